Context: an optimization exercise on an open-source flow, tuned for small area. The choices shown serve that exercise and are no tape-out recipe. Function was checked by simulation only, so behaviour that the tests miss may differ from the original. Runs are listed by start time; runs that overlapped did not see each other's results, and the first one shown may already differ from the original design. The series may have gaps, and a smaller design here may also do less where the tests do not look. The flow treats the clock pin as an ideal source. Dropping or thinning the clock tree relies on that and would not hold on a real chip. Power figures rest on the tool's default switching activity, not on a simulated workload.

### design/flow/run.sh
#!/bin/bash
# synth_recipe.tcl (not shown) runs the flow's synth.tcl, then flattens the netlist and writes it again
# the make line also repeats each setting of config.mk as NAME=value (left out here)
make -C /OpenROAD-flow-scripts/flow DESIGN_CONFIG=/design/flow/config.mk WORK_HOME=/design/flow/orfs CLKGATE_MAP_FILE= SYNTH_SCRIPT=/design/flow/synth_recipe.tcl finish
### design/flow/config.mk
export PLATFORM = sky130hd
export DESIGN_NAME = Student_Project
export DESIGN_NICKNAME = Student_Project
export VERILOG_FILES = /design/flow/design.v
export SDC_FILE = /design/flow/constraint.sdc
export NUM_CORES = 4
export LEC_CHECK = 0
export CAP_MARGIN = 20
export CORE_MARGIN = 2
export CORE_UTILIZATION = 40
export PLACE_DENSITY = 0.6
export SLEW_MARGIN = 20
### design/flow/constraint.sdc
create_clock -name core_clock -period 10.0 [get_ports {M_CLOCK}]
set_input_delay 2.0000 -clock core_clock [delete_from_list [all_inputs] [get_ports {M_CLOCK}]]
set_output_delay 2.0000 -clock core_clock [all_outputs]
set_load 0.01 [all_outputs]
### design/flow/design.v
`timescale 1ns / 1ps
module Student_Project(input [3:0] IO_PB, input [7:0] IO_DSW, input M_CLOCK, input rst,
							  output reg [7:0] IO_SSEG, output reg [3:0] IO_SSEGD, output [3:0] F_LED, output IO_SSEG_COL, output reg [7:0] IO_LED);
localparam [31:0] CYCLE_COUNT = 32'd98;
reg [31:0] CycleCounter;
reg clock1;
localparam [31:0] CYCLE_COUNT200Hz = 32'd2;
reg [31:0] CycleCounter2;
reg clock2;
reg tick1;
reg tick2;
integer display;
reg [7:0] sequenceLED;
reg [3:0] sequenceHold;
reg [3:0] sequenceHold1;
reg [3:0] sequenceHold2;
reg [3:0] sequenceHold3;
reg [3:0] sequenceHold4;
reg [3:0] sequenceHold5;
reg [3:0] sequenceHold6;
reg [3:0] sequenceHold7;
reg [3:0] score0;
reg [3:0] score1;
integer decrementFlag;
reg [3:0] PBarray;
reg [7:0] score0segs;
reg [7:0] score1segs;
assign F_LED = 4'b0000;
assign IO_SSEG_COL = 1'b1;
always @* begin
	IO_LED[7:0] = sequenceLED;
	{PBarray[0], PBarray[1], PBarray[2], PBarray[3]} = ~IO_PB[3:0];
end
integer i;
integer j;
integer k;
integer l;
integer m;
integer n;
integer p;
integer a;
parameter SHOW = 0;
parameter READY = 1;
reg state;
reg [2:0] round;
reg [2:0] order;
reg [3:0] simonSays;
reg [3:0] simonSays1;
reg [3:0] simonSays2;
reg [3:0] simonSays3;
reg [3:0] simonSays4;
reg [3:0] simonSays5;
reg [3:0] simonSays6;
reg [3:0] simonSays7;
always @(posedge M_CLOCK) begin
	if(rst) begin
		CycleCounter = 0;
		clock1 = 1'b0;
		CycleCounter2 = 0;
		clock2 = 1'b0;
		display = 0;
		IO_SSEGD = 4'b1111;
		IO_SSEG = 8'b11111111;
		sequenceLED = 8'b00000000;
		sequenceHold = 4'b0000;
		sequenceHold1 = 4'b0000;
		sequenceHold2 = 4'b0000;
		sequenceHold3 = 4'b0000;
		sequenceHold4 = 4'b0000;
		sequenceHold5 = 4'b0000;
		sequenceHold6 = 4'b0000;
		sequenceHold7 = 4'b0000;
		score0 = 4'b0000;
		score1 = 4'b0000;
		decrementFlag = 0;
		i = 0;
		j = 0;
		k = 0;
		l = 0;
		m = 0;
		n = 0;
		p = 0;
		a = 0;
		state = SHOW;
		round = 3'b000;
		order = 3'b000;
		simonSays = 4'b0000;
		simonSays1 = 4'b0000;
		simonSays2 = 4'b0000;
		simonSays3 = 4'b0000;
		simonSays4 = 4'b0000;
		simonSays5 = 4'b0000;
		simonSays6 = 4'b0000;
		simonSays7 = 4'b0000;
		tick1 = 1'b0;
		tick2 = 1'b0;
		score0segs = 8'b11000000;
		score1segs = 8'b11000000;
	end
	else begin
	tick1 = (CycleCounter > CYCLE_COUNT) && (clock1 == 1'b0);
	tick2 = (CycleCounter2 > CYCLE_COUNT200Hz) && (clock2 == 1'b0);
		case(score0)
			4'b0000:	score0segs = 8'b11000000;  
			4'b0001: score0segs = 8'b11111001;  
			4'b0010: score0segs = 8'b10100100;  
			4'b0011: score0segs = 8'b10110000;  
			4'b0100: score0segs = 8'b10011001;  
			4'b0101: score0segs = 8'b10010010;  
			4'b0110: score0segs = 8'b10000010;  
			4'b0111: score0segs = 8'b11111000;  
			4'b1000: score0segs = 8'b10000000;  
			4'b1001: score0segs = 8'b10011000;  
			default: score0segs = 8'b11000000;
		endcase
		case(score1)
			4'b0000:	score1segs = 8'b11000000;  
			4'b0001: score1segs = 8'b11111001;  
			4'b0010: score1segs = 8'b10100100;  
			4'b0011: score1segs = 8'b10110000;  
			4'b0100: score1segs = 8'b10011001;  
			4'b0101: score1segs = 8'b10010010;  
			4'b0110: score1segs = 8'b10000010;  
			4'b0111: score1segs = 8'b11111000;  
			4'b1000: score1segs = 8'b10000000;  
			4'b1001: score1segs = 8'b10011000;  
			default: score1segs = 8'b11000000;
		endcase
	if(tick2) begin  
		if(display == 1)
			display = 0;				
		else
			display = display + 1;
		case(display)		
			0: begin
				IO_SSEGD[3:0] = 4'b0111;
				IO_SSEG = score0segs;  
			end
			1: begin
				IO_SSEGD[3:0] = 4'b1011;
				IO_SSEG = score1segs;  
			end
			default: begin
				IO_SSEGD[3:0] = 4'b1111;
				IO_SSEG = 8'b11001100;
			end
		endcase
	end
	if(tick1) begin
		if(state == SHOW) begin  
			if(round == 3'b000) begin  
				simonSays[2] = 1'b1;  
				sequenceLED[7:4] = simonSays;  
				sequenceHold = simonSays;
				score0 = 4'b1001;  
				score1 = 4'b0000;
				decrementFlag = 0;
				state = READY;
			end
			else if(round == 3'b001) begin  
				simonSays[0] = 1'b1;  
				simonSays1[3] = 1'b1;  
				sequenceHold = simonSays;
				sequenceHold1 = simonSays1;
				sequenceLED[7:4] = simonSays;
				i = i + 1;
				if(state == SHOW && i > 1) begin
					i = 0;
					sequenceLED[7:4] = simonSays1;
					state = READY;
				end
			end
			else if(round == 3'b010) begin  
				simonSays[0] = 1'b1;  
				simonSays1[1] = 1'b1;  
				simonSays2[2] = 1'b1;  
				sequenceHold = simonSays;
				sequenceHold1 = simonSays1;
				sequenceHold2 = simonSays2;
				sequenceLED[7:4] = simonSays;
				i = i + 1;
				if(state == SHOW && i > 1) begin
					sequenceLED[7:4] = simonSays1;
					j = j + 1;
					if(state == SHOW && j > 1) begin
						i = 0;
						j = 0;
						sequenceLED[7:4] = simonSays2;
						state = READY;
					end
				end
			end
			else if(round == 3'b011) begin  
				simonSays[3] = 1'b1;  
				simonSays1[2] = 1'b1;  
				simonSays2[1] = 1'b1;  
				simonSays3[0] = 1'b1;  
				sequenceHold = simonSays;
				sequenceHold1 = simonSays1;
				sequenceHold2 = simonSays2;
				sequenceHold3 = simonSays3;
				sequenceLED[7:4] = simonSays;
				i = i + 1;
				if(state == SHOW && i > 1) begin
					sequenceLED[7:4] = simonSays1;
					j = j + 1;
					if(state == SHOW && j > 1) begin
						sequenceLED[7:4] = simonSays2;
						k = k + 1;
						if(state == SHOW && k > 1) begin
							i = 0;
							j = 0;
							k = 0;
							sequenceLED[7:4] = simonSays3;
							state = READY;
						end
					end
				end
			end
			else if(round == 3'b100) begin  
				simonSays[2] = 1'b1;  
				simonSays1[3] = 1'b1;  
				simonSays2[2] = 1'b1;  
				simonSays3[3] = 1'b1;  
				simonSays4[0] = 1'b1;  
				sequenceHold = simonSays;
				sequenceHold1 = simonSays1;
				sequenceHold2 = simonSays2;
				sequenceHold3 = simonSays3;
				sequenceHold4 = simonSays4;
				sequenceLED[7:4] = simonSays;
				i = i + 1;
				if(state == SHOW && i > 1) begin
					sequenceLED[7:4] = simonSays1;
					j = j + 1;
					if(state == SHOW && j > 1) begin
						sequenceLED[7:4] = simonSays2;
						k = k + 1;
						if(state == SHOW && k > 1) begin
							sequenceLED[7:4] = simonSays3;
							l = l + 1;
							if(state == SHOW && l > 1) begin
								i = 0;
								j = 0;
								k = 0;
								l = 0;
								sequenceLED[7:4] = simonSays4;
								state = READY;
							end
						end
					end
				end
			end
			else if(round == 3'b101) begin  
				simonSays[3] = 1'b1;  
				simonSays1[3] = 1'b1;  
				simonSays2[0] = 1'b1;  
				simonSays3[1] = 1'b1;  
				simonSays4[2] = 1'b1;  
				simonSays5[3] = 1'b1;  
				sequenceHold = simonSays;
				sequenceHold1 = simonSays1;
				sequenceHold2 = simonSays2;
				sequenceHold3 = simonSays3;
				sequenceHold4 = simonSays4;
				sequenceHold5 = simonSays5;
				sequenceLED[7:4] = simonSays;
				i = i + 1;
				if(state == SHOW && i > 1) begin
					sequenceLED[7:4] = simonSays1;
					j = j + 1;
					if(state == SHOW && j > 1) begin
						sequenceLED[7:4] = simonSays2;
						k = k + 1;
						if(state == SHOW && k > 1) begin
							sequenceLED[7:4] = simonSays3;
							l = l + 1;
							if(state == SHOW && l > 1) begin
								sequenceLED[7:4] = simonSays4;
								m = m + 1;
								if(state == SHOW && m > 1) begin
									i = 0;
									j = 0;
									k = 0;
									l = 0;
									m = 0;
									sequenceLED[7:4] = simonSays5;
									state = READY;
								end
							end
						end
					end
				end
			end
			else if(round == 3'b110) begin  
				simonSays[2] = 1'b1;  
				simonSays1[1] = 1'b1;  
				simonSays2[3] = 1'b1;  
				simonSays3[0] = 1'b1;  
				simonSays4[1] = 1'b1;  
				simonSays5[2] = 1'b1;  
				simonSays6[2] = 1'b1;  
				sequenceHold = simonSays;
				sequenceHold1 = simonSays1;
				sequenceHold2 = simonSays2;
				sequenceHold3 = simonSays3;
				sequenceHold4 = simonSays4;
				sequenceHold5 = simonSays5;
				sequenceHold6 = simonSays6;
				sequenceLED[7:4] = simonSays;
				i = i + 1;
				if(state == SHOW && i > 1) begin
					sequenceLED[7:4] = simonSays1;
					j = j + 1;
					if(state == SHOW && j > 1) begin
						sequenceLED[7:4] = simonSays2;
						k = k + 1;
						if(state == SHOW && k > 1) begin
							sequenceLED[7:4] = simonSays3;
							l = l + 1;
							if(state == SHOW && l > 1) begin
								sequenceLED[7:4] = simonSays4;
								m = m + 1;
								if(state == SHOW && m > 1) begin
									sequenceLED[7:4] = simonSays5;
									n = n + 1;
									if(state == SHOW && n > 1) begin
										i = 0;
										j = 0;
										k = 0;
										l = 0;
										m = 0;
										n = 0;
										sequenceLED[7:4] = simonSays6;
										state = READY;
									end
								end
							end
						end
					end
				end
			end
			else if(round == 3'b111) begin  
				simonSays[1] = 1'b1;  
				simonSays1[0] = 1'b1;  
				simonSays2[3] = 1'b1;  
				simonSays3[2] = 1'b1;  
				simonSays4[1] = 1'b1;  
				simonSays5[3] = 1'b1;  
				simonSays6[1] = 1'b1;  
				simonSays7[2] = 1'b1;  
				sequenceHold = simonSays;
				sequenceHold1 = simonSays1;
				sequenceHold2 = simonSays2;
				sequenceHold3 = simonSays3;
				sequenceHold4 = simonSays4;
				sequenceHold5 = simonSays5;
				sequenceHold6 = simonSays6;
				sequenceHold7 = simonSays7;
				sequenceLED[7:4] = simonSays;
				i = i + 1;
				if(state == SHOW && i > 1) begin
					sequenceLED[7:4] = simonSays1;
					j = j + 1;
					if(state == SHOW && j > 1) begin
						sequenceLED[7:4] = simonSays2;
						k = k + 1;
						if(state == SHOW && k > 1) begin
							sequenceLED[7:4] = simonSays3;
							l = l + 1;
							if(state == SHOW && l > 1) begin
								sequenceLED[7:4] = simonSays4;
								m = m + 1;
								if(state == SHOW && m > 1) begin
									sequenceLED[7:4] = simonSays5;
									n = n + 1;
									if(state == SHOW && n > 1) begin
										sequenceLED[7:4] = simonSays6;
										p = p + 1;
										if(state == SHOW && p > 1) begin
											i = 0;
											j = 0;
											k = 0;
											l = 0;
											m = 0;
											n = 0;
											p = 0;
											sequenceLED[7:4] = simonSays7;
											state = READY;
										end
									end
								end
							end
						end
					end
				end
			end
			a = 0;
		end
		a = a + 1;
		if(state == READY && a > 1) begin
			a = 0;
			sequenceLED[7:4] = 4'b0000;
		end
		if(state == READY) begin  
			if(round == 3'b000) begin  
				if(sequenceHold == PBarray) begin
					round = 3'b001;
					state = SHOW;
					simonSays = 4'b0000;
					sequenceHold = 4'b0000;
					score0 = score0 + 1'b1;
					if(score0 > 4'b1001) begin
						score0 = score0 - 4'b1010;
						score1 = score1 + 1'b1;
					end
				end
				else begin
				round = 3'b000;
				state = READY;
					if((score0 != 4'b0000) || (score1 != 4'b0000)) begin  
						score0 = score0 - 4'b0001;
						if(decrementFlag == 1) begin
							score0 = 4'b1001;
							score1 = score1 - 4'b0001;
							decrementFlag = 0;
						end
						if(score0 == 0) begin
							decrementFlag = 1;
						end
					end
					else begin
						decrementFlag = 0;
						score0 = 1'b0;
					end
				end
			end
			else if(round == 3'b001) begin  
				if(sequenceHold == PBarray && order == 3'b000) begin
					round = 3'b001;
					state = READY;
					order = 3'b001;
					simonSays = 4'b0000;
					sequenceHold = 4'b0000;
					score0 = score0 + 1'b1;
					if(score0 > 4'b1001) begin
						score0 = score0 - 4'b1010;
						score1 = score1 + 1'b1;
					end
				end
				else if(sequenceHold1 == PBarray && order == 3'b001) begin
					round = 3'b010;  
					state = SHOW;
					order = 3'b000;
					simonSays1 = 4'b0000;
					sequenceHold1 = 4'b0000;
					score0 = score0 + 2'b10;
					if(score0 > 4'b1001) begin
						score0 = score0 - 4'b1010;
						score1 = score1 + 1'b1;
					end
				end
				else begin
				round = 3'b001;
				state = READY;
					if((score0 != 4'b0000) || (score1 != 4'b0000)) begin  
						score0 = score0 - 4'b0001;
						if(decrementFlag == 1) begin
							score0 = 4'b1001;
							score1 = score1 - 4'b0001;
							decrementFlag = 0;
						end
						if(score0 == 0) begin
							decrementFlag = 1;
						end
					end
					else begin
						decrementFlag = 0;
						score0 = 1'b0;
					end
				end
			end
			else if(round == 3'b010) begin  
				if(sequenceHold == PBarray && order == 3'b000) begin
					round = 3'b010;
					state = READY;
					order = 3'b001;
					simonSays = 4'b0000;
					sequenceHold = 4'b0000;
					score0 = score0 + 1'b1;
					if(score0 > 4'b1001) begin
						score0 = score0 - 4'b1010;
						score1 = score1 + 1'b1;
					end
				end
				else if(sequenceHold1 == PBarray && order == 3'b001) begin
					round = 3'b010;
					state = READY;
					order = 3'b010;
					simonSays1 = 4'b0000;
					sequenceHold1 = 4'b0000;
					score0 = score0 + 2'b10;
					if(score0 > 4'b1001) begin
						score0 = score0 - 4'b1010;
						score1 = score1 + 1'b1;
					end
				end
				else if(sequenceHold2 == PBarray && order == 3'b010) begin
					round = 3'b011;
					state = SHOW;
					order = 3'b000;
					simonSays2 = 4'b0000;
					sequenceHold2 = 4'b0000;
					score0 = score0 + 2'b11;
					if(score0 > 4'b1001) begin
						score0 = score0 - 4'b1010;
						score1 = score1 + 1'b1;
					end
				end
				else begin
				round = 3'b010;
				state = READY;
					if((score0 != 4'b0000) || (score1 != 4'b0000)) begin  
						score0 = score0 - 4'b0001;
						if(decrementFlag == 1) begin
							score0 = 4'b1001;
							score1 = score1 - 4'b0001;
							decrementFlag = 0;
						end
						if(score0 == 0) begin
							decrementFlag = 1;
						end
					end
					else begin
						decrementFlag = 0;
						score0 = 1'b0;
					end
				end
			end
			else if(round == 3'b011) begin  
				if(sequenceHold == PBarray && order == 3'b000) begin
					round = 3'b011;
					state = READY;
					order = 3'b001;
					simonSays = 4'b0000;
					sequenceHold = 4'b0000;
					score0 = score0 + 1'b1;
					if(score0 > 4'b1001) begin
						score0 = score0 - 4'b1010;
						score1 = score1 + 1'b1;
					end
				end
				else if(sequenceHold1 == PBarray && order == 3'b001) begin
					round = 3'b011;
					state = READY;
					order = 3'b010;
					simonSays1 = 4'b0000;
					sequenceHold1 = 4'b0000;
					score0 = score0 + 2'b10;
					if(score0 > 4'b1001) begin
						score0 = score0 - 4'b1010;
						score1 = score1 + 1'b1;
					end
				end
				else if(sequenceHold2 == PBarray && order == 3'b010) begin
					round = 3'b011;
					state = READY;
					order = 3'b011;
					simonSays2 = 4'b0000;
					sequenceHold2 = 4'b0000;
					score0 = score0 + 2'b11;
					if(score0 > 4'b1001) begin
						score0 = score0 - 4'b1010;
						score1 = score1 + 1'b1;
					end
				end
				else if(sequenceHold3 == PBarray && order == 3'b011) begin
					round = 3'b100;
					state = SHOW;
					order = 3'b000;
					simonSays3 = 4'b0000;
					sequenceHold3 = 4'b0000;
					score0 = score0 + 3'b100;
					if(score0 > 4'b1001) begin
						score0 = score0 - 4'b1010;
						score1 = score1 + 1'b1;
					end
				end
				else begin
				round = 3'b011;
				state = READY;
					if((score0 != 4'b0000) || (score1 != 4'b0000)) begin  
						score0 = score0 - 4'b0001;
						if(decrementFlag == 1) begin
							score0 = 4'b1001;
							score1 = score1 - 4'b0001;
							decrementFlag = 0;
						end
						if(score0 == 0) begin
							decrementFlag = 1;
						end
					end
					else begin
						decrementFlag = 0;
						score0 = 1'b0;
					end
				end
			end
			else if(round == 3'b100) begin  
				if(sequenceHold == PBarray && order == 3'b000) begin
					round = 3'b100;
					state = READY;
					order = 3'b001;
					simonSays = 4'b0000;
					sequenceHold = 4'b0000;
					score0 = score0 + 1'b1;
					if(score0 > 4'b1001) begin
						score0 = score0 - 4'b1010;
						score1 = score1 + 1'b1;
					end
				end
				else if(sequenceHold1 == PBarray && order == 3'b001) begin
					round = 3'b100;
					state = READY;
					order = 3'b010;
					simonSays1 = 4'b0000;
					sequenceHold1 = 4'b0000;
					score0 = score0 + 2'b10;
					if(score0 > 4'b1001) begin
						score0 = score0 - 4'b1010;
						score1 = score1 + 1'b1;
					end
				end
				else if(sequenceHold2 == PBarray && order == 3'b010) begin
					round = 3'b100;
					state = READY;
					order = 3'b011;
					simonSays2 = 4'b0000;
					sequenceHold2 = 4'b0000;
					score0 = score0 + 2'b11;
					if(score0 > 4'b1001) begin
						score0 = score0 - 4'b1010;
						score1 = score1 + 1'b1;
					end
				end
				else if(sequenceHold3 == PBarray && order == 3'b011) begin
					round = 3'b100;
					state = READY;
					order = 3'b100;
					simonSays3 = 4'b0000;
					sequenceHold3 = 4'b0000;
					score0 = score0 + 3'b100;
					if(score0 > 4'b1001) begin
						score0 = score0 - 4'b1010;
						score1 = score1 + 1'b1;
					end
				end
				else if(sequenceHold4 == PBarray && order == 3'b100) begin
					round = 3'b101;
					state = SHOW;
					order = 3'b000;
					simonSays4 = 4'b0000;
					sequenceHold4 = 4'b0000;
					score0 = score0 + 3'b101;
					if(score0 > 4'b1001) begin
						score0 = score0 - 4'b1010;
						score1 = score1 + 1'b1;
					end
				end
				else begin
				round = 3'b100;
				state = READY;
					if((score0 != 4'b0000) || (score1 != 4'b0000)) begin  
						score0 = score0 - 4'b0001;
						if(decrementFlag == 1) begin
							score0 = 4'b1001;
							score1 = score1 - 4'b0001;
							decrementFlag = 0;
						end
						if(score0 == 0) begin
							decrementFlag = 1;
						end
					end
					else begin
						decrementFlag = 0;
						score0 = 1'b0;
					end
				end
			end
			else if(round == 3'b101) begin  
				if(sequenceHold == PBarray && order == 3'b000) begin
					round = 3'b101;
					state = READY;
					order = 3'b001;
					simonSays = 4'b0000;
					sequenceHold = 4'b0000;
					score0 = score0 + 1'b1;
					if(score0 > 4'b1001) begin
						score0 = score0 - 4'b1010;
						score1 = score1 + 1'b1;
					end
				end
				else if(sequenceHold1 == PBarray && order == 3'b001) begin
					round = 3'b101;
					state = READY;
					order = 3'b010;
					simonSays1 = 4'b0000;
					sequenceHold1 = 4'b0000;
					score0 = score0 + 2'b10;
					if(score0 > 4'b1001) begin
						score0 = score0 - 4'b1010;
						score1 = score1 + 1'b1;
					end
				end
				else if(sequenceHold2 == PBarray && order == 3'b010) begin
					round = 3'b101;
					state = READY;
					order = 3'b011;
					simonSays2 = 4'b0000;
					sequenceHold2 = 4'b0000;
					score0 = score0 + 2'b11;
					if(score0 > 4'b1001) begin
						score0 = score0 - 4'b1010;
						score1 = score1 + 1'b1;
					end
				end
				else if(sequenceHold3 == PBarray && order == 3'b011) begin
					round = 3'b101;
					state = READY;
					order = 3'b100;
					simonSays3 = 4'b0000;
					sequenceHold3 = 4'b0000;
					score0 = score0 + 3'b100;
					if(score0 > 4'b1001) begin
						score0 = score0 - 4'b1010;
						score1 = score1 + 1'b1;
					end
				end
				else if(sequenceHold4 == PBarray && order == 3'b100) begin
					round = 3'b101;
					state = READY;
					order = 3'b101;
					simonSays4 = 4'b0000;
					sequenceHold4 = 4'b0000;
					score0 = score0 + 3'b101;
					if(score0 > 4'b1001) begin
						score0 = score0 - 4'b1010;
						score1 = score1 + 1'b1;
					end
				end
				else if(sequenceHold5 == PBarray && order == 3'b101) begin
					round = 3'b110;
					state = SHOW;
					order = 3'b000;
					simonSays5 = 4'b0000;
					sequenceHold5 = 4'b0000;
					score0 = score0 + 3'b110;
					if(score0 > 4'b1001) begin
						score0 = score0 - 4'b1010;
						score1 = score1 + 1'b1;
					end
				end
				else begin
				round = 3'b101;
				state = READY;
					if((score0 != 4'b0000) || (score1 != 4'b0000)) begin  
						score0 = score0 - 4'b0001;
						if(decrementFlag == 1) begin
							score0 = 4'b1001;
							score1 = score1 - 4'b0001;
							decrementFlag = 0;
						end
						if(score0 == 0) begin
							decrementFlag = 1;
						end
					end
					else begin
						decrementFlag = 0;
						score0 = 1'b0;
					end
				end
			end
			else if(round == 3'b110) begin  
				if(sequenceHold == PBarray && order == 3'b000) begin
					round = 3'b110;
					state = READY;
					order = 3'b001;
					simonSays = 4'b0000;
					sequenceHold = 4'b0000;
					score0 = score0 + 1'b1;
					if(score0 > 4'b1001) begin
						score0 = score0 - 4'b1010;
						score1 = score1 + 1'b1;
					end
				end
				else if(sequenceHold1 == PBarray && order == 3'b001) begin
					round = 3'b110;
					state = READY;
					order = 3'b010;
					simonSays1 = 4'b0000;
					sequenceHold1 = 4'b0000;
					score0 = score0 + 2'b10;
					if(score0 > 4'b1001) begin
						score0 = score0 - 4'b1010;
						score1 = score1 + 1'b1;
					end
				end
				else if(sequenceHold2 == PBarray && order == 3'b010) begin
					round = 3'b110;
					state = READY;
					order = 3'b011;
					simonSays2 = 4'b0000;
					sequenceHold2 = 4'b0000;
					score0 = score0 + 2'b11;
					if(score0 > 4'b1001) begin
						score0 = score0 - 4'b1010;
						score1 = score1 + 1'b1;
					end
				end
				else if(sequenceHold3 == PBarray && order == 3'b011) begin
					round = 3'b110;
					state = READY;
					order = 3'b100;
					simonSays3 = 4'b0000;
					sequenceHold3 = 4'b0000;
					score0 = score0 + 3'b100;
					if(score0 > 4'b1001) begin
						score0 = score0 - 4'b1010;
						score1 = score1 + 1'b1;
					end
				end
				else if(sequenceHold4 == PBarray && order == 3'b100) begin
					round = 3'b110;
					state = READY;
					order = 3'b101;
					simonSays4 = 4'b0000;
					sequenceHold4 = 4'b0000;
					score0 = score0 + 3'b101;
					if(score0 > 4'b1001) begin
						score0 = score0 - 4'b1010;
						score1 = score1 + 1'b1;
					end
				end
				else if(sequenceHold5 == PBarray && order == 3'b101) begin
					round = 3'b110;
					state = READY;
					order = 3'b110;
					simonSays5 = 4'b0000;
					sequenceHold5 = 4'b0000;
					score0 = score0 + 3'b110;
					if(score0 > 4'b1001) begin
						score0 = score0 - 4'b1010;
						score1 = score1 + 1'b1;
					end
				end
				else if(sequenceHold6 == PBarray && order == 3'b110) begin
					round = 3'b111;
					state = SHOW;
					order = 3'b000;
					simonSays6 = 4'b0000;
					sequenceHold6 = 4'b0000;
					score0 = score0 + 3'b111;
					if(score0 > 4'b1001) begin
						score0 = score0 - 4'b1010;
						score1 = score1 + 1'b1;
					end
				end
				else begin
				round = 3'b110;
				state = READY;
					if((score0 != 4'b0000) || (score1 != 4'b0000)) begin  
						score0 = score0 - 4'b0001;
						if(decrementFlag == 1) begin
							score0 = 4'b1001;
							score1 = score1 - 4'b0001;
							decrementFlag = 0;
						end
						if(score0 == 0) begin
							decrementFlag = 1;
						end
					end
					else begin
						decrementFlag = 0;
						score0 = 1'b0;
					end
				end
			end
			else if(round == 3'b111) begin  
				if(sequenceHold == PBarray && order == 3'b000) begin
					round = 3'b111;
					state = READY;
					order = 3'b001;
					simonSays = 4'b0000;
					sequenceHold = 4'b0000;
					score0 = score0 + 1'b1;
					if(score0 > 4'b1001) begin
						score0 = score0 - 4'b1010;
						score1 = score1 + 1'b1;
					end
				end
				else if(sequenceHold1 == PBarray && order == 3'b001) begin
					round = 3'b111;
					state = READY;
					order = 3'b010;
					simonSays1 = 4'b0000;
					sequenceHold1 = 4'b0000;
					score0 = score0 + 2'b10;
					if(score0 > 4'b1001) begin
						score0 = score0 - 4'b1010;
						score1 = score1 + 1'b1;
					end
				end
				else if(sequenceHold2 == PBarray && order == 3'b010) begin
					round = 3'b111;
					state = READY;
					order = 3'b011;
					simonSays2 = 4'b0000;
					sequenceHold2 = 4'b0000;
					score0 = score0 + 2'b11;
					if(score0 > 4'b1001) begin
						score0 = score0 - 4'b1010;
						score1 = score1 + 1'b1;
					end
				end
				else if(sequenceHold3 == PBarray && order == 3'b011) begin
					round = 3'b111;
					state = READY;
					order = 3'b100;
					simonSays3 = 4'b0000;
					sequenceHold3 = 4'b0000;
					score0 = score0 + 3'b100;
					if(score0 > 4'b1001) begin
						score0 = score0 - 4'b1010;
						score1 = score1 + 1'b1;
					end
				end
				else if(sequenceHold4 == PBarray && order == 3'b100) begin
					round = 3'b111;
					state = READY;
					order = 3'b101;
					simonSays4 = 4'b0000;
					sequenceHold4 = 4'b0000;
					score0 = score0 + 3'b101;
					if(score0 > 4'b1001) begin
						score0 = score0 - 4'b1010;
						score1 = score1 + 1'b1;
					end
				end
				else if(sequenceHold5 == PBarray && order == 3'b101) begin
					round = 3'b111;
					state = READY;
					order = 3'b110;
					simonSays5 = 4'b0000;
					sequenceHold5 = 4'b0000;
					score0 = score0 + 3'b110;
					if(score0 > 4'b1001) begin
						score0 = score0 - 4'b1010;
						score1 = score1 + 1'b1;
					end
				end
				else if(sequenceHold6 == PBarray && order == 3'b110) begin
					round = 3'b111;
					state = READY;
					order = 3'b111;
					simonSays6 = 4'b0000;
					sequenceHold6 = 4'b0000;
					score0 = score0 + 3'b111;
					if(score0 > 4'b1001) begin
						score0 = score0 - 4'b1010;
						score1 = score1 + 1'b1;
					end
				end
				else if(sequenceHold7 == PBarray && order == 3'b111) begin
					round = 3'b000;  
					state = SHOW;
					order = 3'b000;
					simonSays7 = 4'b0000;
					sequenceHold7 = 4'b0000;
					score0 = score0 + 4'b1000;
					if(score0 > 4'b1001) begin
						score0 = score0 - 4'b1010;
						score1 = score1 + 1'b1;
					end
				end
				else begin
				round = 3'b111;
				state = READY;
					if((score0 != 4'b0000) || (score1 != 4'b0000)) begin  
						score0 = score0 - 4'b0001;
						if(decrementFlag == 1) begin
							score0 = 4'b1001;
							score1 = score1 - 4'b0001;
							decrementFlag = 0;
						end
						if(score0 == 0) begin
							decrementFlag = 1;
						end
					end
					else begin
						decrementFlag = 0;
						score0 = 1'b0;
					end
				end
			end
		end
	end
	if(CycleCounter <= CYCLE_COUNT)	begin
		CycleCounter = CycleCounter + 1;
	end
	else begin
		CycleCounter = 0;
		clock1 = ~clock1;
	end
	if(CycleCounter2 <= CYCLE_COUNT200Hz)	begin
		CycleCounter2 = CycleCounter2 + 1;
	end
	else begin
		CycleCounter2 = 0;
		clock2 = ~clock2;
	end
	end
end
endmodule
==> results.cfg, run 1 <==
[outcome]
status = timing/DRC/antenna clean

[global_routing]
antenna_found_initial = 2
grt_pass1_vias = 32200
grt_max_degree = 85
grt.total_usage = 0.251
grt_first_pass_wirelength_mm = 180
gr-total-overflow = 0

[cts]
clkLatencyLatePin_ns = 0.65
clock-root-buffer = clkbuf_16
clk_pin_slew_ns = 0.06
post-cts-setup-buffers = 0
cts_buffers = 58
hold_buffers = 0
clockBufferDepth = 3
cts_sinks = 488
cts_resized = 0
h-tree-depth = 2
cts_tree = built

[sta]
hold_viol_final = 0
fmax_mhz = 140
setup_tns_ns = 0
period_minus_slack_ns = 7.12
slew_headroom = 0.239
finClkSkew_ns = 0.0401
setup_violations = 0
rsz0062_at_grt = no
fin_hold_ws_ns = 0.449
final.setup.worst_slack_ns = 2.88
maxSlewViolCount = 0
post-route-period-util = 0.712
worst_pin_slew_ns = 1.14

[synthesis]
synth_mux_area_frac = 0.0133
synth_top_family_by_area = simple AND/OR/NAND/NOR gates
ys_seq_area_frac = 0.287
synth_adder_area_share = 0.0226
synthTopCellsByArea = dfxtp_1 29%, a21oi_1 6.4%, o21ai_0 5.7%
synth_xor_area_frac = 0.0425
synth-edff-count = 0
synth_compound_area_frac = 0.267
synth_simple_gate_area_frac = 0.310
ys_async_sr_fraction = 0
yosysMostFrequentCell = nor2_1
synth_flop_cell = dfxtp_1
syn_inst = 4679
yosysTopAreaCell = dfxtp_1
ys_ff_latch = 488
synth_area_um2 = 34000
syn_area_per_cell_um2 = 7.27
synth.distinct_cells = 118
synth_top_cell_area_share = 0.287
synth_commonest_cells = 512 x nor2_1, 488 x dfxtp_1, 433 x a21oi_1
ys_warn_count = 1

[power]
p_per_area_nw_per_um2 = 167
ir_worst_vdd_v = 0.000146
power_leakage_uw = 0.0124

[setup_path]
critPathArrivalTime_ns = 7.66
end_kind = register
slowest_delay_ns = 0.93
crit_type = input port to register
crit_chain = clkdlybuf4s50_1 -> xor2_1 -> nand2_1 -> o221a_2 -> a221oi_1 -> and2_1 -> nor3_2 -> a21oi_1 -> a31oi_1 -> a221o_1 -> a211oi_1 -> mux2i_1 -> mux2_2 -> o211ai_1
cp.required_ns = 10.53
critical_path.top_delay_family = compound AO/OA/AOI/OAI gates
worst-path-buf-inv = 1
cp_slowest_cell = clkdlybuf4s50_1
path_max_fanout = 19
start_kind = input port

[drt]
vias_per_cell = 6.25
wire_per_inst_um = 19.9
vias = 35700
dr.pass1.iters = 9
drt-initial-drc-count = 4082
postRouteAntennaNets = 0
wirelength_mm = 113
drc_errors = 0

[finish]
nets = 4601
n_antenna_cell = 0
fin_cells = 5712
syn_to_final_growth_pct = 9.11
drive_gt1_frac = 0.0684

[placement]
numPortBuffers = 18
dpl.cell_count = 5602
routabilityCongestion = 1.03
place_ws_ns = 2.51
dpl.hpwl_mm = 75.2

[floorplan]
fp-row-count = 106
io_pins = 39
die_y_um = 296
core_um2 = 84000
die_w_um = 296
dieArea_um2 = 87300
initial_core_util = 0.405

[job]
cap_violations = 0

[worst_hold_path]
holdCritPathClass = register to register
kinds of logic after synthesis:
| group | after synthesis |
|---|---|
| muxes | 44 |
| adders and majority gates | 62 |
| other | 2 |
| xor gates and xnor gates | 165 |
| buffers and inverters | 476 |
| DFF | 488 |
| AOI/OAI and AO/OA | 1442 |
| and+or+nand+nor | 2000 |
sequential cells by signal (all words and copies together) (netlist names), 7 cells and up, named ones only:
| name | count |
|---|---|
| IO_SSEG | 7 |
| decrementFlag | 32 |
| display | 32 |
| p | 32 |
| m | 32 |
| n | 32 |
| CycleCounter | 32 |
| CycleCounter2 | 32 |
| a | 32 |
| i | 32 |
| k | 32 |
| l | 32 |
| j | 32 |
final timing paths:
| path | startpoint | end | slack [ns] | depth (start not counted) |
|---|---|---|---|---|
| hold / removal | sequenceHold4[1] | sequenceHold4[1] | 0.45 | 2 |
| setup / recovery | IO_PB[0] | register | 2.88 | 14 |
| hold reg to reg | sequenceHold4[1] | sequenceHold4[1] | 0.45 | 2 |
| setup reg to reg | round[1] | register | 3.41 | 17 |
per-layer routing:
layer / up-vias / share of wire / global-route usage
met5: - / 0 / 0
li1: 17100 / - / -
met3: 374 / 0.087 / 0.0479
met2: 1514 / 0.42 / 0.380
met4: 0 / 0.041 / 0.0979
met1: 16700 / 0.45 / 0.350
cell usage in the layout, fill, tap and decap left out, drive strengths merged, types with 108 or more instances in the layout:
| master | instances |
|---|---|
| nor2 | 516 |
| dfxtp | 488 |
| a21oi | 434 |
| o21ai | 397 |
| nand2 | 325 |
| nand3 | 187 |
| nor3 | 161 |
| nand4 | 138 |
| xnor2 | 120 |
| or3 | 113 |
| inv | 110 |
| nor4 | 108 |
power by group:
part           total [uW]  internal [uW]  leakage, uW  switching [uW]
combinational        1750            556      0.00734            1190
sequential           2070           2010      0.00396            62.5
clock                2370           1460      0.00105             917
total                6190           4020       0.0124            2170
tightest hold or removal path, stage by stage, from the launching register on:
cell and delay (ns):
dfxtp_1 0.30, nand2_1 0.05, a21oi_1 0.05
through the flow:
step	utilization	instance area [um^2]	total power (uW)
final	0.442	37100	6190
after global routing	0.442	37100	6460
after CTS	0.442	37100	6180
after detailed placement	0.416	34900	3790
after global placement	0.416	34900	3790
after floorplan	-	34200	3270
cell type report:
class,count,area (um^2)
multi-input combinational,3779,22600
clock inverter,36,552
fill,8586,46900
tap,1134,1420
sequential,488,9770
timing repair buffer,92,741
inverter,109,409
clock buffer,74,1610
==> run 2: changes to the inputs <==
==> design/flow/design.v (replaced) <==
module Student_Project(input [3:0] IO_PB, input [7:0] IO_DSW, input M_CLOCK, input rst,
		       output [7:0] IO_SSEG, output [3:0] IO_SSEGD, output [3:0] F_LED, output IO_SSEG_COL, output [7:0] IO_LED);
assign F_LED = 4'b0000;
assign IO_SSEG_COL = 1'b1;
reg [2:0] c8;
reg [4:0] c25;
reg ph;          
wire t2 = &c8;
wire blank = c25[4] & c25[3] & c25[0];
wire t1 = t2 & (c25 == 5'd11);
wire ap = t2 & (c25 == 5'd12);
always @(posedge M_CLOCK) begin
	if (rst) begin
		c8 <= 3'd4;
		c25 <= 5'd31;
	end else begin
		c8 <= c8 + 3'd1;
		if (t2)
			c25 <= (c25[4] & c25[3]) ? 5'd0 : c25 + 5'd1;
	end
	if (t2)
		ph <= blank | ~ph;
end
reg S;           
reg [2:0] r;     
reg [2:0] p;     
reg L;           
reg eok;         
reg [1:0] sp;
always @* begin
	case ({r, p})
		6'o00: sp = 2;
		6'o10: sp = 0; 6'o11: sp = 3; 6'o17: sp = 2;
		6'o20: sp = 0; 6'o21: sp = 1; 6'o22: sp = 2;
		6'o30: sp = 3; 6'o31: sp = 2; 6'o32: sp = 1; 6'o33: sp = 0;
		6'o40: sp = 2; 6'o41: sp = 3; 6'o42: sp = 2; 6'o43: sp = 3; 6'o44: sp = 0;
		6'o50: sp = 3; 6'o51: sp = 3; 6'o52: sp = 0; 6'o53: sp = 1; 6'o54: sp = 2; 6'o55: sp = 3;
		6'o60: sp = 2; 6'o61: sp = 1; 6'o62: sp = 3; 6'o63: sp = 0; 6'o64: sp = 1; 6'o65: sp = 2; 6'o66: sp = 2;
		6'o70: sp = 1; 6'o71: sp = 0; 6'o72: sp = 3; 6'o73: sp = 2; 6'o74: sp = 1; 6'o75: sp = 3; 6'o76: sp = 1; 6'o77: sp = 2;
		default: sp = 2'bxx;
	endcase
end
reg [1:0] sf, sl;
always @* begin
	case (r)
		3'd0: begin sf = 2; sl = 2; end
		3'd1: begin sf = 0; sl = 3; end
		3'd2: begin sf = 0; sl = 2; end
		3'd3: begin sf = 3; sl = 0; end
		3'd4: begin sf = 2; sl = 0; end
		3'd5: begin sf = 3; sl = 3; end
		3'd6: begin sf = 2; sl = 2; end
		default: begin sf = 1; sl = 2; end
	endcase
end
wire [1:0] ci = S ? sp : sf;
wire ok = (IO_PB == ~(4'b1000 >> ci));
wire [2:0] n = p + 3'd1;
always @(posedge M_CLOCK) begin
	if (rst) begin
		S <= 1'b0;
		r <= 3'd0;
		p <= 3'd7;
		L <= 1'b0;
	end else if (t1) begin
		L <= ~S;
		if (!S) begin
			if (n == r) begin
				if (ok) begin
					if (r == 3'd0) begin
						r <= 3'd1;
						p <= 3'd7;
					end else begin
						p <= 3'd1;
						S <= 1'b1;
					end
				end else begin
					p <= 3'd0;
					S <= 1'b1;
				end
			end else
				p <= n;
		end else if (ok) begin
			if (p == r) begin
				r <= r + 3'd1;
				p <= 3'd7;
				S <= 1'b0;
			end else
				p <= n;
		end
	end
	if (t1)
		eok <= ok;
end
reg [3:0] s0, s1;
reg fl;
wire base = L & ((S & (r == 3'd0)) | (~S & (r == 3'd1) & (p == 3'd7)));
wire chk = ~(L & ~S & (p != 3'd7));
wire [3:0] inc = S ? {1'b0, p} : {r == 3'd0, r};
wire nz = (s0 != 4'd0) | (s1 != 4'd0);
wire dec = ~eok & nz;
wire [3:0] sum = s0 + (eok ? inc : 4'd15);
wire cy = eok & sum[3] & (sum[2] | sum[1]);
wire [3:0] s0n = base ? {~eok, 3'b000} : (dec & fl) ? 4'd9 : cy ? sum + 4'd6 : (eok | dec) ? sum : s0;
wire [3:0] s1n = base ? {3'b000, eok} : s1 + {{3{dec & fl}}, cy | (dec & fl)};
wire fln = base ? 1'b0 : eok ? fl : dec ? (~fl & (s0 == 4'd1)) : 1'b0;
always @(posedge M_CLOCK) begin
	if (rst) begin
		s0 <= 4'd0;
		s1 <= 4'd0;
	end else if (ap && chk) begin
		s0 <= s0n;
		s1 <= s1n;
	end
	if (ap && chk)
		fl <= fln;
end
wire [3:0] dig = ph ? s1 : s0;
reg [6:0] sg;
always @*
	case (dig)
		4'd1: sg = 7'b1111001;
		4'd2: sg = 7'b0100100;
		4'd3: sg = 7'b0110000;
		4'd4: sg = 7'b0011001;
		4'd5: sg = 7'b0010010;
		4'd6: sg = 7'b0000010;
		4'd7: sg = 7'b1111000;
		4'd8: sg = 7'b0000000;
		4'd9: sg = 7'b0011000;
		default: sg = 7'b1000000;
	endcase
assign IO_SSEG = {1'b1, blank ? 7'h7F : sg};
assign IO_SSEGD = {blank | ph, blank | ~ph, 2'b11};
wire [1:0] li = S ? sl : sp;
assign IO_LED = {L ? (4'b0001 << li) : 4'b0000, 4'b0000};
endmodule
==> run 2 against run 1 <==
Compared with the run above: power is 97% lower; first-iteration DRC count decreased by 96%; worst hold slack lost 0.019 ns; register-to-register slack improved by 2.8 ns; clock skew decreased by 0.034 ns; critical path depth shrank 5; die area down 92%; sequential power down 94%; largest power group is now sequential cells.
==> results.cfg, run 2 <==
[global_routing]
grt_pass1_vias = 2019
grt.total_usage = 0.153
gr-total-overflow = 0
antenna_found_initial = 0
grt_max_degree = 27
grt_first_pass_wirelength_mm = 9.32

[job]
cap_violations = 0

[cts]
clockBufferDepth = 2
clock-root-buffer = clkbuf_8
cts_buffers = 3
hold_buffers = 0
cts_resized = 0
cts_sinks = 27
cts_tree = built
clk_pin_slew_ns = 0.08
h-tree-depth = 1
clkLatencyLatePin_ns = 0.27
post-cts-setup-buffers = 0

[finish]
nets = 371
syn_to_final_growth_pct = 7.64
top_register = c25
n_antenna_cell = 0
final_common_cell = nand2_1
fill_cells = 655
final_cell_mix = 30 x nand2_1, 28 x ha_1, 26 x nor2_1, 24 x dfxtp_1, 20 x inv_1
fin_cells = 403
largest_reg_flops = 5
top_regs = c25 (5), s0 (4), s1 (4)
drive_gt1_frac = 0.0491

[sta]
period_minus_slack_ns = 5.53
hold_viol_final = 0
slew_headroom = 0.402
worst_pin_slew_ns = 0.884
finClkSkew_ns = 0.00588
maxSlewViolCount = 0
setup_tns_ns = 0
fmax_mhz = 181
fin_hold_ws_ns = 0.431
rsz0062_at_grt = no
setup_violations = 0
post-route-period-util = 0.553

[setup_path]
cp.required_ns = 8.00
critical_path.top_delay_family = buffers and inverters
slowest_delay_ns = 0.64
critPathArrivalTime_ns = 3.53
start_kind = register
end_kind = primary output
crit_chain = inv_1 -> ha_1 -> clkinv_1 -> mux4_2 -> o211a_1 -> o31a_1 -> or2_2 -> nor2_1 -> clkdlybuf4s50_1
worst-path-buf-inv = 3
cp_slowest_cell = dfxtp_1
crit_type = register to primary output
path_max_fanout = 15

[floorplan]
die_y_um = 84.4
io_pins = 39
initial_core_util = 0.410
dieArea_um2 = 7130
core_um2 = 6310
die_w_um = 84.4
fp-row-count = 29

[outcome]
status = timing/DRC/antenna clean

[power]
power_leakage_uw = 0.00119
p_per_area_nw_per_um2 = 72.7
ir_worst_vdd_v = 0.0000470

[synthesis]
ys_warn_count = 1
synth-edff-count = 3
syn_inst = 322
ys_ff_latch = 27
syn_area_per_cell_um2 = 8.04
synth.distinct_cells = 67
synthTopCellsByArea = dfxtp_1 19%, ha_1 14%, nand2_1 4.4%
synth_commonest_cells = 30 x nand2_1, 28 x ha_1, 26 x nor2_1
synth_top_cell_area_share = 0.186
synth_area_um2 = 2590
yosysTopAreaCell = dfxtp_1
synth_flop_cell = dfxtp_1
ys_async_sr_fraction = 0
yosysMostFrequentCell = nand2_1
ys_seq_area_frac = 0.221

[drt]
vias = 2221
dr.pass1.iters = 4
drc_errors = 0
drt-initial-drc-count = 147
vias_per_cell = 5.51
postRouteAntennaNets = 0
wire_per_inst_um = 13.1
wirelength_mm = 5.27

[placement]
numPortBuffers = 18
routabilityCongestion = 0.857
dpl.hpwl_mm = 3.99
dpl.cell_count = 399

[worst_hold_path]
holdCritPathClass = register to register
==> run 2: cell count changes in the layout (fill, tap and decap cells not counted), moves of 113 or more <==
cell / previous run / this run
a21oi_1: 433 / 18
nor3_1: 154 / 12
xnor2_1: 120 / 7
nand3_1: 187 / 5
nor2_1: 507 / 26
o21ai_0: 385 / 10
dfxtp_1: 484 / 24
nand2_1: 324 / 30
nand4_1: 136 / 2
==> run 2: final cells by class <==
type | count | area (um^2) | area share
Timing Repair Buffer | 19 | 188 | 0.0674
Clock buffer | 4 | 45.0 | 0.0162
Inverter | 22 | 82.6 | 0.0296
Multi-Input combinational cell | 254 | 1800 | 0.647
Sequential cell | 27 | 571 | 0.205
Tap cell | 77 | 96.3 | 0.0346
==> run 2: path summary, 6_finish.rpt <==
| kind | cells past startpoint | slack [ns] | endpoint | start |
|---|---|---|---|---|
| setup / recovery | 9 | 4.47 | IO_LED[5] | p[0] |
| hold / removal | 1 | 0.43 | c8[0] | c8[0] |
| setup reg to reg | 16 | 6.19 | s1[3] | r[0] |
| hold reg to reg | 1 | 0.43 | c8[0] | c8[0] |
==> run 2: metal layers <==
layer | global-route usage | up-vias | routed length, um
li1 | - | 1133 | -
met1 | 0.213 | 1026 | 2590
met2 | 0.255 | 56 | 2440
met3 | 0.0275 | 6 | 209
met4 | 0.0173 | 0 | 34
met5 | 0 | - | 0
==> run 2: where the power goes <==
| part | leakage [uW] | total (uW) | internal (uW) | switching (uW) |
|---|---|---|---|---|
| logic | 0.000950 | 28.1 | 13.7 | 14.4 |
| clock network | 0.0000228 | 60.5 | 28.5 | 32.0 |
| registers | 0.000219 | 114 | 112 | 2.24 |
==> run 2: worst reg2reg max path, stage by stage, from the launching register on <==
cell and delay (ns):
dfxtp_1 0.73, inv_1 0.28, o211ai_1 0.24, ha_1 0.20, inv_1 0.05, fa_1 0.37, xor2_1 0.17, ha_1 0.21
nor3b_1 0.41, or2_2 0.19, ha_1 0.17, a21o_1 0.12, a21oi_1 0.07, xnor2_1 0.19, o21ai_0 0.10, nand2_1 0.12
a21oi_1 0.06
==> run 2: cells by family after synthesis <==
| kind of cell | count (synthesis) | share of synthesized area |
|---|---|---|
| xor gates and xnor gates | 12 | 0.0406 |
| adders and majority gates | 30 | 0.151 |
| buffers and inverters | 51 | 0.0972 |
| and+or+nand+nor | 113 | 0.233 |
| DFF | 27 | 0.221 |
| other | 2 | 0.00290 |
| muxes | 11 | 0.0484 |
| AOI/OAI and AO/OA | 76 | 0.207 |
==> run 2: metrics by stage <==
stage	instance area (um^2)	setup WS, ns	util	power (uW)
3_5_place_dp	2740	4.76	0.434	145
2_1_floorplan	2630	5.51	-	135
6_report	2790	4.47	0.441	202
4_1_cts	2790	4.44	0.441	206
3_3_place_gp	2740	4.80	0.434	144
5_1_grt	2790	4.30	0.441	213
==> run 3: changes to the inputs <==
==> design/flow/flow/run.sh (new file) <==
#!/bin/bash
# Standard synthesis, then the combinational logic re-mapped for area (registers
# untouched), then the standard layout with small port buffers.
set -euo pipefail
R=orfs/results/sky130hd/Student_Project/base
export LIB=$FLOW_HOME/platforms/sky130hd/lib/sky130_fd_sc_hd__tt_025C_1v80.lib
export DONT_USE="$(grep -o 'cell *( *"*sky130_fd_sc_hd__\(lpflow\|probe\)[a-z0-9_]*' $LIB | sed 's/.*(\s*"*//' | sort -u | tr '\n' ' ')"
bash standard.sh synth > 1_standard_synth.log 2>&1
cp $R/1_2_yosys.v std_netlist.v
for i in 1 2 3; do
	IN=std_netlist.v OUT=reopt_$i.v ABCSCRIPT=flow/abc_$i.script yosys -c flow/reopt.tcl > 2_reopt_$i.log 2>&1 &
done
wait
best=std_netlist.v
besta=1e12
for i in 1 2 3; do
	a=$(grep "Chip area for module '.Student_Project'" 2_reopt_$i.log | tail -1 | awk '{print $NF}' || true)
	[[ -n "$a" && -s reopt_$i.v ]] || continue
	if GOLD=std_netlist.v GATE=reopt_$i.v yosys -c flow/equiv.tcl > 3_equiv_$i.log 2>&1; then
		if python3 -c "import sys; sys.exit(0 if float('$a') < float('$besta') else 1)"; then
			best=reopt_$i.v; besta=$a
		fi
	fi
done
echo "chosen netlist: $best ($besta)" > chosen.log
cp $best $R/1_2_yosys.v
rm -f $R/1_synth.odb $R/1_synth.sdc
bash standard.sh BUFFER_PORTS_ARGS="-buffer_cell sky130_fd_sc_hd__buf_1" finish > 4_standard_finish.log 2>&1
==> design/flow/flow/abc_1.script (new file) <==
&get -n
&st
&deepsyn -T 30
&dch -f
&nf -R 1000
&put
==> design/flow/flow/abc_2.script (new file) <==
&get -n
&st
&deepsyn -T 30
&put
dch -f
map -a
topo
==> design/flow/flow/abc_3.script (new file) <==
strash
dch -f
map -a
topo
==> design/flow/flow/equiv.tcl (new file) <==
# Prove that the re-mapped netlist equals the standard synthesis netlist.
yosys -import
read_liberty -overwrite -ignore_miss_func $::env(LIB)
read_verilog $::env(GOLD)
rename Student_Project gold
read_verilog $::env(GATE)
rename Student_Project gate
flatten gold gate
opt_clean
equiv_make gold gate equiv
hierarchy -top equiv
equiv_simple -seq 2
equiv_induct -seq 2
equiv_status -assert
==> design/flow/flow/reopt.tcl (new file) <==
# Re-map the combinational logic of the standard synthesis netlist for area.
# Flip-flops (and tie cells) are kept as they are, under their own names.
yosys -import
set lib $::env(LIB)
read_liberty -overwrite -ignore_miss_func -setattr liberty_cell $lib
read_verilog -overwrite $::env(IN)
hierarchy -top Student_Project
setattr -mod -set keep_hierarchy 1 sky130_fd_sc_hd__df* sky130_fd_sc_hd__edf* sky130_fd_sc_hd__sdf* sky130_fd_sc_hd__conb_1
flatten
opt -purge
set dont_use {}
foreach c [split $::env(DONT_USE) " "] { if {$c ne ""} { lappend dont_use -dont_use $c } }
abc -liberty $lib {*}$dont_use -script $::env(ABCSCRIPT)
opt_clean -purge
rename -enumerate
stat -liberty $lib
select Student_Project
write_verilog -noattr -noexpr -selected $::env(OUT)
==> design/flow/standard.sh (new file) <==
#!/bin/bash
# synth_recipe.tcl (not shown) runs the flow's synth.tcl, then flattens the netlist and writes it again
# the make line also repeats each setting of config.mk as NAME=value (left out here)
make -C /OpenROAD-flow-scripts/flow DESIGN_CONFIG=/design/flow/config.mk WORK_HOME=/design/flow/orfs CLKGATE_MAP_FILE= SYNTH_SCRIPT=/design/flow/synth_recipe.tcl "${@:-finish}"
removed: design/flow/run.sh
==> run 3 against run 2 <==
Compared with the run above: non-clock buffer count is 1 lower; fmax is 6.7% higher; first-iteration DRC count is 50% lower; final cell count is 0.25% lower; area after synthesis stayed put; sequential power hardly changed; global-route usage is 0.28 points higher.
==> results.cfg, run 3 <==
[global_routing]
grt_first_pass_wirelength_mm = 9.34
grt.total_usage = 0.156
grt_max_degree = 27
antenna_found_initial = 0
gr-total-overflow = 0
grt_pass1_vias = 1959

[floorplan]
die_y_um = 84.4
io_pins = 39
fp-row-count = 29
dieArea_um2 = 7130
die_w_um = 84.4
initial_core_util = 0.410
core_um2 = 6310

[setup_path]
start_kind = register
r2r-start = r[0]
path_max_fanout = 15
critPathArrivalTime_ns = 3.18
end_kind = primary output
cp.required_ns = 8.00
crit_type = register to primary output
startpoint = p[0]

[sta]
rsz0062_at_grt = no
hold_viol_final = 0
worst_pin_slew_ns = 0.945
slew_headroom = 0.370
period_minus_slack_ns = 5.18
maxSlewViolCount = 0
setup_violations = 0
finClkSkew_ns = 0.00388
post-route-period-util = 0.518
fin_hold_ws_ns = 0.424
fmax_mhz = 193
setup_tns_ns = 0

[outcome]
status = timing/DRC/antenna clean

[drt]
wire_per_inst_um = 13.2
postRouteAntennaNets = 0
vias_per_cell = 5.44
drt-initial-drc-count = 73
dr.pass1.iters = 4
vias = 2188
wirelength_mm = 5.32
drc_errors = 0

[power]
ir_worst_vdd_v = 0.0000651
power_leakage_uw = 0.00114
p_per_area_nw_per_um2 = 74.5

[placement]
routabilityCongestion = 0.854
dpl.hpwl_mm = 3.98
dpl_cell_area_um2 = 2620
numPortBuffers = 18

[cts]
cts_resized = 0
clock-root-buffer = clkbuf_8
cts_tree = built
cts_sinks = 27
hold_buffers = 0
clk_pin_slew_ns = 0.09
cts_buffers = 3
clkLatencyLatePin_ns = 0.27
h-tree-depth = 1
clockBufferDepth = 2
post-cts-setup-buffers = 0

[finish]
top_regs = c25 (5), s0 (4), s1 (4)
drive_gt1_frac = 0.0462
seqCellArea_um2 = 571
multi_input_area_um2 = 1800
top_register = c25
nets = 370
design_area_um2 = 2670
fill_cells = 648
final_cell_mix = 30 x nand2_1, 28 x ha_1, 26 x nor2_1, 24 x dfxtp_1, 20 x inv_1
n_antenna_cell = 0
syn_to_final_growth_pct = 3.00
largest_reg_flops = 5
final_common_cell = nand2_1

[synthesis]
synth_flop_cell = dfxtp_1
synth_top_cell_area_share = 0.186
yosysTopAreaCell = dfxtp_1
syn_area_per_cell_um2 = 8.04
synth.distinct_cells = 67
synth_area_um2 = 2590
synth-edff-count = 3
ys_async_sr_fraction = 0
ys_warn_count = 1
synthTopCellsByArea = dfxtp_1 19%, ha_1 14%, nand2_1 4.4%
ys_seq_area_frac = 0.221
syn_inst = 322
synth_commonest_cells = 30 x nand2_1, 28 x ha_1, 26 x nor2_1
ys_ff_latch = 27
yosysMostFrequentCell = nand2_1

[worst_hold_path]
hp-start = c8[0]
holdCritPathClass = register to register

[job]
cap_violations = 0
==> run 3: layout make-up <==
type	count	share of cell area
inverters	22	0.0310
clock buffers	4	0.0169
multi-input cells	254	0.677
repair buffers	18	0.0254
well taps	77	0.0362
flip-flops and latches	27	0.214
==> run 3: power by group <==
group,switching (uW),internal (uW)
logic,14.4,7.17
registers,2.32,112
clock network,34.3,28.6
==> run 3: critical path, stage by stage, from the launching register on <==
cell      delay [ns]
dfxtp_1         0.67
inv_1           0.22
ha_1            0.40
clkinv_1        0.07
mux4_2          0.49
o211a_1         0.23
o31a_1          0.28
or2_2           0.29
nor2_1          0.10
buf_1           0.16
==> run 3: worst paths after layout <==
path / slack, ns / to / cells after the start
worst max-delay path: 4.82 / IO_LED[5] / 9
worst min-delay path: 0.42 / c8[0] / 1
worst max register to register: 6.11 / s1[3] / 16
worst min register to register: 0.42 / c8[0] / 1
==> run 3: cells by family after synthesis <==
| group | share of synthesized area |
|---|---|
| simple gates | 0.233 |
| compound gates | 0.207 |
| buf+inv | 0.0972 |
| fa+ha+maj | 0.151 |
| flops | 0.221 |
| xor+xnor | 0.0406 |
| mux | 0.0484 |
| other cells | 0.00290 |
==> run 3: stage by stage <==
step / utilization / power (uW) / std cells / setup WS [ns]
6_report: 0.422 / 198 / 402 / 4.82
5_1_grt: 0.422 / 209 / 402 / 4.63
4_1_cts: 0.422 / 203 / 402 / 4.81
3_5_place_dp: 0.415 / 138 / 398 / 5.14
3_3_place_gp: 0.415 / 138 / 398 / 5.13
2_1_floorplan: - / 135 / 332 / 5.51
==> run 3: metal layers <==
metal / vias to the layer above / GRT usage / part of all wire
li1: 1136 / - / -
met1: 1002 / 0.215 / 0.49
met2: 44 / 0.255 / 0.46
met3: 6 / 0.0275 / 0.036
met4: 0 / 0.0346 / 0.011
met5: - / 0 / 0
==> run 4: changes to the inputs <==
==> design/flow/flow/equiv.tcl (replaced) <==
# Prove that the re-mapped netlist equals the standard synthesis netlist.
# Both keep the same flip-flop instances; only ports and flip-flop nets are
# matched by name.
yosys -import
read_liberty -overwrite -ignore_miss_func $::env(LIB)
read_verilog $::env(GOLD)
yosys rename Student_Project gold
read_verilog $::env(GATE)
yosys rename Student_Project gate
flatten gold gate
yosys rename -hide gold/w:_* gate/w:_*
opt_clean
equiv_make gold gate equiv
hierarchy -top equiv
equiv_simple -seq 2
equiv_induct -seq 2
equiv_status -assert
--- a/design/flow/flow/reopt.tcl
+++ b/design/flow/flow/reopt.tcl
@@ -12,7 +12,7 @@
 foreach c [split $::env(DONT_USE) " "] { if {$c ne ""} { lappend dont_use -dont_use $c } }
 abc -liberty $lib {*}$dont_use -script $::env(ABCSCRIPT)
 opt_clean -purge
-rename -enumerate
+yosys rename -enumerate
 stat -liberty $lib
 select Student_Project
 write_verilog -noattr -noexpr -selected $::env(OUT)
==> run 4 against run 3 <==
Compared with the run above: clock power increased by 5.7%; design area decreased by 24%; fmax increased by 19%; die area decreased by 29%; count of clock-buffer cells in the layout decreased by 1; sequential share of layout area increased by 6.7 points; non-clock buffer count unchanged; synthesized cell count decreased by 25%; final cell count decreased by 19%; critical path type unchanged.
==> results.cfg, run 4 <==
[synthesis]
synth_area_um2 = 1810
syn_inst = 240
ys_warn_count = 1
syn_area_per_cell_um2 = 7.53

[finish]
syn_to_final_growth_pct = 12.2
top_register = c25
fill_cells = 454
final_common_cell = nor2_1
n_antenna_cell = 0
top_regs = c25 (5), s0 (4), s1 (4)
drive_gt1_frac = 0.0147
fin_util = 0.466
final_cell_mix = 34 x nor2_1, 24 x dfxtp_1, 24 x nand2_1, 18 x a21oi_1, 18 x buf_1
multi_input_area_um2 = 1250
largest_reg_flops = 5
nets = 287
seqCellArea_um2 = 571

[drt]
dr.pass1.iters = 4
postRouteAntennaNets = 0
vias = 1782
wirelength_mm = 3.99
vias_per_cell = 5.50
drt-initial-drc-count = 112
wire_per_inst_um = 12.3
drc_errors = 0

[cts]
clk_pin_slew_ns = 0.10
clockBufferDepth = 2
cts_resized = 0
h-tree-depth = 1
post-cts-setup-buffers = 0
cts_buffers = 3
cts_tree = built
hold_buffers = 0
clkLatencyLatePin_ns = 0.28
clock-root-buffer = clkbuf_8
cts_sinks = 27

[sta]
post-route-period-util = 0.437
setup_tns_ns = 0
hold_viol_final = 0
fmax_mhz = 229
slew_headroom = 0.490
rsz0062_at_grt = no
final.setup.worst_slack_ns = 5.63
worst_pin_slew_ns = 0.765
setup_violations = 0
finClkSkew_ns = 0.00226
period_minus_slack_ns = 4.37
maxSlewViolCount = 0

[worst_hold_path]
holdCritPathClass = register to register
holdPathStages = 1

[floorplan]
core_um2 = 4350
initial_core_util = 0.415
fp-row-count = 24
io_pins = 39
die_y_um = 71.2
die_w_um = 71.2
dieArea_um2 = 5070

[outcome]
status = timing/DRC/antenna clean

[placement]
place_ws_ns = 5.95
routabilityCongestion = 0.876
numPortBuffers = 18
dpl.hpwl_mm = 3.02

[setup_path]
crit_chain = nor2b_1 -> nor2_1 -> nand2_1 -> nor2_1 -> o21ai_0 -> nand3_1 -> o21ai_0 -> and3_1 -> buf_1
start_kind = register
end_kind = primary output
path_depth = 9
reg2reg_depth = 12
worst-path-buf-inv = 1
cp_slowest_cell = dfxtp_1
critical_path.top_delay_family = simple AND/OR/NAND/NOR gates
path_max_fanout = 14
critPathArrivalTime_ns = 2.37
slowest_delay_ns = 0.61
cp.required_ns = 8.00
crit_type = register to primary output

[power]
ir_worst_vdd_v = 0.000101
p_per_area_nw_per_um2 = 103
power_leakage_uw = 0.000810

[global_routing]
gr-max-usage-layer = met2
grt_pass1_vias = 1584
grtUsageMet2 = 0.275
met1_usage = 0.225
grt_first_pass_wirelength_mm = 6.96
grt_max_degree = 19
use_met3 = 0.0313
gr-total-overflow = 0
grt.total_usage = 0.165
antenna_found_initial = 0

[job]
cap_violations = 0
[run 4: metrics by stage]
stage	hold slack [ns]	total power [uW]	area, um^2	std cells
finish	0.459	208	2030	324
global route	0.498	217	2030	324
CTS	0.468	210	2030	324
detailed placement	0.443	144	1980	320
global placement	0.438	143	1980	320
floorplan	0.418	135	1840	250
[run 4: power breakdown]
part / switching, uW / internal, uW / total, uW
sequential: 3.64 / 112 / 116
combinational: 16.1 / 9.22 / 25.3
clock: 37.3 / 29.3 / 66.6
total: 57.0 / 151 / 208
[run 4: path summary, 6_finish.rpt]
path / end / from / slack [ns]
min: c8[0] / c8[0] / 0.46
min reg2reg: c8[0] / c8[0] / 0.46
max: IO_LED[6] / r[1] / 5.63
max reg2reg: s1[2] / S / 6.60
[run 4: layout make-up]
type / count / area share
timing repair buffer: 18 / 0.0333
clock buffer: 3 / 0.0204
tap: 52 / 0.0321
inverter: 6 / 0.0111
clock inverter: 1 / 0.00432
sequential: 27 / 0.281
multi-input combinational: 217 / 0.617
[run 4: routing by layer]
| metal | share of wire | routed length (um) |
|---|---|---|
| met1 | 0.50 | 1980 |
| met2 | 0.47 | 1860 |
| met3 | 0.031 | 124 |
| met4 | 0.0063 | 25 |
| met5 | 0 | 0 |
==> run 5: changes to the inputs <==
==> design/flow/flow/run.sh (replaced) <==
#!/bin/bash
# Standard synthesis, then the combinational logic re-mapped for area (registers
# untouched, result proven equal to the standard netlist), then the standard
# layout with small port buffers and a small clock tree.
set -euo pipefail
R=orfs/results/sky130hd/Student_Project/base
export LIB=$FLOW_HOME/platforms/sky130hd/lib/sky130_fd_sc_hd__tt_025C_1v80.lib
export DONT_USE="$(grep -o 'cell *( *"*sky130_fd_sc_hd__\(lpflow\|probe\)[a-z0-9_]*' $LIB | sed 's/.*(\s*"*//' | sort -u | tr '\n' ' ')"
bash standard.sh synth > 1_standard_synth.log 2>&1
cp $R/1_2_yosys.v std_netlist.v
# candidate ABC scripts: deepsyn with several seeds, and a plain area mapping
printf 'strash\ndch -f\nmap -a\ntopo\n' > abc_0.script
for s in 1 2 3 4 5 6 7; do
	printf '&get -n\n&st\n&deepsyn -T 60 -S %d\n&dch -f\n&nf -R 1000\n&put\n' $s > abc_$s.script
done
run_one() {
	IN=std_netlist.v OUT=reopt_$1.v ABCSCRIPT=abc_$1.script yosys -c flow/reopt.tcl > 2_reopt_$1.log 2>&1 || true
}
for s in 0 1 2 3; do run_one $s & done; wait
for s in 4 5 6 7; do run_one $s & done; wait
best=std_netlist.v
besta=1e12
for s in 0 1 2 3 4 5 6 7; do
	a=$(grep "Chip area for top module '.Student_Project'" 2_reopt_$s.log | tail -1 | awk '{print $NF}' || true)
	[[ -n "$a" && -s reopt_$s.v ]] || continue
	python3 -c "import sys; sys.exit(0 if float('$a') < float('$besta') else 1)" || continue
	if GOLD=std_netlist.v GATE=reopt_$s.v yosys -c flow/equiv.tcl > 3_equiv_$s.log 2>&1; then
		best=reopt_$s.v; besta=$a
	fi
done
echo "chosen netlist: $best ($besta)" > chosen.log
cp $best $R/1_2_yosys.v
rm -f $R/1_synth.odb $R/1_synth.sdc
bash standard.sh BUFFER_PORTS_ARGS="-buffer_cell sky130_fd_sc_hd__buf_1" \
	CTS_ARGS="-sink_clustering_enable -repair_clock_nets -dont_use_dummy_load -buf_list sky130_fd_sc_hd__clkbuf_8 -root_buf sky130_fd_sc_hd__clkbuf_8 -sink_clustering_size 30 -sink_clustering_max_diameter 500" \
	finish > 4_standard_finish.log 2>&1
removed: design/flow/flow/abc_1.script
removed: design/flow/flow/abc_2.script
removed: design/flow/flow/abc_3.script
==> run 5 against run 4 <==
Compared with the run above: still clean on timing, DRC and antenna; die area down 3.1%; count of clock-buffer cells in the layout unchanged; via count down 5.1%; critical path type unchanged.
==> results.cfg, run 5 <==
[global_routing]
grt_max_degree = 18
grt.total_usage = 0.158
antenna_found_initial = 0
grt_first_pass_wirelength_mm = 6.52
gr-total-overflow = 0
grt_pass1_vias = 1414

[finish]
n_antenna_cell = 0
top_register = c25
syn_to_final_growth_pct = 12.1
largest_reg_flops = 5
fin_util = 0.456
nets = 280
drive_gt1_frac = 0.0114
top_regs = c25 (5), s0 (4), s1 (4)
final_cell_mix = 31 x nor2_1, 28 x a21oi_1, 24 x dfxtp_1, 22 x o21ai_0, 21 x nand2_1
final_common_cell = nor2_1

[sta]
rsz0062_at_grt = no
setup_tns_ns = 0
fmax_mhz = 232
post-route-period-util = 0.431
worst_pin_slew_ns = 0.620
period_minus_slack_ns = 4.31
finClkSkew_ns = 0.00872
hold_viol_final = 0
slew_headroom = 0.582
maxSlewViolCount = 0
setup_violations = 0
fin_hold_ws_ns = 0.466

[cts]
hold_buffers = 0
cts_resized = 0
clockBufferDepth = 2
cts_tree = built
h-tree-depth = 1
clkLatencyLatePin_ns = 0.27
cts_sinks = 27
post-cts-setup-buffers = 0
clock-root-buffer = clkbuf_8
cts_buffers = 3
clk_pin_slew_ns = 0.09

[placement]
numPortBuffers = 18
routabilityCongestion = 0.841
dpl.hpwl_mm = 2.90

[drt]
dr.pass1.iters = 4
vias_per_cell = 5.35
postRouteAntennaNets = 0
wire_per_inst_um = 12.0
vias = 1691
wirelength_mm = 3.80
drt-initial-drc-count = 95
drc_errors = 0

[synthesis]
syn_inst = 233
syn_area_per_cell_um2 = 7.50
synth_area_um2 = 1750
ys_warn_count = 1

[power]
power_frac_seq = 0.576
intPower_uw = 148
ir_worst_vdd_v = 0.0000895
switching_share = 0.263
clockPowerShare = 0.298
p_comb_frac = 0.126
p_per_area_nw_per_um2 = 103
power_leakage_uw = 0.000713
p_sw_uw = 52.8

[setup_path]
reg2reg_depth = 14
path_max_fanout = 17
critPathArrivalTime_ns = 2.31
end_kind = primary output
start_kind = register
cp.required_ns = 8.00
crit_type = register to primary output

[worst_hold_path]
holdCritPathClass = register to register
holdPathStages = 1

[job]
cap_violations = 0

[floorplan]
fp-row-count = 24
initial_core_util = 0.407
io_pins = 39
die_y_um = 70.1
core_um2 = 4290
dieArea_um2 = 4910
die_w_um = 70.1

[outcome]
status = timing/DRC/antenna clean
## run 5: layout make-up
| cell class | count | area [um^2] |
|---|---|---|
| Fill cell | 452 | 2330 |
| Timing Repair Buffer | 18 | 67.6 |
| Multi-Input combinational cell | 207 | 1180 |
| Clock buffer | 3 | 41.3 |
| Tap cell | 52 | 65.1 |
| Sequential cell | 27 | 571 |
| Inverter | 9 | 33.8 |
## run 5: metal layers
layer | routed length [um] | vias up | GRT usage
met5 | 0 | - | 0
met4 | 15 | 0 | 0.0363
met3 | 105 | 2 | 0.0303
met2 | 1810 | 23 | 0.253
met1 | 1870 | 774 | 0.221
li1 | - | 892 | -
## run 5: path summary, 6_finish.rpt
check | start | endpoint | slack (ns)
setup reg to reg | S | s1[3] | 6.46
hold reg to reg | c8[0] | c8[0] | 0.47
hold / removal | c8[0] | c8[0] | 0.47
setup / recovery | r[1] | IO_LED[6] | 5.69
## run 5: worst max-delay path, stage by stage, from the launching register on
cell       delay, ns
dfxtp_1         0.69
xor2_1          0.20
a22o_1          0.22
nand2_1         0.06
o2111ai_1       0.17
a21oi_1         0.24
nand2_1         0.09
nor3_1          0.18
buf_1           0.17
## run 5: power by group through the flow
stage               clock (uW)  sequential (uW)  combinational, uW
CTS                       60.5              116               25.6
global route              65.3              116               29.3
floorplan                    0              117               18.3
global placement             0              118               25.2
finish                    59.9              116               25.3
detailed placement           0              118               25.5
## run 5: per-stage QoR
stage,area (um^2),instances,power [uW],worst slack [ns]
2_1_floorplan,1790,243,136,6.34
3_3_place_gp,1920,313,143,6.05
3_5_place_dp,1920,313,144,6.05
4_1_cts,1960,316,202,5.72
5_1_grt,1960,316,211,5.50
6_report,1960,316,201,5.69
==> run 6: changes to the inputs <==
--- a/design/flow/design.v
+++ b/design/flow/design.v
@@ -26,20 +26,9 @@
 reg [2:0] p;     
 reg L;           
 reg eok;         
-reg [1:0] sp;
-always @* begin
-	case ({r, p})
-		6'o00: sp = 2;
-		6'o10: sp = 0; 6'o11: sp = 3; 6'o17: sp = 2;
-		6'o20: sp = 0; 6'o21: sp = 1; 6'o22: sp = 2;
-		6'o30: sp = 3; 6'o31: sp = 2; 6'o32: sp = 1; 6'o33: sp = 0;
-		6'o40: sp = 2; 6'o41: sp = 3; 6'o42: sp = 2; 6'o43: sp = 3; 6'o44: sp = 0;
-		6'o50: sp = 3; 6'o51: sp = 3; 6'o52: sp = 0; 6'o53: sp = 1; 6'o54: sp = 2; 6'o55: sp = 3;
-		6'o60: sp = 2; 6'o61: sp = 1; 6'o62: sp = 3; 6'o63: sp = 0; 6'o64: sp = 1; 6'o65: sp = 2; 6'o66: sp = 2;
-		6'o70: sp = 1; 6'o71: sp = 0; 6'o72: sp = 3; 6'o73: sp = 2; 6'o74: sp = 1; 6'o75: sp = 3; 6'o76: sp = 1; 6'o77: sp = 2;
-		default: sp = 2'bxx;
-	endcase
-end
+wire [1:0] sp;
+assign sp[0] = r[1]&p[2]&~p[1]&~p[0] | r[0]&p[2]&~p[1]&p[0] | r[2]&~r[1]&r[0]&~p[2]&~p[1] | r[1]&r[0]&~p[0] | ~r[1]&~p[2]&p[0] | ~r[0]&~p[2]&~p[1]&p[0] | r[2]&r[1]&~p[2]&p[1]&~p[0];
+assign sp[1] = r[2]&r[1]&r[0]&~p[2]&p[1] | ~r[2]&~r[1]&p[0] | ~r[2]&r[1]&r[0]&~p[1] | r[2]&~r[0]&~p[2]&~p[0] | ~r[0]&p[1]&~p[0] | ~r[1]&~r[0]&~p[2] | p[2]&p[0] | r[2]&~r[1]&r[0]&~p[1];
 reg [1:0] sf, sl;
 always @* begin
 	case (r)
==> run 6 against run 5 <==
Compared with the run above: count of clock-buffer cells in the layout stayed put; register-to-register slack worse by 0.46 ns; combinational power is 8% lower; sequential share of layout area hardly changed; sequential power hardly changed; worst hold slack better by 0.0011 ns; wire length is 1.4% higher; largest cell class unchanged.
==> results.cfg, run 6 <==
[drt]
drc_errors = 0
dr.pass1.iters = 4
wirelength_mm = 3.86
vias_per_cell = 5.51
drt-initial-drc-count = 182
postRouteAntennaNets = 0
wire_per_inst_um = 12.3
vias = 1726

[floorplan]
io_pins = 39
dieArea_um2 = 4920
die_y_um = 70.2
fp-row-count = 24
die_w_um = 70.2
initial_core_util = 0.408
core_um2 = 4290

[finish]
top_regs = c25 (5), s0 (4), s1 (4)
n_antenna_cell = 0
final_common_cell = nand2_1
drive_gt1_frac = 0.0115
final_cell_mix = 36 x nand2_1, 24 x dfxtp_1, 23 x a21oi_1, 20 x o21ai_0
fill_cells = 469
fin_cells = 313
syn_to_final_growth_pct = 12.1
largest_reg_flops = 5
top_register = c25
nets = 277
fin_util = 0.457

[sta]
maxSlewViolCount = 0
setup_tns_ns = 0
setup_violations = 0
finClkSkew_ns = 0.0208
period_minus_slack_ns = 4.32
fmax_mhz = 232
fin_hold_ws_ns = 0.467
rsz0062_at_grt = no
worst_pin_slew_ns = 0.865
slew_headroom = 0.415
hold_viol_final = 0
post-route-period-util = 0.432

[placement]
routabilityCongestion = 0.834
numPortBuffers = 18
dpl.hpwl_mm = 2.95
dpl.cell_count = 310

[synthesis]
ys_warn_count = 1
syn_inst = 230
synth_area_um2 = 1750
syn_area_per_cell_um2 = 7.61

[cts]
h-tree-depth = 1
cts_tree = built
hold_buffers = 0
cts_resized = 0
clock-root-buffer = clkbuf_8
clkLatencyLatePin_ns = 0.28
clockBufferDepth = 2
clk_pin_slew_ns = 0.10
post-cts-setup-buffers = 0
cts_sinks = 27
cts_buffers = 3

[power]
p_per_area_nw_per_um2 = 100
power_leakage_uw = 0.000721
ir_worst_vdd_v = 0.0000502

[global_routing]
grt_first_pass_wirelength_mm = 6.89
gr-total-overflow = 0
grt_max_degree = 19
antenna_found_initial = 0
grt_pass1_vias = 1578
grt.total_usage = 0.167

[worst_hold_path]
holdCritPathClass = register to register

[setup_path]
critical_path.top_delay_family = simple AND/OR/NAND/NOR gates
start_kind = register
crit_type = register to primary output
path_max_fanout = 13
cp.required_ns = 8.00
slowest_delay_ns = 0.45
critPathArrivalTime_ns = 2.32
end_kind = primary output
worst-path-buf-inv = 1
crit_chain = nor2_1 -> nor2b_1 -> nand2b_1 -> o211ai_1 -> a41oi_1 -> nand2_1 -> nand2_1 -> nor2_1 -> nor3b_1 -> buf_1
cp_slowest_cell = dfxtp_1

[job]
cap_violations = 0

[outcome]
status = timing/DRC/antenna clean
[run 6: power breakdown]
part,switching (uW),leakage (uW),total [uW],internal [uW]
clock network,31.6,0.0000216,58.5,27.0
logic,14.9,0.000476,23.3,8.36
registers,2.97,0.000224,115,112
total,49.4,0.000721,197,147
[run 6: final cells by class]
class	instances	area [um^2]	area share
well taps	52	65.1	0.0332
clock buffers	3	41.3	0.0210
repair buffers	18	67.6	0.0344
inverters	1	3.75	0.00191
multi-input cells	212	1210	0.619
flip-flops and latches	27	571	0.291
[run 6: worst paths after layout]
path	from	slack (ns)	end	cells after the start
setup / recovery	r[1]	5.68	IO_LED[7]	10
hold / removal	c8[0]	0.47	c8[0]	1
setup reg to reg	S	6.00	s1[2]	14
hold reg to reg	c8[0]	0.47	c8[0]	1
[run 6: metal layers]
metal | vias to the layer above | GRT usage | share of wire
met4 | 0 | 0.0342 | 0.0054
met3 | 4 | 0.0375 | 0.037
met1 | 791 | 0.237 | 0.52
met2 | 26 | 0.262 | 0.44
met5 | - | 0 | 0
li1 | 905 | - | -
[run 6: per-stage QoR]
stage | cell area (um^2) | worst slack [ns] | power, uW
after floorplan | 1790 | 6.31 | 133
after global placement | 1920 | 5.97 | 141
after detailed placement | 1920 | 6.00 | 141
after CTS | 1960 | 5.67 | 201
after global routing | 1960 | 5.45 | 209
final | 1960 | 5.68 | 197
==> run 7: changes to the inputs <==
--- a/design/flow/flow/run.sh
+++ b/design/flow/flow/run.sh
@@ -31,6 +31,6 @@
 echo "chosen netlist: $best ($besta)" > chosen.log
 cp $best $R/1_2_yosys.v
 rm -f $R/1_synth.odb $R/1_synth.sdc
-bash standard.sh BUFFER_PORTS_ARGS="-buffer_cell sky130_fd_sc_hd__buf_1" \
+bash standard.sh POST_CTS_TCL=$PWD/flow/post_cts.tcl POST_FLOORPLAN_TCL=$PWD/flow/post_floorplan.tcl BUFFER_PORTS_ARGS="-buffer_cell sky130_fd_sc_hd__buf_1" \
 	CTS_ARGS="-sink_clustering_enable -repair_clock_nets -dont_use_dummy_load -buf_list sky130_fd_sc_hd__clkbuf_8 -root_buf sky130_fd_sc_hd__clkbuf_8 -sink_clustering_size 30 -sink_clustering_max_diameter 500" \
 	finish > 4_standard_finish.log 2>&1
==> design/flow/flow/post_cts.tcl (new file) <==
# Collapse the clock tree to its root buffer (made a clkbuf_16): the leaf buffers that the root
# drives are removed and their sinks moved onto the root buffer's net.
set block [ord::get_db_block]
set port_net [$block findNet M_CLOCK]
set root ""
foreach it [$port_net getITerms] {
	if {[string match "sky130_fd_sc_hd__clkbuf_*" [[[$it getInst] getMaster] getName]]} { set root [$it getInst] }
}
if {$root ne ""} {
	set rootnet [[$root findITerm X] getNet]
	set moved 0
	foreach it [$rootnet getITerms] {
		set inst [$it getInst]
		if {$inst eq $root} continue
		if {![string match "sky130_fd_sc_hd__clkbuf_*" [[$inst getMaster] getName]]} continue
		set onet [[$inst findITerm X] getNet]
		foreach s [$onet getITerms] {
			if {[$s getInst] eq $inst} continue
			$s disconnect
			$s connect $rootnet
			incr moved
		}
		odb::dbInst_destroy $inst
		odb::dbNet_destroy $onet
	}
	puts "post_cts: moved $moved clock sinks onto [$rootnet getName]"
	# one strong buffer keeps the flip-flop clock-pin slew low
	$root swapMaster [[ord::get_db] findMaster sky130_fd_sc_hd__clkbuf_16]
	detailed_placement
	check_placement -verbose
	estimate_parasitics -placement
	report_check_types -max_slew -max_capacitance -violators
}
==> design/flow/flow/post_floorplan.tcl (new file) <==
# Share tie cells: each tie-high cell's net is moved onto the HI pin of a
# tie-low cell, and the tie-high cell is removed.
set block [ord::get_db_block]
set lo {}
set hi {}
foreach inst [$block getInsts] {
	if {[[$inst getMaster] getName] ne "sky130_fd_sc_hd__conb_1"} continue
	set l [[$inst findITerm LO] getNet]
	set h [[$inst findITerm HI] getNet]
	if {$l ne "NULL" && $h eq "NULL"} { lappend lo $inst }
	if {$h ne "NULL" && $l eq "NULL"} { lappend hi $inst }
}
set n 0
foreach a $lo b $hi {
	if {$a eq "" || $b eq ""} break
	set bh [$b findITerm HI]
	set net [$bh getNet]
	$bh disconnect
	[$a findITerm HI] connect $net
	odb::dbInst_destroy $b
	incr n
}
puts "post_floorplan: merged $n tie cells"
==> run 7 against run 6 <==
Compared with the run above: still clean on timing, DRC and antenna; clock skew is 0.018 ns lower; final cell count is 1.9% lower; count of clock-buffer cells in the layout is 2 lower; combinational power hardly changed.
==> results.cfg, run 7 <==
[placement]
dpl.cell_count = 306
routabilityCongestion = 0.864
dpl.hpwl_mm = 2.82
numPortBuffers = 18
dpl_cell_area_um2 = 1910

[finish]
final_cell_mix = 36 x nand2_1, 24 x dfxtp_1, 23 x a21oi_1, 20 x o21ai_0
drive_gt1_frac = 0.00392
fill_cells = 449
fin_cells = 307
final_common_cell = nand2_1
nets = 275
design_area_um2 = 1930
largest_reg_flops = 5
syn_to_final_growth_pct = 10.3
top_register = c25
n_antenna_cell = 0
top_regs = c25 (5), s0 (4), s1 (4)

[drt]
wire_per_inst_um = 12.3
drt-initial-drc-count = 120
vias = 1726
wirelength_mm = 3.79
vias_per_cell = 5.62
dr.pass1.iters = 5
drc_errors = 0
postRouteAntennaNets = 0

[sta]
setup_violations = 0
post-route-period-util = 0.427
period_minus_slack_ns = 4.27
maxSlewViolCount = 0
finClkSkew_ns = 0.00272
fmax_mhz = 234
worst_pin_slew_ns = 0.890
slew_headroom = 0.399
setup_tns_ns = 0
hold_viol_final = 0
rsz0062_at_grt = no

[floorplan]
dieArea_um2 = 4920
initial_core_util = 0.408
core_um2 = 4290
io_pins = 39
die_y_um = 70.2
die_w_um = 70.2
fp-row-count = 24

[setup_path]
critPathArrivalTime_ns = 2.27
end_kind = primary output
reg2reg_depth = 14
reg2reg_slack_ns = 6.03
crit_type = register to primary output
r2r-start = S
cp.required_ns = 8.00
start_kind = register
path_max_fanout = 13
r2r_end = s1[2]

[cts]
clkLatencyLatePin_ns = 0.17
cts_sinks = 27
clk_pin_slew_ns = 0.11

[global_routing]
grt_pass1_vias = 1463
grt_max_degree = 28
grt_first_pass_wirelength_mm = 6.47
antenna_found_initial = 0
grt.total_usage = 0.175
gr-total-overflow = 0

[worst_hold_path]
hp-start = c8[0]
holdPathStages = 1
whs_endpoint = c8[0]
holdCritPathClass = register to register

[outcome]
status = timing/DRC/antenna clean

[power]
p_per_area_nw_per_um2 = 95.9
ir_worst_vdd_v = 0.0000690
power_leakage_uw = 0.000699

[job]
cap_violations = 0

[synthesis]
syn_area_per_cell_um2 = 7.61
synth_area_um2 = 1750
ys_warn_count = 1
syn_inst = 230
==> run 7: per-layer routing <==
metal / vias up / wire length, um / track usage
li1: 896 / - / -
met1: 784 / 1790 / 0.258
met2: 40 / 1780 / 0.272
met3: 6 / 167 / 0.0231
met4: 0 / 55 / 0.0427
met5: - / 0 / 0
==> run 7: worst max path at each step <==
stage	from	end	slack (ns)	cells after the start
after floorplan	r[1]	IO_LED[7]	6.31	7
after global routing	S	s1[2]	5.46	14
final	r[1]	IO_LED[7]	5.73	10
after global placement	r[1]	IO_LED[6]	5.96	10
after detailed placement	r[1]	IO_LED[7]	5.96	10
==> run 7: worst max-delay path: stages (launching register included) <==
cell and delay [ns]:
dfxtp_1 0.46, nor2_1 0.38, nor2b_1 0.17, nand2b_1 0.10
o211ai_1 0.08, a41oi_1 0.29, nand2_1 0.11, nand2_1 0.07
nor2_1 0.06, nor3b_1 0.21, buf_1 0.17
==> run 7: metrics by stage <==
stage / worst slack [ns] / utilization / total power, uW / hold WS [ns]
6_report: 5.73 / 0.450 / 185 / 0.470
3_3_place_gp: 5.96 / 0.444 / 140 / 0.436
3_5_place_dp: 5.96 / 0.444 / 141 / 0.442
2_1_floorplan: 6.31 / - / 133 / 0.418
5_1_grt: 5.46 / 0.450 / 195 / 0.502
==> run 7: final cells by class <==
type	count	area, um^2	share of cell area
tap	52	65.1	0.0337
sequential	27	571	0.296
inverter	1	3.75	0.00194
timing repair buffer	18	67.6	0.0350
multi-input combinational	208	1200	0.621
clock buffer	1	25.0	0.0130
==> run 7: power breakdown <==
part	total [uW]	leakage [uW]	internal, uW	switching, uW
clock network	47.2	0.0000123	18.6	28.6
logic	23.0	0.000463	8.36	14.6
registers	115	0.000224	112	2.97
total	185	0.000699	139	46.2
==> run 8: changes to the inputs <==
--- a/design/flow/flow/run.sh
+++ b/design/flow/flow/run.sh
@@ -11,7 +11,7 @@
 # candidate ABC scripts: deepsyn with several seeds, and a plain area mapping
 printf 'strash\ndch -f\nmap -a\ntopo\n' > abc_0.script
 for s in 1 2 3 4 5 6 7; do
-	printf '&get -n\n&st\n&deepsyn -T 60 -S %d\n&dch -f\n&nf -R 1000\n&put\n' $s > abc_$s.script
+	printf '&get -n\n&st\n&deepsyn -T 60 -S %d\n&dch -f\n&nf -R 1000 -p\n&put\n' $s > abc_$s.script
 done
 run_one() {
 	IN=std_netlist.v OUT=reopt_$1.v ABCSCRIPT=abc_$1.script yosys -c flow/reopt.tcl > 2_reopt_$1.log 2>&1 || true
==> run 8 against run 7 <==
Compared with the run above: core utilization increased by 2.0 points; flip-flop and latch count did not move; still clean; area after synthesis fell by 0.57%.
==> results.cfg, run 8 <==
[global_routing]
grt_first_pass_wirelength_mm = 6.29
gr-total-overflow = 0
grt_max_degree = 28
use_met3 = 0.0202
antenna_found_initial = 0
grtUsageMet2 = 0.260
grt_pass1_vias = 1390
gr-max-usage-layer = met1
grt.total_usage = 0.169
met1_usage = 0.261

[setup_path]
crit_type = register to primary output
cp.required_ns = 8.00
start_kind = register
path_max_fanout = 13
end_kind = primary output
critPathArrivalTime_ns = 2.22

[placement]
routabilityCongestion = 0.802
place_ws_ns = 6.02
dpl.hpwl_mm = 2.81
numPortBuffers = 18

[floorplan]
die_w_um = 70.0
core_um2 = 4090
die_y_um = 70.0
dieArea_um2 = 4890
initial_core_util = 0.426
fp-row-count = 23
io_pins = 39

[job]
cap_violations = 0

[drt]
vias = 1711
drt-initial-drc-count = 194
postRouteAntennaNets = 0
dr.pass1.iters = 4
wire_per_inst_um = 12.2
vias_per_cell = 5.63
drc_errors = 0
wirelength_mm = 3.72

[sta]
rsz0062_at_grt = no
hold_viol_final = 0
post-route-period-util = 0.422
maxSlewViolCount = 0
setup_tns_ns = 0
period_minus_slack_ns = 4.22
slew_headroom = 0.472
fmax_mhz = 237
setup_violations = 0
worst_pin_slew_ns = 0.781
final.setup.worst_slack_ns = 5.78
finClkSkew_ns = 0.00328

[power]
clockPowerShare = 0.257
intPower_uw = 139
ir_worst_vdd_v = 0.0000664
power.total_uw = 186
p_per_area_nw_per_um2 = 96.9
p_sw_uw = 46.9
power_frac_seq = 0.619
power_leakage_uw = 0.000689
switching_share = 0.252
p_comb_frac = 0.124

[finish]
drive_gt1_frac = 0.00394
top_register = c25
syn_to_final_growth_pct = 10.2
fill_cells = 419
final_common_cell = nand2_1
top_regs = c25 (5), s0 (4), s1 (4)
seqCellArea_um2 = 571
final_cell_mix = 35 x nand2_1, 24 x dfxtp_1, 23 x a21oi_1, 20 x o21ai_0
n_antenna_cell = 0
largest_reg_flops = 5
multi_input_area_um2 = 1190
nets = 274

[cts]
clkLatencyLatePin_ns = 0.17
cts_sinks = 27
clk_pin_slew_ns = 0.11

[synthesis]
synth_area_um2 = 1740
syn_area_per_cell_um2 = 7.60
ys_warn_count = 1
syn_inst = 229

[outcome]
status = timing/DRC/antenna clean

[worst_hold_path]
holdCritPathClass = register to register
-- run 8: area by class of cell --
class                      instances  area share
multi-input combinational        207       0.620
timing repair buffer              18      0.0352
inverter                           1     0.00196
tap                               50      0.0326
sequential                        27       0.297
clock buffer                       1      0.0130
-- run 8: final timing paths --
| check | slack, ns | endpoint | start | cells past startpoint |
|---|---|---|---|---|
| worst min-delay path | 0.47 | c8[0] | c8[0] | 1 |
| worst min register to register | 0.47 | c8[0] | c8[0] | 1 |
| worst max register to register | 6.15 | s1[2] | S | 14 |
| worst max-delay path | 5.78 | IO_LED[7] | r[1] | 10 |
-- run 8: power groups by stage --
stage / Combinational [uW] / Clock, uW / Sequential (uW)
after floorplan: 15.8 / 0 / 117
after global placement: 23.2 / 0 / 117
after detailed placement: 23.4 / 0 / 117
after global routing: 26.1 / 52.7 / 115
final: 23.1 / 47.7 / 115
-- run 8: per-layer routing --
| metal | vias up | share of wire |
|---|---|---|
| li1 | 886 | - |
| met1 | 766 | 0.52 |
| met2 | 55 | 0.42 |
| met3 | 4 | 0.053 |
| met4 | 0 | 0.0062 |
| met5 | - | 0 |
-- run 8: stage by stage --
stage	util	cells	instance area, um^2	hold slack, ns
finish	0.469	304	1920	0.467
global route	0.469	304	1920	0.507
detailed placement	0.463	303	1890	0.447
global placement	0.463	303	1890	0.439
floorplan	-	239	1780	0.418
-- run 8: worst max-delay path: stages (launching register included) --
cell and delay (ns):
dfxtp_1 0.44, nor2_1 0.35, nor2b_1 0.14, nand2b_1 0.09
o211ai_1 0.09, a41oi_1 0.32, nand2_1 0.11, nand2_1 0.07
nor2_1 0.05, nor3b_1 0.21, buf_1 0.17
==> run 9: changes to the inputs <==
--- a/design/flow/design.v
+++ b/design/flow/design.v
@@ -6,17 +6,18 @@
 reg [4:0] c25;
 reg ph;          
 wire t2 = &c8;
-wire blank = c25[4] & c25[3] & c25[0];
-wire t1 = t2 & (c25 == 5'd11);
-wire ap = t2 & (c25 == 5'd12);
+wire blank = ~c25[4] & ~c25[3] & ~c25[0];
+wire t1 = t2 & ~c25[3] & ~c25[2] & c25[1] & ~c25[0];
+wire ap = t2 & ~c25[3] & ~c25[2] & c25[1] & c25[0];
+wire [5:0] c25i = c25 + 5'd1;
 always @(posedge M_CLOCK) begin
 	if (rst) begin
 		c8 <= 3'd4;
-		c25 <= 5'd31;
+		c25 <= 5'd6;
 	end else begin
 		c8 <= c8 + 3'd1;
 		if (t2)
-			c25 <= (c25[4] & c25[3]) ? 5'd0 : c25 + 5'd1;
+			c25 <= {c25i[4:3], c25i[2:0] | {3{c25i[5]}}};
 	end
 	if (t2)
 		ph <= blank | ~ph;
@@ -88,21 +89,23 @@
 wire [3:0] inc = S ? {1'b0, p} : {r == 3'd0, r};
 wire nz = (s0 != 4'd0) | (s1 != 4'd0);
 wire dec = ~eok & nz;
-wire [3:0] sum = s0 + (eok ? inc : 4'd15);
-wire cy = eok & sum[3] & (sum[2] | sum[1]);
-wire [3:0] s0n = base ? {~eok, 3'b000} : (dec & fl) ? 4'd9 : cy ? sum + 4'd6 : (eok | dec) ? sum : s0;
-wire [3:0] s1n = base ? {3'b000, eok} : s1 + {{3{dec & fl}}, cy | (dec & fl)};
-wire fln = base ? 1'b0 : eok ? fl : dec ? (~fl & (s0 == 4'd1)) : 1'b0;
+wire ab = ap & chk & base;
+wire ao = ap & chk & ~base;
+wire [3:0] sum = s0 + ((ao & eok) ? inc : {4{ao & nz}});
+wire cy = ao & eok & sum[3] & (sum[2] | sum[1]);
+wire dn = ao & dec & fl;
+wire [3:0] s0n = ab ? {~eok, 3'b000} : dn ? 4'd9 : {sum[3] & ~cy, sum[2] ^ (cy & ~sum[1]), sum[1] ^ cy, sum[0]};
+wire [3:0] s1n = ab ? {3'b000, eok} : s1 + {dn, dn, dn, cy | dn};
+wire fln = ab ? 1'b0 : (ao & ~eok) ? (dec & ~fl & (s0 == 4'd1)) : fl;
 always @(posedge M_CLOCK) begin
 	if (rst) begin
 		s0 <= 4'd0;
 		s1 <= 4'd0;
-	end else if (ap && chk) begin
+	end else begin
 		s0 <= s0n;
 		s1 <= s1n;
 	end
-	if (ap && chk)
-		fl <= fln;
+	fl <= fln;
 end
 wire [3:0] dig = ph ? s1 : s0;
 reg [6:0] sg;
--- a/design/flow/flow/run.sh
+++ b/design/flow/flow/run.sh
@@ -8,19 +8,24 @@
 export DONT_USE="$(grep -o 'cell *( *"*sky130_fd_sc_hd__\(lpflow\|probe\)[a-z0-9_]*' $LIB | sed 's/.*(\s*"*//' | sort -u | tr '\n' ' ')"
 bash standard.sh synth > 1_standard_synth.log 2>&1
 cp $R/1_2_yosys.v std_netlist.v
-# candidate ABC scripts: deepsyn with several seeds, and a plain area mapping
+# candidate ABC scripts: deepsyn with several seeds (two variants), and a
+# plain area mapping
 printf 'strash\ndch -f\nmap -a\ntopo\n' > abc_0.script
-for s in 1 2 3 4 5 6 7; do
+for s in 1 2 3 4 5 6 7 8; do
 	printf '&get -n\n&st\n&deepsyn -T 60 -S %d\n&dch -f\n&nf -R 1000 -p\n&put\n' $s > abc_$s.script
+done
+for s in 9 10 11; do
+	printf '&get -n\n&st\n&deepsyn -T 60 -S %d -t\n&dch -f\n&nf -R 1000 -p\n&put\n' $s > abc_$s.script
 done
 run_one() {
 	IN=std_netlist.v OUT=reopt_$1.v ABCSCRIPT=abc_$1.script yosys -c flow/reopt.tcl > 2_reopt_$1.log 2>&1 || true
 }
 for s in 0 1 2 3; do run_one $s & done; wait
 for s in 4 5 6 7; do run_one $s & done; wait
+for s in 8 9 10 11; do run_one $s & done; wait
 best=std_netlist.v
 besta=1e12
-for s in 0 1 2 3 4 5 6 7; do
+for s in 0 1 2 3 4 5 6 7 8 9 10 11; do
 	a=$(grep "Chip area for top module '.Student_Project'" 2_reopt_$s.log | tail -1 | awk '{print $NF}' || true)
 	[[ -n "$a" && -s reopt_$s.v ]] || continue
 	python3 -c "import sys; sys.exit(0 if float('$a') < float('$besta') else 1)" || continue
==> run 9 against run 8 <==
Compared with the run above: critical path type unchanged; critical path depth down 2; setup slack improved by 0.096 ns; core utilization down 0.60 points; critical endpoint is now IO_LED[6].
==> results.cfg, run 9 <==
[outcome]
status = timing/DRC/antenna clean

[sta]
setup_violations = 0
post-route-period-util = 0.413
maxSlewViolCount = 0
worst_pin_slew_ns = 0.709
setup_tns_ns = 0
finClkSkew_ns = 0.00459
hold_viol_final = 0
slew_headroom = 0.515
fmax_mhz = 242
period_minus_slack_ns = 4.13
rsz0062_at_grt = no

[setup_path]
start_kind = register
r2r_end = s1[3]
end_kind = primary output
crit_type = register to primary output
path_max_fanout = 15
r2r-start = c8[0]
critPathArrivalTime_ns = 2.13
reg2reg_slack_ns = 6.33
reg2reg_depth = 15
cp.required_ns = 8.00

[finish]
final_cell_mix = 30 x nor2_1, 29 x a21oi_1, 28 x nand2_1, 25 x dfxtp_1, 20 x o21ai_0
largest_reg_flops = 5
syn_to_final_growth_pct = 10.5
top_regs = c25 (5), s0 (4), s1 (4)
top_register = c25
final_common_cell = nor2_1
n_antenna_cell = 0
drive_gt1_frac = 0.00389
fin_util = 0.463
nets = 277

[worst_hold_path]
holdCritPathClass = register to register
hp-start = c8[0]
whs_endpoint = c8[0]
holdPathStages = 1

[global_routing]
grt_pass1_vias = 1340
grt_first_pass_wirelength_mm = 6.04
grt_max_degree = 28
gr-total-overflow = 0
grt.total_usage = 0.184
antenna_found_initial = 0

[drt]
dr.pass1.iters = 5
vias = 1661
drc_errors = 0
drt-initial-drc-count = 94
wirelength_mm = 3.67
wire_per_inst_um = 11.9
postRouteAntennaNets = 0
vias_per_cell = 5.41

[power]
power_leakage_uw = 0.000689
p_per_area_nw_per_um2 = 93.4
ir_worst_vdd_v = 0.0000739

[synthesis]
syn_area_per_cell_um2 = 7.28
synth_area_um2 = 1690
ys_warn_count = 1
syn_inst = 232

[floorplan]
fp-row-count = 23
initial_core_util = 0.419
io_pins = 39
die_y_um = 69.0
die_w_um = 69.0
core_um2 = 4030
dieArea_um2 = 4760

[placement]
dpl.hpwl_mm = 2.83
numPortBuffers = 18
routabilityCongestion = 0.818

[cts]
clkLatencyLatePin_ns = 0.16
clk_pin_slew_ns = 0.10
cts_sinks = 27

[job]
cap_violations = 0
[run 9: report_power, final]
group | total, uW | leakage, uW | switching [uW] | internal [uW]
Combinational | 15.5 | 0.000457 | 10.2 | 5.25
Sequential | 113 | 0.000220 | 2.05 | 111
Clock | 46.3 | 0.0000123 | 27.8 | 18.5
[run 9: area by class of cell]
cell class | instances | area (um^2)
multi-input combinational | 205 | 1130
tap | 50 | 62.6
sequential | 27 | 561
fill | 446 | 2160
inverter | 6 | 22.5
timing repair buffer | 18 | 67.6
clock buffer | 1 | 25.0
[run 9: metrics by stage]
step | worst slack (ns) | power, uW | hold WS [ns] | area, um^2 | std cells
finish | 5.87 | 174 | 0.469 | 1870 | 307
global route | 5.58 | 182 | 0.516 | 1870 | 307
detailed placement | 6.06 | 131 | 0.450 | 1840 | 306
global placement | 6.05 | 130 | 0.440 | 1840 | 306
floorplan | 6.29 | 126 | 0.419 | 1730 | 242
[run 9: routing by layer]
metal | GRT usage | share of wire | vias up
li1 | - | - | 888
met1 | 0.270 | 0.47 | 731
met2 | 0.292 | 0.47 | 34
met3 | 0.0227 | 0.043 | 8
met4 | 0.0270 | 0.011 | 0
met5 | 0 | 0 | -
[run 9: worst max-delay path by stage]
stage	from	end	slack [ns]
after floorplan	s0[0]	IO_SSEG[5]	6.29
after global placement	r[0]	IO_LED[6]	6.05
after detailed placement	r[0]	IO_LED[6]	6.06
after global routing	r[0]	IO_LED[6]	5.58
final	r[0]	IO_LED[6]	5.87
[run 9: critical path, cell delays in order (launching register included)]
cell      delay, ns
dfxtp_1        0.60
nand2_1        0.19
o21ai_0        0.23
a21oi_1        0.08
o221ai_1       0.24
o21ai_0        0.13
nand2b_1       0.19
nor2_1         0.14
buf_1          0.16
==> run 10: changes to the inputs <==
--- a/design/flow/design.v
+++ b/design/flow/design.v
@@ -84,7 +84,7 @@
 end
 reg [3:0] s0, s1;
 reg fl;
-wire base = L & ((S & (r == 3'd0)) | (~S & (r == 3'd1) & (p == 3'd7)));
+wire base = L & ((S & (r == 3'd0)) | (~S & (p == 3'd7)));
 wire chk = ~(L & ~S & (p != 3'd7));
 wire [3:0] inc = S ? {1'b0, p} : {r == 3'd0, r};
 wire nz = (s0 != 4'd0) | (s1 != 4'd0);
==> run 10 against run 9 <==
Compared with the run above: largest power group unchanged; synthesized cell count down 0.86%; fmax rose by 6.2%; area after synthesis up 0.96%; wire length is 0.82% higher; first-iteration DRC count up 12%; highest routed layer unchanged; count of clock-buffer cells in the layout unchanged; sequential share of layout area is 0.38 points lower; global-route usage down 1.4 points; critical path depth is 1 lower; worst hold slack lost 0.0077 ns.
==> results.cfg, run 10 <==
[setup_path]
slowest_delay_ns = 0.59
crit_type = register to primary output
cp.required_ns = 8.00
reg2reg_slack_ns = 6.56
critPathArrivalTime_ns = 1.89
path_max_fanout = 13
cp_slowest_cell = dfxtp_1
path_depth = 7
worst-path-buf-inv = 1
r2r_end = s1[3]
crit_path_end = IO_LED[7]
r2r-start = c8[0]
crit_top_cell = nor2b_1
startpoint = r[1]
critical_path.top_delay_family = simple AND/OR/NAND/NOR gates
end_kind = primary output
crit_chain = nor2b_1 -> or3_1 -> o2111ai_1 -> a31oi_1 -> nand2b_1 -> nor2b_1 -> buf_1
reg2reg_depth = 14
start_kind = register

[drt]
drt-initial-drc-count = 105
postRouteAntennaNets = 0
wire_per_inst_um = 12.1
vias_per_cell = 5.52
vias = 1688
drc_errors = 0
dr.pass1.iters = 6
wirelength_mm = 3.70

[power]
clockPowerShare = 0.260
power_leakage_uw = 0.000703
ir_worst_vdd_v = 0.0000819
p_per_area_nw_per_um2 = 91.0
p_sw_uw = 37.8
switching_share = 0.220
intPower_uw = 134
power.total_uw = 172
p_comb_frac = 0.082
power_frac_seq = 0.658

[synthesis]
syn_inst = 230
ys_warn_count = 1
syn_area_per_cell_um2 = 7.41
synth_area_um2 = 1710

[floorplan]
fp-row-count = 23
core_um2 = 4060
die_w_um = 69.3
initial_core_util = 0.420
dieArea_um2 = 4800
die_y_um = 69.3
io_pins = 39

[cts]
cts_sinks = 27
clk_pin_slew_ns = 0.10
clkLatencyLatePin_ns = 0.16

[sta]
worst_pin_slew_ns = 0.525
finClkSkew_ns = 0.00408
maxSlewViolCount = 0
rsz0062_at_grt = no
setup_violations = 0
fmax_mhz = 257
period_minus_slack_ns = 3.89
hold_viol_final = 0
setup_tns_ns = 0
slew_headroom = 0.647
post-route-period-util = 0.389
fin_hold_ws_ns = 0.461

[global_routing]
grt.total_usage = 0.170
grt_pass1_vias = 1393
grt_first_pass_wirelength_mm = 6.27
grt_max_degree = 28
antenna_found_initial = 0
gr-total-overflow = 0

[placement]
dpl.cell_count = 305
dpl.hpwl_mm = 2.81
numPortBuffers = 18
routabilityCongestion = 0.867

[finish]
syn_to_final_growth_pct = 10.9
drive_gt1_frac = 0.00781
fin_util = 0.466
nets = 276
top_register = c25
final_cell_mix = 35 x nor2_1, 25 x dfxtp_1, 25 x nand2_1, 19 x a21oi_1, 18 x buf_1
top_regs = c25 (5), s0 (4), s1 (4)
fin_cells = 306
n_antenna_cell = 0
largest_reg_flops = 5
final_common_cell = nor2_1

[worst_hold_path]
holdCritPathClass = register to register

[job]
cap_violations = 0

[outcome]
status = timing/DRC/antenna clean
run 10: area by class of cell:
cell class	count	area (um^2)
fillers	417	2170
multi-input cells	202	1140
repair buffers	19	75.1
flip-flops and latches	27	561
well taps	50	62.6
inverters	7	26.3
clock buffers	1	25.0
run 10: power groups by stage:
stage          sequential (uW)  combinational (uW)  clock [uW]
2_1_floorplan              115                9.73           0
3_3_place_gp               116                14.1           0
3_5_place_dp               116                14.2           0
5_1_grt                    114                16.1        51.8
6_report                   113                14.2        44.7
run 10: worst min path at each step:
stage                     start  endpoint  slack, ns  cells after the start
after detailed placement  c8[0]     c8[0]       0.44                      1
after global routing      c8[0]     c8[0]       0.51                      1
after global placement    c8[0]     c8[0]       0.44                      1
after floorplan           c8[0]     c8[0]       0.42                      1
final                     c8[0]     c8[0]       0.46                      1
run 10: per-stage QoR:
step	area (um^2)	worst slack [ns]
2_1_floorplan	1740	6.55
3_3_place_gp	1870	6.30
3_5_place_dp	1870	6.27
5_1_grt	1890	5.88
6_report	1890	6.11
run 10: routing by layer:
metal / global-route usage / vias to the layer above / share of wire
li1: - / 879 / -
met1: 0.256 / 759 / 0.48
met2: 0.271 / 48 / 0.46
met3: 0.0174 / 2 / 0.058
met4: 0.0131 / 0 / 0.0030
met5: 0 / - / 0
==> run 11: changes to the inputs <==
--- a/design/flow/design.v
+++ b/design/flow/design.v
@@ -84,7 +84,7 @@
 end
 reg [3:0] s0, s1;
 reg fl;
-wire base = L & ((S & (r == 3'd0)) | (~S & (p == 3'd7)));
+wire base = L & ((S & (r == 3'd0)) | (~S & (r == 3'd1) & (p == 3'd7)));
 wire chk = ~(L & ~S & (p != 3'd7));
 wire [3:0] inc = S ? {1'b0, p} : {r == 3'd0, r};
 wire nz = (s0 != 4'd0) | (s1 != 4'd0);
--- a/design/flow/flow/run.sh
+++ b/design/flow/flow/run.sh
@@ -11,21 +11,22 @@
 # candidate ABC scripts: deepsyn with several seeds (two variants), and a
 # plain area mapping
 printf 'strash\ndch -f\nmap -a\ntopo\n' > abc_0.script
-for s in 1 2 3 4 5 6 7 8; do
+for s in $(seq 1 15); do
 	printf '&get -n\n&st\n&deepsyn -T 60 -S %d\n&dch -f\n&nf -R 1000 -p\n&put\n' $s > abc_$s.script
 done
-for s in 9 10 11; do
+for s in $(seq 16 19); do
 	printf '&get -n\n&st\n&deepsyn -T 60 -S %d -t\n&dch -f\n&nf -R 1000 -p\n&put\n' $s > abc_$s.script
 done
 run_one() {
 	IN=std_netlist.v OUT=reopt_$1.v ABCSCRIPT=abc_$1.script yosys -c flow/reopt.tcl > 2_reopt_$1.log 2>&1 || true
 }
-for s in 0 1 2 3; do run_one $s & done; wait
-for s in 4 5 6 7; do run_one $s & done; wait
-for s in 8 9 10 11; do run_one $s & done; wait
+for b in 0 4 8 12 16; do
+	for s in $b $((b+1)) $((b+2)) $((b+3)); do run_one $s & done
+	wait
+done
 best=std_netlist.v
 besta=1e12
-for s in 0 1 2 3 4 5 6 7 8 9 10 11; do
+for s in $(seq 0 19); do
 	a=$(grep "Chip area for top module '.Student_Project'" 2_reopt_$s.log | tail -1 | awk '{print $NF}' || true)
 	[[ -n "$a" && -s reopt_$s.v ]] || continue
 	python3 -c "import sys; sys.exit(0 if float('$a') < float('$besta') else 1)" || continue
==> run 11 against run 10 <==
Compared with the run above: still clean; power is 0.47% lower; fmax is 7.2% lower; setup slack worse by 0.30 ns; synthesized cell count is 1.3% higher; register-to-register slack better by 0.14 ns; sequential share of layout area is 0.24 points higher; count of clock-buffer cells in the layout stayed put; critical path depth is 1 higher; sequential power hardly changed; critical path type unchanged; highest routed layer unchanged.
==> results.cfg, run 11 <==
[outcome]
status = timing/DRC/antenna clean

[placement]
numPortBuffers = 18
place_ws_ns = 6.00
routabilityCongestion = 0.853
dpl.hpwl_mm = 2.86
dpl.cell_count = 308

[drt]
dr.pass1.iters = 5
wire_per_inst_um = 12.0
drc_errors = 0
vias = 1687
drt-initial-drc-count = 123
vias_per_cell = 5.46
wirelength_mm = 3.70
postRouteAntennaNets = 0

[floorplan]
core_um2 = 4030
io_pins = 39
die_w_um = 69.0
dieArea_um2 = 4760
fp-row-count = 23
die_y_um = 69.0
initial_core_util = 0.420

[sta]
post-route-period-util = 0.419
period_minus_slack_ns = 4.19
hold_viol_final = 0
fmax_mhz = 239
final.setup.worst_slack_ns = 5.81
maxSlewViolCount = 0
rsz0062_at_grt = no
setup_violations = 0
setup_tns_ns = 0
finClkSkew_ns = 0.00360

[setup_path]
end_kind = primary output
critPathArrivalTime_ns = 2.19
reg2reg_slack_ns = 6.70
start_kind = register
r2r-start = S
startpoint = r[1]
cp.required_ns = 8.00
crit_type = register to primary output
path_max_fanout = 11

[finish]
fin_cells = 309
largest_reg_flops = 5
drive_gt1_frac = 0.00772
fill_cells = 439
top_regs = c25 (5), s0 (4), s1 (4)
final_common_cell = nor2_1
syn_to_final_growth_pct = 11.0
top_register = c25
n_antenna_cell = 0
final_cell_mix = 35 x nor2_1, 30 x a21oi_1, 25 x dfxtp_1, 25 x nand2_1, 18 x buf_1
nets = 279

[cts]
cts_sinks = 27
clk_pin_slew_ns = 0.10
clkLatencyLatePin_ns = 0.16

[worst_hold_path]
holdCritPathClass = register to register
hp-start = c8[0]

[synthesis]
syn_inst = 233
syn_area_per_cell_um2 = 7.25
ys_warn_count = 1
synth_area_um2 = 1690

[power]
power_leakage_uw = 0.000696
ir_worst_vdd_v = 0.0000685
power.total_uw = 171
p_per_area_nw_per_um2 = 91.3

[job]
cap_violations = 0

[global_routing]
grt_max_degree = 28
antenna_found_initial = 0
grt_first_pass_wirelength_mm = 6.81
grt.total_usage = 0.181
gr-total-overflow = 0
grt_pass1_vias = 1539
-- run 11: layout make-up --
cell class	count	area (um^2)	area share
sequential	27	561	0.299
clock buffer	1	25.0	0.0133
inverter	13	48.8	0.0260
multi-input combinational	199	1100	0.588
tap	50	62.6	0.0334
timing repair buffer	19	75.1	0.0400
-- run 11: layer usage --
layer / GRT usage / share of wire
met1: 0.255 / 0.47
met5: 0 / 0
met3: 0.0175 / 0.031
met2: 0.314 / 0.49
met4: 0.0131 / 0.0035
-- run 11: worst max-delay path, cell delays in order (launching register included) --
cell	delay, ns
dfxtp_1	0.56
clkinv_1	0.20
nand2_1	0.14
a21oi_1	0.10
a311oi_1	0.37
mux2i_1	0.16
nand2b_1	0.19
nor3_1	0.14
buf_1	0.17
-- run 11: report_power, final --
| part | switching (uW) | total [uW] | internal [uW] | leakage, uW |
|---|---|---|---|---|
| combinational | 9.21 | 14.0 | 4.82 | 0.000463 |
| sequential | 1.67 | 112 | 110 | 0.000220 |
| clock | 26.7 | 45.2 | 18.5 | 0.0000123 |
-- run 11: worst paths after layout --
| path | to | cells after the start |
|---|---|---|
| setup / recovery | IO_LED[5] | 8 |
| hold / removal | c8[0] | 1 |
| setup reg to reg | s1[3] | 17 |
| hold reg to reg | c8[0] | 1 |
-- run 11: metrics by stage --
step | hold slack (ns) | utilization | instance area (um^2)
2_1_floorplan | 0.419 | - | 1730
3_3_place_gp | 0.436 | 0.459 | 1850
3_5_place_dp | 0.450 | 0.459 | 1850
5_1_grt | 0.522 | 0.466 | 1880
6_report | 0.465 | 0.466 | 1880
==> run 12: changes to the inputs <==
--- a/design/flow/design.v
+++ b/design/flow/design.v
@@ -84,7 +84,7 @@
 end
 reg [3:0] s0, s1;
 reg fl;
-wire base = L & ((S & (r == 3'd0)) | (~S & (r == 3'd1) & (p == 3'd7)));
+wire base = L & ((S & (r == 3'd0)) | (~S & (p == 3'd7)));
 wire chk = ~(L & ~S & (p != 3'd7));
 wire [3:0] inc = S ? {1'b0, p} : {r == 3'd0, r};
 wire nz = (s0 != 4'd0) | (s1 != 4'd0);
==> run 12 against run 11 <==
Compared with the run above: first-iteration DRC count grew 19%; still clean on timing, DRC and antenna; final cell count shrank 2.3%; global-route usage grew 0.068 points; highest routed layer unchanged; power grew 0.58%.
==> results.cfg, run 12 <==
[worst_hold_path]
holdPathStages = 1
whs_endpoint = c8[0]
holdCritPathClass = register to register
hp-start = c8[0]

[global_routing]
grt_max_degree = 28
grt_first_pass_wirelength_mm = 6.09
antenna_found_initial = 0
grt_pass1_vias = 1368
gr-total-overflow = 0
grt.total_usage = 0.182

[setup_path]
critPathArrivalTime_ns = 2.12
cp_slowest_cell = dfxtp_1
reg2reg_depth = 17
path_max_fanout = 9
slowest_delay_ns = 0.53
reg2reg_slack_ns = 6.16
end_kind = primary output
crit_chain = clkinv_1 -> o311ai_0 -> nand3_1 -> nor2_1 -> a31oi_1 -> and2_0 -> buf_1
start_kind = register
cp.required_ns = 8.00
r2r_end = s1[0]
crit_type = register to primary output
r2r-start = c8[0]

[power]
p_per_area_nw_per_um2 = 92.2
power_frac_seq = 0.653
switching_share = 0.221
ir_worst_vdd_v = 0.0000779
power_leakage_uw = 0.000696
clockPowerShare = 0.262
power.total_uw = 172
p_comb_frac = 0.084
p_sw_uw = 38.1
intPower_uw = 134

[sta]
hold_viol_final = 0
period_minus_slack_ns = 4.12
worst_pin_slew_ns = 0.633
finClkSkew_ns = 0.00605
final.setup.worst_slack_ns = 5.88
setup_tns_ns = 0
setup_violations = 0
fmax_mhz = 243
post-route-period-util = 0.412
slew_headroom = 0.578
rsz0062_at_grt = no
maxSlewViolCount = 0

[drt]
vias_per_cell = 5.47
wire_per_inst_um = 12.1
dr.pass1.iters = 5
drt-initial-drc-count = 146
vias = 1653
wirelength_mm = 3.66
postRouteAntennaNets = 0
drc_errors = 0

[floorplan]
fp-row-count = 23
dieArea_um2 = 4760
io_pins = 39
core_um2 = 4030
die_w_um = 69.0
initial_core_util = 0.419
die_y_um = 69.0

[finish]
final_cell_mix = 30 x nor2_1, 25 x dfxtp_1, 23 x a21oi_1, 21 x nand2_1, 19 x o21ai_0
final_common_cell = nor2_1
nets = 272
top_register = c25
n_antenna_cell = 0
drive_gt1_frac = 0.00397
fill_cells = 424
largest_reg_flops = 5
design_area_um2 = 1870
top_regs = c25 (5), s0 (4), s1 (4)
syn_to_final_growth_pct = 10.5

[cts]
cts_sinks = 27
clkLatencyLatePin_ns = 0.16
clk_pin_slew_ns = 0.10

[placement]
place_ws_ns = 6.08
routabilityCongestion = 0.804
numPortBuffers = 18
dpl_cell_area_um2 = 1840
dpl.hpwl_mm = 2.81

[synthesis]
syn_area_per_cell_um2 = 7.44
syn_inst = 227
synth_area_um2 = 1690
ys_warn_count = 1

[job]
cap_violations = 0

[outcome]
status = timing/DRC/antenna clean
## run 12: cell count changes in the layout (fill, tap and decap cells not counted), sizes merged, moves of 3 or more
cell and delta:
a21oi -7, nor3 -5, o21ai +9, nor2b +4
nor2 -5, nand2 -4, a311oi -3, xor2 +4
## run 12: power groups by stage
stage                     logic [uW]  clock network, uW  registers [uW]
after detailed placement        14.4                  0             115
after global routing            16.9               50.6             113
after floorplan                 10.2                  0             115
final                           14.5               45.2             113
after global placement          14.3                  0             115
## run 12: metal layers
metal	GRT usage	share of wire
met1	0.262	0.50
met2	0.303	0.45
met3	0.0227	0.042
met4	0.0123	0.0052
met5	0	0
## run 12: worst max-delay path, delay by kind of cell (launching register included)
family / cells / cell delay, ns
flops: 1 / 0.53
compound gates: 2 / 0.50
buf+inv: 2 / 0.37
simple gates: 3 / 0.55
## run 12: layout make-up
class	count	area, um^2	area share
clock buffers	1	25.0	0.0134
inverters	11	41.3	0.0221
multi-input cells	195	1110	0.595
flip-flops and latches	27	561	0.300
well taps	50	62.6	0.0335
repair buffers	18	67.6	0.0362
## run 12: stage by stage
stage | hold slack, ns | utilization | instances
floorplan | 0.418 | - | 237
detailed placement | 0.452 | 0.457 | 301
global route | 0.500 | 0.463 | 302
global placement | 0.437 | 0.457 | 301
finish | 0.474 | 0.463 | 302
## run 12: worst max-delay path by stage
| stage | start | to | slack [ns] |
|---|---|---|---|
| after floorplan | r[1] | IO_LED[5] | 6.48 |
| after global placement | r[1] | IO_LED[6] | 6.07 |
| after detailed placement | r[1] | IO_LED[6] | 6.08 |
| after global routing | r[1] | IO_LED[6] | 5.59 |
| final | r[1] | IO_LED[6] | 5.88 |
==> run 13: changes to the inputs <==
--- a/design/flow/design.v
+++ b/design/flow/design.v
@@ -28,8 +28,8 @@
 reg L;           
 reg eok;         
 wire [1:0] sp;
-assign sp[0] = r[1]&p[2]&~p[1]&~p[0] | r[0]&p[2]&~p[1]&p[0] | r[2]&~r[1]&r[0]&~p[2]&~p[1] | r[1]&r[0]&~p[0] | ~r[1]&~p[2]&p[0] | ~r[0]&~p[2]&~p[1]&p[0] | r[2]&r[1]&~p[2]&p[1]&~p[0];
-assign sp[1] = r[2]&r[1]&r[0]&~p[2]&p[1] | ~r[2]&~r[1]&p[0] | ~r[2]&r[1]&r[0]&~p[1] | r[2]&~r[0]&~p[2]&~p[0] | ~r[0]&p[1]&~p[0] | ~r[1]&~r[0]&~p[2] | p[2]&p[0] | r[2]&~r[1]&r[0]&~p[1];
+assign sp[0] = ~r[1]&p[0] | ~r[0]&~p[2]&~p[1]&p[0] | r[0]&p[2]&~p[1]&p[0] | r[1]&p[2]&~p[1]&~p[0] | r[1]&r[0]&~p[0] | r[2]&r[0]&~p[2]&~p[1]&~p[0] | r[2]&r[1]&~p[2]&p[1]&~p[0];
+assign sp[1] = ~r[1]&~r[0]&~p[2] | ~r[2]&~r[1]&p[0] | ~r[0]&p[1]&~p[0] | p[2]&p[0] | ~r[2]&r[1]&r[0]&~p[1] | r[2]&~r[0]&~p[2]&~p[0] | r[2]&~r[1]&r[0]&~p[1] | r[2]&r[1]&r[0]&~p[2]&p[1];
 reg [1:0] sf, sl;
 always @* begin
 	case (r)
@@ -45,12 +45,15 @@
 end
 wire [1:0] ci = S ? sp : sf;
 wire ok = (IO_PB == ~(4'b1000 >> ci));
-wire [2:0] n = p + 3'd1;
+wire eq = (p == r);
+wire [2:0] p1 = p + 3'd1;
+wire [2:0] n = eq ? 3'd0 : p1;    
+wire [2:0] r1 = r + 3'd1;
 always @(posedge M_CLOCK) begin
 	if (rst) begin
 		S <= 1'b0;
 		r <= 3'd0;
-		p <= 3'd7;
+		p <= 3'd0;
 		L <= 1'b0;
 	end else if (t1) begin
 		L <= ~S;
@@ -58,8 +61,8 @@
 			if (n == r) begin
 				if (ok) begin
 					if (r == 3'd0) begin
-						r <= 3'd1;
-						p <= 3'd7;
+						r <= r1;
+						p <= r1;
 					end else begin
 						p <= 3'd1;
 						S <= 1'b1;
@@ -71,12 +74,12 @@
 			end else
 				p <= n;
 		end else if (ok) begin
-			if (p == r) begin
-				r <= r + 3'd1;
-				p <= 3'd7;
+			if (eq) begin
+				r <= r1;
+				p <= r1;
 				S <= 1'b0;
 			end else
-				p <= n;
+				p <= p1;
 		end
 	end
 	if (t1)
@@ -84,9 +87,9 @@
 end
 reg [3:0] s0, s1;
 reg fl;
-wire base = L & ((S & (r == 3'd0)) | (~S & (p == 3'd7)));
-wire chk = ~(L & ~S & (p != 3'd7));
-wire [3:0] inc = S ? {1'b0, p} : {r == 3'd0, r};
+wire base = L & ((S & (r == 3'd0)) | (~S & eq));
+wire chk = ~(L & ~S & ~eq);
+wire [3:0] inc = {p == 3'd0, p};
 wire nz = (s0 != 4'd0) | (s1 != 4'd0);
 wire dec = ~eok & nz;
 wire ab = ap & chk & base;
@@ -124,6 +127,6 @@
 	endcase
 assign IO_SSEG = {1'b1, blank ? 7'h7F : sg};
 assign IO_SSEGD = {blank | ph, blank | ~ph, 2'b11};
-wire [1:0] li = S ? sl : sp;
+wire [1:0] li = S ? sl : (eq ? 2'd2 : sp);
 assign IO_LED = {L ? (4'b0001 << li) : 4'b0000, 4'b0000};
 endmodule
==> run 13 against run 12 <==
Compared with the run above: still clean on timing, DRC and antenna; global-route usage is 0.13 points higher; design area up 0.13%; combinational power fell by 8%; largest power group unchanged; highest routed layer unchanged.
==> results.cfg, run 13 <==
[sta]
final.setup.worst_slack_ns = 5.49
maxSlewViolCount = 0
post-route-period-util = 0.451
slew_headroom = 0.582
finClkSkew_ns = 0.00243
fmax_mhz = 222
rsz0062_at_grt = no
worst_pin_slew_ns = 0.618
hold_viol_final = 0
setup_violations = 0
period_minus_slack_ns = 4.51
fin_hold_ws_ns = 0.467
setup_tns_ns = 0

[finish]
final_common_cell = nor2_1
top_regs = c25 (5), s0 (4), s1 (4)
nets = 273
final_cell_mix = 31 x nor2_1, 25 x dfxtp_1, 25 x o21ai_0, 20 x nand2_1
seqCellArea_um2 = 561
n_antenna_cell = 0
drive_gt1_frac = 0.0119
fill_cells = 426
top_register = c25
largest_reg_flops = 5
syn_to_final_growth_pct = 11.5
multi_input_area_um2 = 1090
fin_util = 0.464

[setup_path]
path_depth = 10
critical_path.top_delay_family = compound AO/OA/AOI/OAI gates
end_kind = primary output
cp.required_ns = 8.00
crit_type = register to primary output
worst-path-buf-inv = 2
crit_path_end = IO_LED[4]
cp_slowest_cell = dfxtp_1
reg2reg_slack_ns = 6.72
crit_top_cell = nand2_1
r2r_end = r[2]
slowest_delay_ns = 0.57
path_max_fanout = 11
crit_chain = clkinv_1 -> nand2_1 -> nand2_1 -> nand2_1 -> nand2_1 -> mux2i_1 -> a21oi_1 -> a221oi_1 -> nor2b_1 -> buf_1
reg2reg_depth = 13
start_kind = register
startpoint = r[0]
r2r-start = r[0]
critPathArrivalTime_ns = 2.51

[drt]
drc_errors = 0
wirelength_mm = 3.68
wire_per_inst_um = 12.1
vias = 1640
dr.pass1.iters = 4
drt-initial-drc-count = 103
vias_per_cell = 5.41
postRouteAntennaNets = 0

[global_routing]
antenna_found_initial = 0
grt_max_degree = 28
grt_pass1_vias = 1394
grt_first_pass_wirelength_mm = 6.14
grt.total_usage = 0.183
gr-total-overflow = 0

[synthesis]
syn_area_per_cell_um2 = 7.42
synth_area_um2 = 1680
syn_inst = 226
ys_warn_count = 1

[floorplan]
die_y_um = 68.7
initial_core_util = 0.416
fp-row-count = 23
io_pins = 39
die_w_um = 68.7
dieArea_um2 = 4730
core_um2 = 4030

[placement]
dpl.hpwl_mm = 2.83
routabilityCongestion = 0.821
numPortBuffers = 18
place_ws_ns = 5.68

[cts]
clkLatencyLatePin_ns = 0.16
clk_pin_slew_ns = 0.10
cts_sinks = 27

[job]
cap_violations = 0

[power]
power_leakage_uw = 0.000642
power.total_uw = 170
p_per_area_nw_per_um2 = 90.8
ir_worst_vdd_v = 0.0000714

[outcome]
status = timing/DRC/antenna clean

[worst_hold_path]
holdCritPathClass = register to register
[run 13: final cells by class]
type | instances | area share
Sequential cell | 27 | 0.300
Inverter | 13 | 0.0261
Timing Repair Buffer | 20 | 0.0442
Tap cell | 50 | 0.0335
Clock buffer | 1 | 0.0134
Multi-Input combinational cell | 192 | 0.583
[run 13: worst min path at each step]
stage / start / to / slack [ns] / cells after the start
final: c8[0] / c8[0] / 0.47 / 1
after global routing: c8[0] / c8[0] / 0.48 / 1
after detailed placement: c8[0] / c8[0] / 0.44 / 1
after global placement: c8[0] / c8[0] / 0.44 / 1
after floorplan: c8[0] / c8[0] / 0.42 / 1
[run 13: where the power goes]
group          internal [uW]  switching [uW]  leakage (uW)  total, uW
Sequential               111            1.68      0.000220        112
Combinational           4.39            8.92      0.000411       13.3
Clock                   18.4            25.7     0.0000123       44.2
[run 13: layer usage]
metal,vias up,wire length (um),global-route usage
li1,862,-,-
met1,743,1710,0.241
met2,33,1810,0.332
met3,2,147,0.0195
met4,0,17,0.0221
met5,-,0,0
[run 13: per-stage QoR]
stage,std cells,cell area [um^2]
detailed placement,302,1840
global placement,302,1840
floorplan,236,1710
global route,303,1870
finish,303,1870
==> run 14: changes to the inputs <==
--- a/design/flow/config.mk
+++ b/design/flow/config.mk
@@ -8,5 +8,6 @@
 export CAP_MARGIN = 20
 export CORE_MARGIN = 2
 export CORE_UTILIZATION = 40
+export GPL_TIMING_DRIVEN = 0
 export PLACE_DENSITY = 0.6
 export SLEW_MARGIN = 20
==> run 14 against run 13 <==
Compared with the run above: still clean on timing, DRC and antenna; critical path depth down 2; first-iteration DRC count up 9.7%; global-route usage down 0.35 points; sequential share of layout area up 0.10 points; design area down 0.33%; area after synthesis up 0.45%; critical path type unchanged.
==> results.cfg, run 14 <==
[outcome]
status = timing/DRC/antenna clean

[finish]
drive_gt1_frac = 0.00405
top_regs = c25 (5), s0 (4), s1 (4)
final_cell_mix = 30 x nor2_1, 25 x dfxtp_1, 23 x a21oi_1, 20 x nand2_1, 18 x buf_1
top_register = c25
largest_reg_flops = 5
fin_cells = 297
multi_input_area_um2 = 1110
design_area_um2 = 1860
syn_to_final_growth_pct = 10.6
fin_util = 0.462
nets = 267
fill_cells = 411
seqCellArea_um2 = 561
final_common_cell = nor2_1
n_antenna_cell = 0

[sta]
rsz0062_at_grt = no
period_minus_slack_ns = 4.02
hold_viol_final = 0
fin_hold_ws_ns = 0.463
setup_violations = 0
fmax_mhz = 249
worst_pin_slew_ns = 1.04
maxSlewViolCount = 0
post-route-period-util = 0.402
slew_headroom = 0.303
setup_tns_ns = 0
finClkSkew_ns = 0.00784

[setup_path]
crit_chain = clkinv_1 -> o21ai_0 -> nor3_1 -> nor2_1 -> a21o_1 -> nand2_1 -> nor2b_1 -> buf_1
critPathArrivalTime_ns = 2.02
end_kind = primary output
path_max_fanout = 8
cp_slowest_cell = dfxtp_1
slowest_delay_ns = 0.49
cp.required_ns = 8.00
crit_type = register to primary output
start_kind = register

[cts]
clk_pin_slew_ns = 0.10
cts_sinks = 27
clkLatencyLatePin_ns = 0.17

[power]
p_per_area_nw_per_um2 = 90.7
power_leakage_uw = 0.000683
ir_worst_vdd_v = 0.0000641

[placement]
dpl_cell_area_um2 = 1840
routabilityCongestion = 0.847
numPortBuffers = 18
dpl.cell_count = 296
dpl.hpwl_mm = 2.74

[floorplan]
die_w_um = 68.9
io_pins = 39
fp-row-count = 23
die_y_um = 68.9
core_um2 = 4030
initial_core_util = 0.418
dieArea_um2 = 4750

[global_routing]
gr-total-overflow = 0
grt_first_pass_wirelength_mm = 5.80
grt_max_degree = 28
antenna_found_initial = 0
grt.total_usage = 0.180
grt_pass1_vias = 1278

[drt]
wire_per_inst_um = 12.1
postRouteAntennaNets = 0
dr.pass1.iters = 5
drt-initial-drc-count = 113
vias_per_cell = 5.51
vias = 1637
drc_errors = 0
wirelength_mm = 3.59

[synthesis]
ys_warn_count = 1
syn_area_per_cell_um2 = 7.59
syn_inst = 222
synth_area_um2 = 1680

[job]
cap_violations = 0

[worst_hold_path]
holdCritPathClass = register to register
==> run 14: through the flow <==
| step | setup WS, ns | total power (uW) |
|---|---|---|
| 6_report | 5.98 | 169 |
| 5_1_grt | 5.72 | 177 |
| 3_5_place_dp | 6.18 | 126 |
| 3_3_place_gp | 6.18 | 126 |
| 2_1_floorplan | 6.50 | 122 |
==> run 14: cell type report <==
cell class	instances	area share
Inverter	10	0.0201
Sequential cell	27	0.301
Clock buffer	1	0.0134
Tap cell	50	0.0336
Multi-Input combinational cell	191	0.596
Timing Repair Buffer	18	0.0363
==> run 14: layer usage <==
layer | global-route usage | up-vias | wire length [um]
met1 | 0.257 | 740 | 1740
met3 | 0.0195 | 4 | 172
met5 | 0 | - | 0
met2 | 0.296 | 39 | 1640
met4 | 0.0294 | 0 | 38
li1 | - | 854 | -
==> run 14: worst max-delay path, delay by kind of cell (launching register included) <==
kind | cells | cell delay [ns]
buffers and inverters | 2 | 0.35
AO/OA/AOI/OAI | 2 | 0.49
flip-flops | 1 | 0.49
AND/OR/NAND/NOR | 4 | 0.53
==> run 14: power by group <==
part | switching [uW] | internal [uW] | leakage [uW]
clock | 27.3 | 18.5 | 0.0000123
combinational | 8.23 | 3.83 | 0.000451
sequential | 1.28 | 110 | 0.000220
total | 36.8 | 132 | 0.000683
==> run 14: path summary, 6_finish.rpt <==
path,start,end,slack (ns),cells past startpoint
max,r[1],IO_LED[7],5.98,8
min,c8[0],c8[0],0.46,1
max reg2reg,c8[0],s1[2],6.24,16
min reg2reg,c8[0],c8[0],0.46,1
==> run 15: changes to the inputs <==
--- a/design/flow/flow/run.sh
+++ b/design/flow/flow/run.sh
@@ -11,22 +11,22 @@
 # candidate ABC scripts: deepsyn with several seeds (two variants), and a
 # plain area mapping
 printf 'strash\ndch -f\nmap -a\ntopo\n' > abc_0.script
-for s in $(seq 1 15); do
+for s in $(seq 1 27); do
 	printf '&get -n\n&st\n&deepsyn -T 60 -S %d\n&dch -f\n&nf -R 1000 -p\n&put\n' $s > abc_$s.script
 done
-for s in $(seq 16 19); do
+for s in $(seq 28 35); do
 	printf '&get -n\n&st\n&deepsyn -T 60 -S %d -t\n&dch -f\n&nf -R 1000 -p\n&put\n' $s > abc_$s.script
 done
 run_one() {
 	IN=std_netlist.v OUT=reopt_$1.v ABCSCRIPT=abc_$1.script yosys -c flow/reopt.tcl > 2_reopt_$1.log 2>&1 || true
 }
-for b in 0 4 8 12 16; do
+for b in $(seq 0 4 32); do
 	for s in $b $((b+1)) $((b+2)) $((b+3)); do run_one $s & done
 	wait
 done
 best=std_netlist.v
 besta=1e12
-for s in $(seq 0 19); do
+for s in $(seq 0 35); do
 	a=$(grep "Chip area for top module '.Student_Project'" 2_reopt_$s.log | tail -1 | awk '{print $NF}' || true)
 	[[ -n "$a" && -s reopt_$s.v ]] || continue
 	python3 -c "import sys; sys.exit(0 if float('$a') < float('$besta') else 1)" || continue
==> run 15 against run 14 <==
Compared with the run above: first-iteration DRC count rose by 31%; synthesized cell count rose by 5.4%; critical path depth rose by 1; die area fell by 0.77%; core utilization barely moved; design area fell by 0.81%; power barely moved; final cell count rose by 4.0%; setup slack got worse by 0.45 ns; via count rose by 2.0%; critical endpoint is now IO_LED[5].
==> results.cfg, run 15 <==
[setup_path]
cp.required_ns = 8.00
end_kind = primary output
slowest_delay_ns = 0.55
crit_chain = clkinv_1 -> o21ai_0 -> nand2_1 -> o21ai_0 -> o21ai_0 -> o21ai_0 -> nand2_1 -> nor2_1 -> buf_1
r2r-start = r[0]
reg2reg_depth = 14
start_kind = register
crit_top_cell = o21ai_0
r2r_end = r[0]
path_max_fanout = 10
critPathArrivalTime_ns = 2.46
crit_type = register to primary output
reg2reg_slack_ns = 6.69
cp_slowest_cell = dfxtp_1

[drt]
drc_errors = 0
vias_per_cell = 5.40
drt-initial-drc-count = 148
postRouteAntennaNets = 0
wirelength_mm = 3.63
wire_per_inst_um = 11.7
dr.pass1.iters = 5
vias = 1669

[power]
power_leakage_uw = 0.000674
power.total_uw = 169
intPower_uw = 132
clockPowerShare = 0.271
p_per_area_nw_per_um2 = 91.5
switching_share = 0.220
ir_worst_vdd_v = 0.0000712
p_comb_frac = 0.071
p_sw_uw = 37.2
power_frac_seq = 0.658

[floorplan]
core_um2 = 4000
die_y_um = 68.6
dieArea_um2 = 4710
initial_core_util = 0.418
io_pins = 39
die_w_um = 68.6
fp-row-count = 23

[sta]
final.setup.worst_slack_ns = 5.54
finClkSkew_ns = 0.00158
post-route-period-util = 0.446
fmax_mhz = 224
period_minus_slack_ns = 4.46
maxSlewViolCount = 0
worst_pin_slew_ns = 0.503
setup_violations = 0
rsz0062_at_grt = no
setup_tns_ns = 0
hold_viol_final = 0
slew_headroom = 0.664

[job]
cap_violations = 0

[synthesis]
synth_area_um2 = 1670
syn_inst = 234
ys_warn_count = 1
syn_area_per_cell_um2 = 7.14

[worst_hold_path]
holdPathStages = 1
holdCritPathClass = register to register
hp-start = c8[0]
whs_endpoint = c8[0]

[placement]
routabilityCongestion = 0.810
place_ws_ns = 5.74
dpl.cell_count = 308
numPortBuffers = 18
dpl.hpwl_mm = 2.83
dpl_cell_area_um2 = 1820

[finish]
drive_gt1_frac = 0.00386
final_common_cell = nor2_1
n_antenna_cell = 0
fin_cells = 309
design_area_um2 = 1850
nets = 279
final_cell_mix = 33 x nor2_1, 32 x nand2_1, 30 x o21ai_0, 25 x dfxtp_1
top_regs = c25 (5), s0 (4), s1 (4)
top_register = c25
largest_reg_flops = 5
syn_to_final_growth_pct = 10.6

[cts]
clk_pin_slew_ns = 0.10
cts_sinks = 27
clkLatencyLatePin_ns = 0.16

[global_routing]
grt_pass1_vias = 1447
gr-max-usage-layer = met2
grtUsageMet2 = 0.306
met1_usage = 0.271
use_met3 = 0.0211
antenna_found_initial = 0
gr-total-overflow = 0
grt_first_pass_wirelength_mm = 6.18
grt.total_usage = 0.188
grt_max_degree = 28

[outcome]
status = timing/DRC/antenna clean
run 15: through the flow:
step	hold WS, ns	util
floorplan	0.419	-
global placement	0.441	0.456
detailed placement	0.448	0.456
global route	0.494	0.462
finish	0.468	0.462
run 15: area by class of cell:
cell class,count,area [um^2]
flip-flops and latches,27,561
repair buffers,18,67.6
fillers,432,2150
clock buffers,1,25.0
inverters,11,41.3
multi-input cells,202,1090
well taps,50,62.6
run 15: layer usage:
| layer | share of wire | routed length, um | vias up |
|---|---|---|---|
| met5 | 0 | 0 | - |
| met2 | 0.44 | 1610 | 43 |
| met1 | 0.49 | 1780 | 752 |
| met3 | 0.056 | 203 | 6 |
| li1 | - | - | 868 |
| met4 | 0.0088 | 32 | 0 |
run 15: worst max-delay path: cells and delay by family, from the launching register on:
family	cells	cell delay, ns
AOI/OAI and AO/OA	4	1.17
buffers and inverters	2	0.29
and+or+nand+nor	3	0.29
DFF	1	0.55
run 15: power groups by stage:
stage | Combinational (uW) | Clock (uW) | Sequential [uW]
after floorplan | 8.20 | 0 | 114
after global placement | 11.9 | 0 | 114
after detailed placement | 11.9 | 0 | 114
after global routing | 13.9 | 50.6 | 112
final | 11.9 | 45.9 | 111
run 15: worst max path at each step:
stage	slack (ns)	from	cells after the start	endpoint
finish	5.54	p[0]	9	IO_LED[5]
global route	5.13	p[0]	9	IO_LED[5]
detailed placement	5.74	p[0]	10	IO_LED[7]
global placement	5.76	p[0]	10	IO_LED[7]
floorplan	6.23	p[0]	8	IO_LED[5]

==> port drivers added, routing unchanged <==
The results above use ideal ports. As a check the final layouts listed here were re-extracted and re-timed, cells and wires unchanged. Step 1 assumes that a clkbuf_16 drives the clock port and a buf_2 every other input. Step 2 adds t to the input delays and takes it off the output delays; t is the mean of the earliest and latest rising clock arrival at the registers after step 1. Input paths then give back, and output paths get back, about the clock's delay inside the block. a / b / c = ideal ports / drivers / drivers and shift; a / b = the first two.
run | t, ns | setup slack, ns | worst setup path after step 2 | clock arrival spread, ns | worst register clock-pin slew, ns
run 1 | 0.699 | 2.876 / 2.920 / 2.221 | input to register | 0.041 / 0.041 | 0.07 / 0.07
run 2 | 0.290 | 4.469 / 4.444 / 4.734 | register to output | 0.006 / 0.006 | 0.09 / 0.09
run 3 | 0.299 | 4.816 / 4.790 / 5.089 | register to output | 0.004 / 0.004 | 0.09 / 0.09
run 4 | 0.300 | 5.629 / 5.603 / 5.903 | register to output | 0.003 / 0.002 | 0.10 / 0.10
run 5 | 0.291 | 5.693 / 5.668 / 5.959 | register to output | 0.008 / 0.009 | 0.09 / 0.09
run 6 | 0.290 | 5.681 / 5.656 / 5.946 | register to output | 0.021 / 0.021 | 0.10 / 0.10
run 7 | 0.195 | 5.728 / 5.697 / 5.892 | register to output | 0.003 / 0.003 | 0.11 / 0.10
run 8 | 0.194 | 5.776 / 5.748 / 5.941 | register to output | 0.004 / 0.003 | 0.11 / 0.11
run 9 | 0.191 | 5.872 / 5.843 / 6.034 | register to output | 0.004 / 0.004 | 0.10 / 0.10
run 10 | 0.187 | 6.114 / 6.085 / 6.262 | input to register | 0.004 / 0.004 | 0.10 / 0.10
run 11 | 0.189 | 5.810 / 5.782 / 5.970 | register to output | 0.003 / 0.003 | 0.10 / 0.10
run 12 | 0.188 | 5.880 / 5.852 / 6.040 | register to output | 0.006 / 0.006 | 0.10 / 0.10
run 13 | 0.187 | 5.485 / 5.455 / 5.642 | register to output | 0.002 / 0.002 | 0.10 / 0.10
run 14 | 0.191 | 5.983 / 5.953 / 6.144 | register to output | 0.008 / 0.008 | 0.10 / 0.10
run 15 | 0.192 | 5.535 / 5.504 / 5.696 | register to output | 0.001 / 0.002 | 0.10 / 0.10
After both steps every run listed still meets setup and hold. For run 1, which loses most, drivers alone change the setup slack by +0.044 ns; drivers and shift together by -0.655 ns.
